This is an optimization exercise on Yosys and OpenROAD, whose aim is small area and a short achievable clock period, not a production implementation. Where RTL was checked, it was by simulation tests only, not by an equivalence proof against the original. Runs are listed by start time; runs that overlapped did not see each other's results, and the first one shown may already differ from the original design. Not every run is shown, and edits may drop behaviour that the tests do not exercise. The RTL of run 2 was laid out without a check of its function. No activity file was given, so power comes from the tool's default toggle rates.

## design/flow/run.sh

```bash
#!/bin/bash
# synth_recipe.tcl (not shown) runs the flow's synth.tcl, then flattens the netlist and writes it again
# the make line also repeats each setting of config.mk as NAME=value (left out here)
make -C /OpenROAD-flow-scripts/flow DESIGN_CONFIG=/design/flow/config.mk WORK_HOME=/design/flow/orfs CLKGATE_MAP_FILE= SYNTH_SCRIPT=/design/flow/synth_recipe.tcl finish
```

## design/flow/config.mk

```make
export PLATFORM = sky130hd
export DESIGN_NAME = system
export DESIGN_NICKNAME = system
export VERILOG_FILES = /design/flow/design.v
export SDC_FILE = /design/flow/constraint.sdc
export NUM_CORES = 4
export LEC_CHECK = 0
export CAP_MARGIN = 20
export CORE_MARGIN = 2
export CORE_UTILIZATION = 30
export PLACE_DENSITY = 0.4
export SETUP_SLACK_MARGIN = 0.3
export SLEW_MARGIN = 20
```

## design/flow/constraint.sdc

```tcl
create_clock -name core_clock -period 10.0 [get_ports {clk}]
set_input_delay 2.0000 -clock core_clock [delete_from_list [all_inputs] [get_ports {clk}]]
set_output_delay 2.0000 -clock core_clock [all_outputs]
set_load 0.01 [all_outputs]
```

## design/flow/design.v

```verilog
module control(op, 
					reg_dst, reg_write, 
					alu_src, alu_op, 
					mem_to_reg, mem_read, mem_write, 
					branch, jump
					);
	input [5:0]op;
	output  alu_src,reg_dst, reg_write,   
			 mem_to_reg, mem_read, mem_write, 
			 branch, jump;
	output [1:0]alu_op;
	reg reg_dst, reg_write, 
			 alu_src, 
			 mem_to_reg, mem_read, mem_write, 
			 branch, jump;
	reg [1:0]alu_op;
	always@(*)begin
	  case(op)
	      6'd0: begin  reg_dst=1'b1;
			               reg_write=1'b1; 
			               alu_src=1'b0;
							       alu_op=2'd2;
			               mem_to_reg=1'b0; 
							       mem_read=1'b0; 
							       mem_write=1'b0; 
			               branch=1'b0; 
							       jump=1'b0;
 					    end 
			6'd4: begin  reg_dst=1'b0; 
			             reg_write=1'b0; 
			             alu_src=1'b0; 
							     alu_op=2'd1;
			             mem_to_reg=1'b0; 
							     mem_read=1'b0; 
							     mem_write=1'b0; 
			             branch=1'b1; 
							     jump=1'b0;
 					end
			6'd35: begin  reg_dst=1'b0; 
			              reg_write=1'b1; 
			              alu_src=1'b1; 
							      alu_op=2'd0;
			              mem_to_reg=1'b1; 
							      mem_read=1'b1;
							      mem_write=1'b0; 
			              branch=1'b0; 
							      jump=1'b0;
 					end
			6'd43: begin  reg_dst=1'b0; 
			              reg_write=1'b0; 
			              alu_src=1'b1; 
							      alu_op=2'd0;
			              mem_to_reg=1'b0; 
							      mem_read=1'b0; 
							      mem_write=1'b1; 
			              branch=1'b0; 
							      jump=1'b0;
 					end
			6'd2: begin  reg_dst=1'b0; 
			             reg_write=1'b0; 
			             alu_src=1'b0; 
							     alu_op=2'd0;
			             mem_to_reg=1'b0; 
							     mem_read=1'b0; 
							     mem_write=1'b0; 
			             branch=1'b0; 
							     jump=1'b1;
 					end
 			default:begin     
 			             reg_dst=1'b0; 
			             reg_write=1'b0; 
			             alu_src=1'b0; 
							     alu_op=2'd0;
			             mem_to_reg=1'b0; 
							     mem_read=1'b0; 
							     mem_write=1'b0; 
			             branch=1'b0; 
							     jump=1'b0;
							     end  
					endcase
					end
	endmodule		
module alu_control(alu_op, funct, alu_operation);
	input [1:0]alu_op;
	input [5:0]funct;
	output [3:0]alu_operation;
	reg  [3:0]alu_operation;
	always@(*)begin 
     case(alu_op)
	      2'd0 :  alu_operation=4'd2 ;
			  2'd1 :  alu_operation=4'd6 ;
	      2'd2 :  begin
			case(funct)
			   6'd32 : alu_operation=4'd2 ;
				 6'd34 : alu_operation=4'd6 ;
				 6'd36 : alu_operation=4'd0 ;
				 6'd37 : alu_operation=4'd1 ;
				 6'd42 : alu_operation=4'd7 ;
				 default alu_operation=4'd0 ;
				endcase
			end
			default alu_operation=4'd0 ;
	  endcase
		end
endmodule
module program_counter(clk, rst, next_pc, pc);
	input clk, rst;
	input [31:0]next_pc;
	output [31:0]pc;
	reg    [31:0]pc;
	always@(posedge clk or posedge rst)
	 begin
	 if(rst)
	   pc<=32'b0;
	 else
	  pc<=next_pc;
	 end
endmodule
module reg_file(clk, rst, reg_write, 
					 read_addr_1, read_addr_2, write_addr, write_data, 
					 read_data_1, read_data_2
					 );
	input clk, rst, reg_write;
	input [4:0]read_addr_1, read_addr_2,write_addr;
	input [31:0]write_data;
	output [31:0]read_data_1, read_data_2;
	reg    [31:0]read_data_1, read_data_2;
	reg    [31:0]register[31:0];
  integer i;
	always@(posedge clk or posedge rst)begin
	  if(rst)
      for(i=0;i<32;i=i+1)
	       register[i] <= 32'd0; 
	  else if(reg_write)
		     register[write_addr]<=write_data; 
   end
	always@(*)begin
		 if(read_addr_1==0)
		   read_data_1=32'd0;
		 else
		   read_data_1=register[read_addr_1];
		 if(read_addr_2==0)
		   read_data_2=32'd0;
		 else
		   read_data_2=register[read_addr_2];
   end
endmodule
module alu_32bit(in1, in2, alu_operation, alu_result, zero);
	input [31:0]in1, in2;
	input [3:0]alu_operation;
	output [31:0]alu_result;
	output zero;
	reg [31:0]alu_result;
	always@(*)begin
		case(alu_operation)
			4'd0 : alu_result = in1 & in2;
			4'd1  : alu_result = in1 | in2;
			4'd2 : alu_result = in1 + in2;
			4'd6 : alu_result = in1 - in2;
			4'd7 : alu_result = ($signed(in1) < $signed(in2)) ? 32'd1 : 32'd0;
			4'd12 : alu_result = ~(in1 | in2);
			default : alu_result = 32'd0;
		endcase
	end
	assign zero = (alu_result == 32'd0);
endmodule
module adder_32bit(in1, in2, sum);
	input [31:0]in1, in2;
	output [31:0]sum;
	assign sum = in1 + in2;
endmodule
module sign_extend(in, out);
	input [15:0]in;
	output [31:0]out;
	reg  [31:0]out;
	always@(in)
	 begin
	 if(in[15])begin
	    out[31:16]<=16'b1111111111111111;
		 out[15:0]<=in[15:0];
		 end
	else 
	   begin
	    out[31:16]<=16'b000000000000000;
		 out[15:0]<=in[15:0];
		 end
 end
endmodule
module system(clk, rst, 
				  instruction, data_mem_out, 
				  mem_read, mem_write, 
				  alu_out, reg_file_out_2, pc
				  );
	input clk, rst;
	input [31:0]instruction, data_mem_out;
	output mem_read, mem_write;
	output [31:0]alu_out, reg_file_out_2, pc;
	wire [5:0]op         = instruction[31:26];
	wire [4:0]rs         = instruction[25:21];
	wire [4:0]rt         = instruction[20:16];
	wire [4:0]rd         = instruction[15:11];
	wire [4:0]shamt      = instruction[10:6];
	wire [5:0]funct      = instruction[5:0];
	wire [15:0]immediate = instruction[15:0];
	wire [25:0]address   = instruction[25:0];
	wire reg_dst;					 
	wire reg_write;
	wire alu_src;
	wire [1:0]alu_op;
	wire mem_to_reg;
	wire branch;
	wire jump;
	wire [3:0]alu_operation;	 
	wire [31:0]next_pc;			 
	wire [4:0]mux1_out;			 
	wire [31:0]mux2_out;
	wire [31:0]reg_file_out_1;
	wire [31:0]reg_file_out_2;
	wire [31:0]mux3_out;			 
	wire [31:0]alu_out;
	wire zero;
	wire [31:0]sign_extend_out;
	wire [31:0]pc_add_4;			 
	wire [31:0]adder2_out;
	wire pc_src;					 
	wire [31:0]jump_addr;
	control C(.op(op), 
				    .reg_dst(reg_dst), 
				    .reg_write(reg_write), 
				    .alu_src(alu_src), 
				    .alu_op(alu_op), 
				    .mem_to_reg(mem_to_reg), 
				    .mem_read(mem_read), 
				    .mem_write(mem_write), 
			    	 .branch(branch), 
				    .jump(jump)
				 );
	alu_control ALU_C(.alu_op(alu_op), 
							      .funct(funct), 
							      .alu_operation(alu_operation)
							      );
	program_counter PC(.clk(clk), 
							       .rst(rst), 
							       .next_pc(next_pc), 
							       .pc(pc)
							       );
	reg_file RF(.clk(clk), 
					    .rst(rst), 
					    .reg_write(reg_write), 
					    .read_addr_1(rs), 
					    .read_addr_2(rt), 
					    .write_addr(mux1_out), 
					    .write_data(mux2_out), 
					    .read_data_1(reg_file_out_1), 
					    .read_data_2(reg_file_out_2)
					    );
	alu_32bit ALU(.in1(reg_file_out_1), 
					      .in2(mux3_out), 
					      .alu_operation(alu_operation), 
					      .alu_result(alu_out), 
					      .zero(zero)
					     );
	adder_32bit ADD1(.in1(4), 
						  .in2(pc), 
						  .sum(pc_add_4)
						  );
	adder_32bit ADD2(.in1(pc_add_4), 
						       .in2({sign_extend_out[29:0],2'b00}), 
						       .sum(adder2_out)
						  );
	sign_extend SE(.in(immediate), 
						     .out(sign_extend_out)
						     );
	assign next_pc = jump ? jump_addr :
						  pc_src ? adder2_out :
						  pc_add_4;
	assign mux1_out = reg_dst ? rd : rt;
	assign mux2_out = mem_to_reg ? data_mem_out : alu_out;
	assign mux3_out = alu_src ? sign_extend_out : reg_file_out_2;
	assign pc_src = branch & zero;
	assign jump_addr={pc_add_4[31:28],address,2'b00};
endmodule
```

==> key figures, run 1 <==
Status
  – Outcome: complete, no violations

Power and ir drop
  – Pwr per Cell Area: 149 nW/um^2
  – Tot Pwr: 0.0108 W
  – Leakage power: 31.5 nW
  – Max IR drop VDD: 0.000145 V

Worst setup path
  – FF-to-FF setup slack: 3.41 ns
  – R2R Path End: PC.pc[24]
  – Worst Path Max Fanout: 15
  – Crit path capture type: output pin
  – Worst Path Required: 8.00 ns
  – CP Class: input pin to output pin
  – R2R Path Start: RF.register[18][0]
  – R2R cell count: 28
  – Startpoint Class: input pin
  – Worst EP arrival: 7.65 ns

Layout
  – Area Growth Syn to Fin: 30.0%
  – Nets: 7,183
  – Filler cells: 18,518
  – Final cell count without fillers: 9,563
  – Fraction of layout cells with a size suffix above 1: 19.9%

Floorplanning
  – Initial Util: 30.2%
  – Core ar.: 183,000 sq um
  – DIE AREA: 188,000 sq um
  – Io pins: 164
  – Die Ht: 434 um
  – Die X: 434 um
  – Site Rows: 157

STA
  – Hold_ws: 0.509 ns
  – Max Slew Vio Count: 0
  – Relative slew slack: 23.4%
  – Layout Skew: 0.0727 ns
  – Setup TNS: 0 ns
  – RSZ-0062 raised after global routing: true
  – Tcrit/Tclk final: 96.5%
  – Final min period: 9.65 ns
  – Slew @ Worst Pin: 1.15 ns
  – Setup violations, final: 0
  – Max frequency: 0.104 GHz
  – Final-report hold violation count: 0

Global route
  – First-pass GRT wire length: 477,000 um
  – Initial antenna violation count: 13
  – Vias in the first global route: 55,668
  – Largest net degree at the start of global routing: 146
  – GR Overflow Total: 0
  – Total global-route track usage: 36.5%

Synthesis
  – Syn avg cell area: 8.72 sq um
  – Post-synthesis sequential area ratio: 46.2%
  – Synthesized cell area: 55,400 sq um
  – Flop and latch count out of synthesis: 1,022
  – Post-synth EDFFs: 0
  – Cell with the most instances after synthesis: nand2_1
  – Post-synth top area share: 46.2%
  – Async S/R FF share, synth: 100%
  – Yosys cell types: 91
  – Yosys warning count: 7
  – Synth area leaders: dfrtp_1, o21ai_0, nand2_1
  – Area leader, netlist: dfrtp_1
  – Top cells by count, synth: nand2_1, o21ai_0, dfrtp_1, clkbuf_1, a22oi_1
  – Primary FF master, synth: dfrtp_1
  – Post-Synthesis Cells: 6,346

Hold path
  – Hold path depth: 2
  – Min-Delay Endpoint: RF.register[10][15]
  – Start point of the worst hold path: RF.register[10][15]
  – Worst hold path class: flop to flop

CTS
  – Clock Sinks: 1,022
  – Clock buffer depth: 3
  – Cts hold-fix bufs: 0
  – Skew-Pair Late Insertion Delay: 0.82 ns
  – CTS Buf Count: 120
  – Clock root buffer master: clkbuf_16
  – CTS tree: built
  – Clock slew at reported path FFs: 0.07 ns
  – H-tree Lvls: 3

Detailed routing
  – DRT Pass-1 Iters: 9
  – Routed wire length per instance: 36.5 um
  – WL final: 349,000 um
  – Initial DRC count: 8,829
  – Vias/cell: 6.16
  – Post-route ant nets: 0
  – Vias: 58,861
  – DR DRC count: 0

Placement
  – GPL Wtd Cong: 1.00
  – IO Port Bufs: 161
  – Placed cells: 9,293
  – Post-DP HPWL: 238,000 um

Job
  – Max_cap viols: 0
[where the power goes]
| part | total [W] | internal [W] | switching (W) |
|---|---|---|---|
| clock | 0.00483 | 0.00284 | 0.00199 |
| sequential | 0.00432 | 0.00422 | 0.000105 |
| combinational | 0.00160 | 0.000622 | 0.000983 |
| total | 0.0108 | 0.00768 | 0.00308 |
[cell usage in the layout, fill, tap and decap left out, types with 13 or more instances in the layout]
master | Yosys | final
a211oi_1 | 17 | 16
a21o_1 | 28 | 28
a21oi_1 | 237 | 224
a221oi_1 | 206 | 189
a221oi_2 | 1 | 18
a222oi_1 | 64 | 64
a22o_1 | 225 | 222
a22oi_1 | 452 | 451
a31oi_1 | 18 | 16
and3_1 | 21 | 21
buf_12 | 0 | 102
buf_4 | 2 | 800
buf_6 | 4 | 13
bufinv_16 | 0 | 17
clkbuf_1 | 510 | 23
clkbuf_16 | 0 | 123
clkbuf_8 | 0 | 21
clkdlybuf4s50_1 | 0 | 141
clkinv_2 | 0 | 28
dfrtp_1 | 1022 | 1022
ha_1 | 126 | 119
inv_1 | 110 | 108
mux2i_1 | 62 | 32
mux2i_2 | 0 | 23
nand2_1 | 1214 | 1179
nand2_4 | 0 | 31
nand2b_1 | 20 | 19
nand3_1 | 167 | 162
nand4_1 | 111 | 111
nor2_1 | 268 | 205
nor2_4 | 0 | 62
nor3_1 | 59 | 36
nor3_2 | 0 | 18
o211ai_1 | 19 | 19
o21ai_0 | 1047 | 1037
o21bai_1 | 14 | 14
xnor2_1 | 38 | 38
xor2_1 | 19 | 19
[worst max path at each step]
| stage | from | end | slack, ns | depth (start not counted) |
|---|---|---|---|---|
| after floorplan | rst | PC.pc[10] | -6.09 | 1 |
| after detailed placement | instruction[20] | alu_out[26] | -0.70 | 27 |
| after global routing | instruction[23] | alu_out[31] | 0.16 | 24 |
| final | instruction[23] | alu_out[31] | 0.35 | 24 |
| after global placement | instruction[20] | alu_out[20] | -0.67 | 24 |
| after CTS | instruction[18] | alu_out[26] | 0.22 | 27 |
[registers in the layout, summed over array words and instances, names as in the netlist]
register	flops
RF.register	992
PC.pc	30
[critical path, stage by stage]
cell and delay, ns:
clkdlybuf4s50_1 0.56, nand2b_1 0.26, buf_12 0.18, nor2_4 0.74
buf_4 0.29, buf_12 0.24, a22o_1 0.16, a221oi_1 0.05
nand3_1 0.11, nor2_1 0.06, a22o_1 0.41, inv_1 0.16
ha_1 0.27, a21oi_1 0.25, o21ai_0 0.18, a21o_1 0.20
a21oi_1 0.16, nor2_1 0.06, a211o_1 0.30, a31oi_1 0.22
nor2_1 0.06, o21ai_0 0.18, o211ai_1 0.17, dlygate4sd2_1 0.32
[cell type report]
| cell class | count | area [sq um] | share of cell area (%) |
|---|---|---|---|
| multi-input combinational | 4657 | 28800 | 40.1 |
| sequential | 1022 | 25600 | 35.5 |
| timing repair buffer | 1076 | 9790 | 13.6 |
| clock buffer | 167 | 3450 | 4.80 |
| tap | 2464 | 3080 | 4.28 |
| clock inverter | 56 | 785 | 1.09 |
| inverter | 111 | 424 | 0.589 |
| antenna | 10 | 25.0 | 0.0348 |
[per-layer routing]
metal  share of wire [%]  GRT usage, %
met1                  41          48.3
met3                  11          10.6
met2                  43          54.6
met5              0.0037         0.104
met4                 5.6          16.7
[through the flow]
stage | worst slack, ns | area, sq um | utilization (%)
5_1_grt | 0.165 | 71900 | 39.2
2_1_floorplan | -6.09 | 55400 | -
4_1_cts | 0.223 | 71300 | 38.9
6_report | 0.348 | 72000 | 39.3
3_5_place_dp | -0.697 | 66700 | 36.4
3_3_place_gp | -0.668 | 66700 | 36.4
[kinds of logic after synthesis]
kind of cell	count (synthesis)	synth area share, %
adders and majority gates	129	2.96
DFF	1022	46.2
xor gates and xnor gates	57	0.902
AOI/OAI and AO/OA	2454	29.0
muxes	74	1.37
other	1	0.00677
and+or+nand+nor	1941	14.9
buffers and inverters	668	4.63
[timing repair]
| action | 4_1_cts | 5_1_grt |
|---|---|---|
| gates resized for setup | 74 | 107 |
| pin swaps | 29 | 58 |
| buffers inserted | 17 | 20 |
| setup endpoints to repair | 27 | 23 |
==> run 2, diff against run 1 <==
==> design/flow/design.v (replaced) <==
module control(op, reg_write, r_type, mem_read, mem_write, branch, jump);
	input [5:0] op;
	output reg_write, r_type, mem_read, mem_write, branch, jump;
	wire is_r  = (op == 6'd0);
	assign mem_read  = (op == 6'd35);
	assign mem_write = (op == 6'd43);
	assign reg_write = is_r | mem_read;
	assign r_type    = ~op[5] & ~op[2] & ~op[1];
	assign branch    = op[2];
	assign jump      = op[1] & ~op[0];
endmodule
module alu_control(r_type, funct, sub, logic_op, or_op, slt_op);
	input r_type;
	input [5:0] funct;
	output sub, logic_op, or_op, slt_op;
	assign sub      = r_type & funct[1];
	assign logic_op = r_type & funct[2];
	assign or_op    = funct[0];
	assign slt_op   = r_type & funct[3];
endmodule
module program_counter(clk, rst, next_pc, pc);
	input clk, rst;
	input [29:0] next_pc;
	output [29:0] pc;
	reg [29:0] pc;
	always @(posedge clk or posedge rst)
		if (rst) pc <= 30'd0;
		else pc <= next_pc;
endmodule
module reg_file(clk, rst, reg_write,
                read_addr_1, read_addr_2, write_addr, write_data,
                read_data_1, read_data_2);
	input clk, rst, reg_write;
	input [4:0] read_addr_1, read_addr_2, write_addr;
	input [31:0] write_data;
	output [31:0] read_data_1, read_data_2;
	reg [31:1] valid;
	wire [31:0] q [1:31];
	wire [31:1] sel1, sel2;
	genvar i;
	generate
		for (i = 1; i < 32; i = i + 1) begin : r
			reg [31:0] data;
			wire we = reg_write & (write_addr == i);
			always @(posedge clk)
				if (we) data <= write_data;
			always @(posedge clk or posedge rst)
				if (rst) valid[i] <= 1'b0;
				else if (we) valid[i] <= 1'b1;
			assign q[i] = data;
			assign sel1[i] = valid[i] & (read_addr_1 == i);
			assign sel2[i] = valid[i] & (read_addr_2 == i);
		end
	endgenerate
	reg [31:0] rd1, rd2;
	integer k;
	always @(*) begin
		rd1 = 32'd0;
		rd2 = 32'd0;
		for (k = 1; k < 32; k = k + 1) begin
			rd1 = rd1 | ({32{sel1[k]}} & q[k]);
			rd2 = rd2 | ({32{sel2[k]}} & q[k]);
		end
	end
	assign read_data_1 = rd1;
	assign read_data_2 = rd2;
endmodule
module alu_32bit(in1, in2, sub, logic_op, or_op, slt_op, alu_result);
	input [31:0] in1, in2;
	input sub, logic_op, or_op, slt_op;
	output [31:0] alu_result;
	wire [31:0] b = in2 ^ {32{sub}};
	wire [32:0] s = {in1, 1'b1} + {b, sub};
	wire [31:0] sum = s[32:1];
	wire lt = (in1[31] ^ in2[31]) ? in1[31] : sum[31];
	wire [31:0] lg = or_op ? (in1 | in2) : (in1 & in2);
	assign alu_result = logic_op ? lg : slt_op ? {31'd0, lt} : sum;
endmodule
module adder_32bit(in1, in2, sum);
	input [29:0] in1, in2;
	output [29:0] sum;
	assign sum = in1 + in2;
endmodule
module sign_extend(in, out);
	input [15:0] in;
	output [31:0] out;
	assign out = {{16{in[15]}}, in};
endmodule
module system(clk, rst,
              instruction, data_mem_out,
              mem_read, mem_write,
              alu_out, reg_file_out_2, pc);
	input clk, rst;
	input [31:0] instruction, data_mem_out;
	output mem_read, mem_write;
	output [31:0] alu_out, reg_file_out_2, pc;
	wire [5:0] op        = instruction[31:26];
	wire [4:0] rs        = instruction[25:21];
	wire [4:0] rt        = instruction[20:16];
	wire [4:0] rd        = instruction[15:11];
	wire [5:0] funct     = instruction[5:0];
	wire [15:0] immediate = instruction[15:0];
	wire [25:0] address  = instruction[25:0];
	wire reg_write, r_type, branch, jump;
	wire sub, logic_op, or_op, slt_op;
	wire [31:0] reg_file_out_1;
	wire [31:0] sign_extend_out;
	wire [29:0] pc_w, pc_add_4, branch_target, next_pc;
	control C(.op(op), .reg_write(reg_write), .r_type(r_type),
	          .mem_read(mem_read), .mem_write(mem_write),
	          .branch(branch), .jump(jump));
	alu_control ALU_C(.r_type(r_type), .funct(funct), .sub(sub),
	                  .logic_op(logic_op), .or_op(or_op), .slt_op(slt_op));
	program_counter PC(.clk(clk), .rst(rst), .next_pc(next_pc), .pc(pc_w));
	reg_file RF(.clk(clk), .rst(rst), .reg_write(reg_write),
	            .read_addr_1(rs), .read_addr_2(rt),
	            .write_addr(r_type ? rd : rt),
	            .write_data(mem_read ? data_mem_out : alu_out),
	            .read_data_1(reg_file_out_1), .read_data_2(reg_file_out_2));
	sign_extend SE(.in(immediate), .out(sign_extend_out));
	alu_32bit ALU(.in1(reg_file_out_1),
	              .in2(r_type ? reg_file_out_2 : sign_extend_out),
	              .sub(sub), .logic_op(logic_op), .or_op(or_op), .slt_op(slt_op),
	              .alu_result(alu_out));
	adder_32bit ADD1(.in1(pc_w), .in2(30'd1), .sum(pc_add_4));
	adder_32bit ADD2(.in1(pc_add_4), .in2(sign_extend_out[29:0]), .sum(branch_target));
	wire beq_taken = branch & (reg_file_out_1 == reg_file_out_2);
	assign next_pc = jump ? {pc_add_4[29:26], address} :
	                 beq_taken ? branch_target : pc_add_4;
	assign pc = {pc_w, 2'b00};
endmodule
==> key figures, run 2 <==
Worst setup path
  – Most frequent CP cell: buf_4
  – Crit path capture type: output pin
  – Startpoint Class: input pin
  – CP cell instances: clkdlybuf4s50_1, buf_4, buf_4, and3b_4, and3_2, buf_4, a222oi_1, nor4bb_2, nand3_1, buf_4, ha_1, nand4_1, buf_4, o21a_1, o21ai_0, a31oi_2, o21ai_2, xnor2_1, a211o_1, nand2_1, clkdlybuf4s50_1
  – Worst setup path startpoint: instruction[23]
  – R2R Path Start: RF.valid[4]
  – Crit path max-delay cell type: clkdlybuf4s50_1
  – Worst Path Required: 8.00 ns
  – Worst EP arrival: 7.76 ns
  – Crit. path cell count: 21
  – Largest delay contributor family on the critical path: buffers and inverters
  – Worst path buffer plus inverter count: 7
  – CP Class: input pin to output pin
  – R2R cell count: 25
  – CP max stage delay: 0.54 ns
  – Worst Path Max Fanout: 12

Synthesis
  – Post-synthesis sequential area ratio: 59.9%
  – Post-Synthesis Cells: 4,321
  – Top cells by count, synth: edfxtp_1, nand3_1, a22oi_1, clkbuf_1, and3_1
  – Cell with the most instances after synthesis: edfxtp_1
  – Post-synth top area share: 56.9%
  – Area leader, netlist: edfxtp_1
  – Primary FF master, synth: edfxtp_1
  – Syn avg cell area: 12.1 sq um
  – Yosys warning count: 2
  – Async S/R FF share, synth: 5.79%
  – Post-synth EDFFs: 992
  – Synthesized cell area: 52,300 sq um
  – Synth area leaders: edfxtp_1, nand3_1, a22oi_1
  – Yosys cell types: 84
  – Flop and latch count out of synthesis: 1,053

Status
  – Outcome: complete, no violations

STA
  – Setup violations, final: 0
  – Setup TNS: 0 ns
  – Final min period: 9.76 ns
  – Layout Skew: 0.0356 ns
  – Final worst-path setup slack: 0.238 ns
  – Relative slew slack: 17.6%
  – Max frequency: 0.102 GHz
  – Max Slew Vio Count: 0
  – RSZ-0062 raised after global routing: true
  – Final-report hold violation count: 0
  – Slew @ Worst Pin: 1.24 ns
  – Tcrit/Tclk final: 97.6%

Placement
  – Placed cells: 7,099
  – DP Worst Slack: -0.488 ns
  – IO Port Bufs: 161
  – GPL Wtd Cong: 1.00
  – Post-DP HPWL: 246,000 um

Floorplanning
  – Core ar.: 174,000 sq um
  – Die Ht: 422 um
  – Die X: 422 um
  – Initial Util: 30.1%
  – DIE AREA: 178,000 sq um
  – Io pins: 164
  – Site Rows: 153

Job
  – Max_cap viols: 0

Layout
  – Filler cells: 16,776
  – Most flop-heavy register: RF.r.data
  – Number of flip-flops in the largest register: 992
  – Nets: 5,046
  – Most frequent cells in the layout: edfxtp_1, nand3_1, buf_4
  – Top Registers: RF.r.data (992), RF.valid (31), PC.pc (30)
  – Commonest non-fill, non-tap cell in the layout: edfxtp_1
  – Area Growth Syn to Fin: 27.8%
  – Final cell count without fillers: 7,371
  – Fraction of layout cells with a size suffix above 1: 23.8%

Global route
  – GR Overflow Total: 0
  – Total global-route track usage: 39.6%
  – First-pass GRT wire length: 469,000 um
  – Vias in the first global route: 46,882
  – Largest net degree at the start of global routing: 62
  – Initial antenna violation count: 33

Power and ir drop
  – Switch share: 27.5%
  – Sw Pwr: 0.00315 W
  – Pwr per Cell Area: 171 nW/um^2
  – Leakage power: 24.3 nW
  – Tot Pwr: 0.0115 W
  – Power share of the combinational group: 14.1%
  – Int Pwr: 0.00831 W
  – Clock power frac: 41.8%
  – Sequential group share of total power: 44.1%
  – Max IR drop VDD: 0.000178 V

Detailed routing
  – DRT Pass-1 Iters: 12
  – Vias: 50,599
  – WL final: 364,000 um
  – Initial DRC count: 9,657
  – Vias/cell: 6.86
  – DR DRC count: 0
  – Post-route ant nets: 0
  – Routed wire length per instance: 49.4 um

CTS
  – CTS Buf Count: 121
  – Clock buffer depth: 3
  – Skew-Pair Late Insertion Delay: 0.79 ns
  – H-tree Lvls: 3
  – Clock slew at reported path FFs: 0.06 ns
  – Clock root buffer master: clkbuf_16
  – Clock Sinks: 1,053
  – CTS tree: built

Hold path
  – Worst hold path class: flop to flop
  – Start point of the worst hold path: RF.valid[1]
  – Hold path depth: 2
## run 2: changes by cell type after synthesis, moves of 205 or more
cell      before  now
nand2_1     1214  113
edfxtp_1       0  992
dfrtp_1     1022   61
o21ai_0     1047   94
nand3_1      167  659
clkbuf_1     510  285
and3_1        21  245
a22o_1       225    7
a221oi_1     206    1
## run 2: kinds of logic (layout without fill, tap and decap cells)
group / count (synthesis) / after routing / share of synthesized area (%)
and+or+nand+nor: 1667 / 1667 / 18.1
DFF: 1053 / 1053 / 59.9
AOI/OAI and AO/OA: 897 / 897 / 13.0
buffers and inverters: 414 / 1112 / 3.40
xor gates and xnor gates: 139 / 139 / 2.33
adders and majority gates: 95 / 95 / 2.14
muxes: 55 / 55 / 1.17
other: 1 / 28 / 0.00717
## run 2: tightest hold or removal path: cells and delay by family (launching register included)
family / cells / cell delay (ns)
compound gates: 1 / 0.07
buf+inv: 1 / 0.06
flops: 1 / 0.35
## run 2: area by class of cell
| cell class | count | area, sq um | area share [%] |
|---|---|---|---|
| repair buffers | 852 | 7920 | 11.8 |
| flip-flops and latches | 1053 | 31300 | 46.8 |
| inverters | 33 | 124 | 0.185 |
| multi-input cells | 2855 | 20400 | 30.5 |
| clock inverters | 92 | 1040 | 1.56 |
| diodes | 26 | 65.1 | 0.0973 |
| well taps | 2325 | 2910 | 4.35 |
| clock buffers | 135 | 3120 | 4.67 |
## run 2: power by group through the flow
stage	clock network (W)	registers, W	logic [W]
finish	0.00478	0.00505	0.00162
global route	0.00495	0.00506	0.00170
CTS	0.00479	0.00505	0.00158
detailed placement	0	0.00514	0.00156
global placement	0	0.00515	0.00156
floorplan	0	0.00514	0.000789
## run 2: worst paths after layout
path                                    end  slack (ns)
max in group asynchronous       RF.valid[1]        7.60
max reg2reg                RF.r[6].data[29]        3.33
min reg2reg                     RF.valid[1]        0.51
min in group asynchronous         PC.pc[21]        1.81
max                              alu_out[0]        0.24
min                             RF.valid[1]        0.51
## run 2: what timing repair did
item	in CTS	in global routing
hold buffers	0	0
setup buffers	6	12
cloned	1	0
pin swaps	18	34
gates resized for setup	110	73
setup endpoints to repair	25	23
## run 2: routing by layer
metal / global-route usage, % / share of wire, %
met5: 0 / 0.031
met4: 23.0 / 7.2
met3: 12.3 / 13
met2: 58.3 / 42
met1: 51.2 / 37
## run 2: metrics by stage
step                      area [sq um]  utilization, %  hold WS, ns
after detailed placement         61800            35.6        0.497
after floorplan                  52300               -        0.445
final                            66900            38.5        0.514
after global routing             66800            38.5        0.564
after global placement           61600            35.5        0.493
after CTS                        66400            38.2        0.514
==> run 3, diff against run 2 <==
--- a/design/flow/design.v
+++ b/design/flow/design.v
@@ -39,3 +39,3 @@
 	wire [31:1] sel1, sel2;
-	genvar i;
+	genvar i, b;
 	generate
@@ -43,5 +43,10 @@
 			reg [31:0] data;
+			wire [31:0] next;
 			wire we = reg_write & (write_addr == i);
+			wire wen = ~we;
+			for (b = 0; b < 32; b = b + 1) begin : h
+				rf_hold H(.we(we), .wen(wen), .wd(write_data[b]), .q(data[b]), .d(next[b]));
+			end
 			always @(posedge clk)
-				if (we) data <= write_data;
+				data <= next;
 			always @(posedge clk or posedge rst)
@@ -53,15 +58,59 @@
 		end
+		for (b = 0; b < 32; b = b + 1) begin : m
+			wire [31:1] d;
+			for (i = 1; i < 32; i = i + 1) begin : c
+				assign d[i] = q[i][b];
+			end
+			rf_read_bit P1(.sel(sel1), .d(d), .y(read_data_1[b]));
+			rf_read_bit P2(.sel(sel2), .d(d), .y(read_data_2[b]));
+		end
 	endgenerate
-	reg [31:0] rd1, rd2;
-	integer k;
-	always @(*) begin
-		rd1 = 32'd0;
-		rd2 = 32'd0;
-		for (k = 1; k < 32; k = k + 1) begin
-			rd1 = rd1 | ({32{sel1[k]}} & q[k]);
-			rd2 = rd2 | ({32{sel2[k]}} & q[k]);
+endmodule
+module rf_hold(we, wen, wd, q, d);
+	input we, wen, wd, q;
+	output d;
+	assign d = (we & wd) | (wen & q);
+endmodule
+module rf_read_bit(sel, d, y);
+	input [31:1] sel, d;
+	output y;
+	wire [10:0] n;
+	genvar j;
+	generate
+		for (j = 0; j < 10; j = j + 1) begin : g
+			rf_aoi222 A(.a1(sel[3*j+1]), .a2(d[3*j+1]), .b1(sel[3*j+2]), .b2(d[3*j+2]),
+			            .c1(sel[3*j+3]), .c2(d[3*j+3]), .y(n[j]));
 		end
-	end
-	assign read_data_1 = rd1;
-	assign read_data_2 = rd2;
+	endgenerate
+	rf_nand2 N0(.a(sel[31]), .b(d[31]), .y(n[10]));
+	wire [2:0] o;
+	rf_nand4 N1(.a(n[0]), .b(n[1]), .c(n[2]), .d(n[3]), .y(o[0]));
+	rf_nand4 N2(.a(n[4]), .b(n[5]), .c(n[6]), .d(n[7]), .y(o[1]));
+	rf_nand3 N3(.a(n[8]), .b(n[9]), .c(n[10]), .y(o[2]));
+	rf_or3 O(.a(o[0]), .b(o[1]), .c(o[2]), .y(y));
+endmodule
+module rf_aoi222(a1, a2, b1, b2, c1, c2, y);
+	input a1, a2, b1, b2, c1, c2;
+	output y;
+	assign y = ~((a1 & a2) | (b1 & b2) | (c1 & c2));
+endmodule
+module rf_nand2(a, b, y);
+	input a, b;
+	output y;
+	assign y = ~(a & b);
+endmodule
+module rf_nand3(a, b, c, y);
+	input a, b, c;
+	output y;
+	assign y = ~(a & b & c);
+endmodule
+module rf_nand4(a, b, c, d, y);
+	input a, b, c, d;
+	output y;
+	assign y = ~(a & b & c & d);
+endmodule
+module rf_or3(a, b, c, y);
+	input a, b, c;
+	output y;
+	assign y = a | b | c;
 endmodule
@@ -119,3 +168,3 @@
 	            .read_data_1(reg_file_out_1), .read_data_2(reg_file_out_2));
-	sign_extend SE(.in(immediate), .out(sign_extend_out));
+	assign sign_extend_out = {{16{immediate[15]}}, immediate};
 	alu_32bit ALU(.in1(reg_file_out_1),
@@ -124,3 +173,3 @@
 	              .alu_result(alu_out));
-	adder_32bit ADD1(.in1(pc_w), .in2(30'd1), .sum(pc_add_4));
+	assign pc_add_4 = pc_w + 30'd1;
 	adder_32bit ADD2(.in1(pc_add_4), .in2(sign_extend_out[29:0]), .sum(branch_target));
--- a/design/flow/config.mk
+++ b/design/flow/config.mk
@@ -9,5 +9,7 @@
 export CORE_MARGIN = 2
-export CORE_UTILIZATION = 30
-export PLACE_DENSITY = 0.4
-export SETUP_SLACK_MARGIN = 0.3
+export CORE_UTILIZATION = 55
+export CTS_BUF_LIST = sky130_fd_sc_hd__clkbuf_4 sky130_fd_sc_hd__clkbuf_8
+export PLACE_DENSITY = 0.65
+export SETUP_SLACK_MARGIN = 2.5
 export SLEW_MARGIN = 20
+export SYNTH_HIERARCHICAL = 1
==> key figures, run 3 <==
CTS
  – Clock Sinks: 1,053
  – Clock buffer depth: 3
  – CTS tree: built
  – H-tree Lvls: 4
  – CTS Buf Count: 168
  – Clock slew at reported path FFs: 0.06 ns
  – Skew-Pair Late Insertion Delay: 0.95 ns
  – Clock root buffer master: clkbuf_8

Worst setup path
  – Crit path capture type: output pin
  – CP Class: input pin to output pin
  – Crit path max-delay cell type: or3_1
  – Worst Path Required: 8.00 ns
  – Worst Path Max Fanout: 23
  – Startpoint Class: input pin
  – Most frequent CP cell: buf_6
  – FF-to-FF setup slack: 3.84 ns
  – Worst EP arrival: 6.88 ns
  – Largest delay contributor family on the critical path: simple AND/OR/NAND/NOR gates
  – CP max stage delay: 0.56 ns
  – CP cell instances: clkdlybuf4s15_2, buf_4, and3b_1, and3_4, buf_6, a222oi_1, nand4_1, or3_1, ha_1, nand4_1, o211ai_4, o2111ai_4, a211oi_4, buf_6, buf_6, nor3_4, o32ai_4, buf_2
  – Worst path buffer plus inverter count: 6

STA
  – Slew @ Worst Pin: 1.31 ns
  – Hold_ws: 0.499 ns
  – Max Slew Vio Count: 0
  – Setup violations, final: 0
  – Max frequency: 0.113 GHz
  – Final worst-path setup slack: 1.12 ns
  – Relative slew slack: 12.5%
  – Final-report hold violation count: 0
  – Final min period: 8.88 ns
  – Tcrit/Tclk final: 88.8%
  – Layout Skew: 0.0626 ns
  – Setup TNS: 0 ns
  – RSZ-0062 raised after global routing: true

Layout
  – Top Registers: RF.r.data (992), RF.valid (31), PC.pc (30)
  – Most flop-heavy register: RF.r.data
  – Nets: 4,936
  – Area Growth Syn to Fin: 24.6%
  – Most frequent cells in the layout: dfxtp_1, a22o_1, a222oi_1
  – Filler cells: 6,370
  – Final cell count without fillers: 6,092
  – Fraction of layout cells with a size suffix above 1: 21.4%
  – Number of flip-flops in the largest register: 992

Synthesis
  – Simple-Gate Fraction of Synth Area: 9.36%
  – Mux share of post-synthesis cell area: 2.01%
  – Xor and xnor area share after synthesis: 2.61%
  – Post-synthesis adder-cell area fraction: 2.15%
  – Primary FF master, synth: dfxtp_1
  – Post-synth top area share: 42.5%
  – Synthesized cell area: 46,700 sq um
  – Top cells by count, synth: a22o_1, dfxtp_1, a222oi_1, nand2_1, nand4_1
  – Yosys cell types: 110
  – Post-synthesis sequential area ratio: 45.8%
  – Compound-Gate Fraction of Synth Area: 37.0%
  – Largest family of logic cells by synthesized area: compound AO/OA/AOI/OAI gates
  – Synth area leaders: dfxtp_1, a22o_1, a222oi_1
  – Post-synth EDFFs: 0
  – Async S/R FF share, synth: 5.79%
  – Flop and latch count out of synthesis: 1,053
  – Syn avg cell area: 11.1 sq um
  – Area leader, netlist: dfxtp_1
  – Yosys warning count: 8
  – Post-Synthesis Cells: 4,215

Detailed routing
  – Vias/cell: 8.22
  – DR DRC count: 0
  – Initial DRC count: 12,481
  – Post-route ant nets: 0
  – DRT Pass-1 Iters: 17
  – WL final: 231,000 um
  – Routed wire length per instance: 37.9 um
  – Vias: 50,086

Power and ir drop
  – Pwr per Cell Area: 181 nW/um^2
  – Leakage power: 22.5 nW
  – Max IR drop VDD: 0.000151 V

Global route
  – Vias in the first global route: 45,444
  – Largest net degree at the start of global routing: 52
  – Routing usage on met1: 65.8%
  – First-pass GRT wire length: 324,000 um
  – Initial antenna violation count: 26
  – M3 GR Usage: 22.0%
  – Total global-route track usage: 50.7%
  – Busiest layer in global routing: met2
  – Grt met2 use: 66.4%
  – GR Overflow Total: 0

Placement
  – Post-DP HPWL: 134,000 um
  – IO Port Bufs: 161
  – Placed cells: 5,582
  – DP Worst Slack: 0.173 ns
  – GPL Wtd Cong: 0.992

Floorplanning
  – Site Rows: 106
  – Io pins: 164
  – Die X: 295 um
  – Initial Util: 55.7%
  – Core ar.: 83,800 sq um
  – DIE AREA: 87,300 sq um
  – Die Ht: 295 um

Status
  – Outcome: complete, no violations

Job
  – Max_cap viols: 0

Hold path
  – Worst hold path class: flop to flop
run 3: cell types whose count changed in the layout (fill, tap and decap cells not counted), moves of 74 or more:
cell and delta:
dfxtp_1 +992, a222oi_1 +524, nand2_1 +74, a22oi_1 -378, nand3_1 -569, a22o_1 +985, and3_1 -211, clkbuf_8 +204
clkbuf_16 -120, buf_4 -362, edfxtp_1 -992
run 3: logic make-up after synthesis:
family / after synthesis
xor gates and xnor gates: 139
AOI/OAI and AO/OA: 1946
muxes: 86
and+or+nand+nor: 801
buffers and inverters: 106
other: 1
adders and majority gates: 83
DFF: 1053
run 3: power breakdown:
part	switching [W]	leakage [nW]	internal, W
Clock	0.00191	1.99	0.00226
Sequential	0.000197	8.80	0.00439
Combinational	0.00104	11.7	0.000759
run 3: path summary, 6_finish.rpt:
path | from | to | cells after the start
max in group asynchronous | rst | PC.pc[2] | 3
hold / removal | RF.r[12].data[19] | RF.r[12].data[19] | 1
min in group asynchronous | rst | PC.pc[26] | 2
hold reg to reg | RF.r[12].data[19] | RF.r[12].data[19] | 1
setup / recovery | instruction[22] | alu_out[21] | 18
setup reg to reg | RF.valid[16] | RF.r[27].data[21] | 19
run 3: per-stage QoR:
| step | power (W) | area (sq um) | utilization, % |
|---|---|---|---|
| 2_1_floorplan | 0.00574 | 47000 | - |
| 3_3_place_gp | 0.00630 | 51200 | 61.1 |
| 3_5_place_dp | 0.00632 | 51200 | 61.1 |
| 4_1_cts | 0.0104 | 57100 | 68.1 |
| 5_1_grt | 0.0108 | 58200 | 69.4 |
| 6_report | 0.0106 | 58200 | 69.4 |
run 3: area by class of cell:
class | instances | area [sq um] | area share, %
Inverter | 27 | 101 | 0.174
Tap cell | 1134 | 1420 | 2.44
Timing Repair Buffer | 471 | 4670 | 8.03
Sequential cell | 1053 | 21400 | 36.7
Clock inverter | 41 | 507 | 0.871
Antenna cell | 26 | 65.1 | 0.112
Clock buffer | 258 | 3230 | 5.54
Multi-Input combinational cell | 3082 | 26800 | 46.1
run 3: worst register-to-register path, cell delays in order, from the launching register on:
cell	delay, ns
dfrtp_1	0.55
and3_4	0.40
a222oi_1	0.42
nand4_1	0.46
or3_4	0.52
mux2_4	0.31
xor2_4	0.18
ha_4	0.35
nand4_1	0.14
o211ai_4	0.32
o2111ai_4	0.19
a211oi_4	0.39
buf_6	0.17
buf_6	0.10
nor3_4	0.04
o32ai_4	0.34
buf_4	0.17
buf_4	0.09
mux2_2	0.70
a22o_1	0.29
run 3: timing repair:
action | in CTS | in global routing
pin swaps | 215 | 61
hold buffers | 0 | 0
resized for setup | 407 | 78
setup buffers | 100 | 41
gates cloned | 31 | 2
setup endpoints to repair | 45 | 32
run 3: metal layers:
layer  share of wire, %  wire length (um)  up-vias
met4                8.9             20600       16
met3                 18             41300     1202
li1                   -                 -    19860
met5               0.11               257        -
met2                 38             87100     5104
met1                 35             81600    23904
run 3: per-module statistics from Yosys (local to each module, per instance), a selection:
module	times used	cells inside	cell area, sq um
control	1	10	73.8
rf_hold	992	1	8.76
alu_32bit	1	408	2910
rf_nand4	128	1	6.26
system	1	314	2260
alu_control	1	4	26.3
rf_aoi222	640	1	10.0
program_counter	1	31	754
rf_nand2	64	1	3.75
adder_32bit	1	235	1750
reg_file	1	1261	22100
rf_nand3	64	1	5.00
rf_or3	64	1	6.26
==> run 4, diff against run 3 <==
--- a/design/flow/design.v
+++ b/design/flow/design.v
@@ -35,3 +35,3 @@
 	input [31:0] write_data;
-	output [31:0] read_data_1, read_data_2;
+	output [31:0] read_data_1, read_data_2;	 
 	reg [31:1] valid;
@@ -89,3 +89,3 @@
 	rf_nand3 N3(.a(n[8]), .b(n[9]), .c(n[10]), .y(o[2]));
-	rf_or3 O(.a(o[0]), .b(o[1]), .c(o[2]), .y(y));
+	rf_nor3 O(.a(o[0]), .b(o[1]), .c(o[2]), .y(y));
 endmodule
@@ -111,22 +111,382 @@
 endmodule
-module rf_or3(a, b, c, y);
+module rf_nor3(a, b, c, y);
 	input a, b, c;
 	output y;
-	assign y = a | b | c;
+	assign y = ~(a | b | c);
 endmodule
-module alu_32bit(in1, in2, sub, logic_op, or_op, slt_op, alu_result);
-	input [31:0] in1, in2;
-	input sub, logic_op, or_op, slt_op;
+module alu_32bit(in1_n, rt_n, imm, r_type, sub, logic_op, or_op, slt_op, alu_result);
+	input [31:0] in1_n, rt_n;
+	input [15:0] imm;
+	input r_type, sub, logic_op, or_op, slt_op;
 	output [31:0] alu_result;
-	wire [31:0] b = in2 ^ {32{sub}};
-	wire [32:0] s = {in1, 1'b1} + {b, sub};
-	wire [31:0] sum = s[32:1];
-	wire lt = (in1[31] ^ in2[31]) ? in1[31] : sum[31];
-	wire [31:0] lg = or_op ? (in1 | in2) : (in1 & in2);
-	assign alu_result = logic_op ? lg : slt_op ? {31'd0, lt} : sum;
+	wire [31:0] immx = {{16{imm[15]}}, imm};
+	wire arith = ~logic_op & ~slt_op;
+	wire [31:0] g, p, x0n, x1n;
+	wire z0n, z1n;
+	wire G1_1, G1_2, P1_2, G1_3, P1_3, G1_4, P1_4, G1_5, P1_5, G1_6, P1_6, G1_7, P1_7, G1_8, P1_8, G1_9, P1_9, G1_10, P1_10, G1_11, P1_11, G1_12, P1_12, G1_13, P1_13, G1_14, P1_14, G1_15, P1_15, G1_16, P1_16, G1_17, P1_17, G1_18, P1_18, G1_19, P1_19, G1_20, P1_20, G1_21, P1_21, G1_22, P1_22, G1_23, P1_23, G1_24, P1_24, G1_25, P1_25, G1_26, P1_26, G1_27, P1_27, G1_28, P1_28, G1_29, P1_29, G1_30, P1_30, v0, G2_2, G2_3, G2_4, P2_4, G2_5, P2_5, G2_6, P2_6, G2_7, P2_7, G2_8, P2_8, G2_9, P2_9, G2_10, P2_10, G2_11, P2_11, G2_12, P2_12, G2_13, P2_13, G2_14, P2_14, G2_15, P2_15, G2_16, P2_16, G2_17, P2_17, G2_18, P2_18, G2_19, P2_19, G2_20, P2_20, G2_21, P2_21, G2_22, P2_22, G2_23, P2_23, G2_24, P2_24, G2_25, P2_25, G2_26, P2_26, G2_27, P2_27, G2_28, P2_28, G2_29, P2_29, G2_30, P2_30, G3_4, v1, G3_5, G3_6, G3_7, G3_8, P3_8, G3_9, P3_9, G3_10, P3_10, G3_11, P3_11, G3_12, P3_12, G3_13, P3_13, G3_14, P3_14, G3_15, P3_15, G3_16, P3_16, G3_17, P3_17, G3_18, P3_18, G3_19, P3_19, G3_20, P3_20, G3_21, P3_21, G3_22, P3_22, G3_23, P3_23, G3_24, P3_24, G3_25, P3_25, G3_26, P3_26, G3_27, P3_27, G3_28, P3_28, G3_29, P3_29, G3_30, P3_30, G4_8, G4_9, v2, G4_10, v3, G4_11, G4_12, G4_13, G4_14, G4_15, G4_16, P4_16, G4_17, P4_17, G4_18, P4_18, G4_19, P4_19, G4_20, P4_20, G4_21, P4_21, G4_22, P4_22, G4_23, P4_23, G4_24, P4_24, G4_25, P4_25, G4_26, P4_26, G4_27, P4_27, G4_28, P4_28, G4_29, P4_29, G4_30, P4_30, G5_16, G5_17, G5_18, G5_19, v4, G5_20, v5, G5_21, v6, G5_22, v7, G5_23, G5_24, G5_25, G5_26, G5_27, G5_28, G5_29, G5_30;
+	alu_bit B0(.a_n(in1_n[0]), .rt_n(rt_n[0]), .imm(immx[0]), .r_type(r_type), .sub(sub), .logic_op(logic_op), .or_op(or_op), .arith(arith), .g(g[0]), .p(p[0]), .x0n(x0n[0]), .x1n(x1n[0]));
+	alu_bit B1(.a_n(in1_n[1]), .rt_n(rt_n[1]), .imm(immx[1]), .r_type(r_type), .sub(sub), .logic_op(logic_op), .or_op(or_op), .arith(arith), .g(g[1]), .p(p[1]), .x0n(x0n[1]), .x1n(x1n[1]));
+	alu_bit B2(.a_n(in1_n[2]), .rt_n(rt_n[2]), .imm(immx[2]), .r_type(r_type), .sub(sub), .logic_op(logic_op), .or_op(or_op), .arith(arith), .g(g[2]), .p(p[2]), .x0n(x0n[2]), .x1n(x1n[2]));
+	alu_bit B3(.a_n(in1_n[3]), .rt_n(rt_n[3]), .imm(immx[3]), .r_type(r_type), .sub(sub), .logic_op(logic_op), .or_op(or_op), .arith(arith), .g(g[3]), .p(p[3]), .x0n(x0n[3]), .x1n(x1n[3]));
+	alu_bit B4(.a_n(in1_n[4]), .rt_n(rt_n[4]), .imm(immx[4]), .r_type(r_type), .sub(sub), .logic_op(logic_op), .or_op(or_op), .arith(arith), .g(g[4]), .p(p[4]), .x0n(x0n[4]), .x1n(x1n[4]));
+	alu_bit B5(.a_n(in1_n[5]), .rt_n(rt_n[5]), .imm(immx[5]), .r_type(r_type), .sub(sub), .logic_op(logic_op), .or_op(or_op), .arith(arith), .g(g[5]), .p(p[5]), .x0n(x0n[5]), .x1n(x1n[5]));
+	alu_bit B6(.a_n(in1_n[6]), .rt_n(rt_n[6]), .imm(immx[6]), .r_type(r_type), .sub(sub), .logic_op(logic_op), .or_op(or_op), .arith(arith), .g(g[6]), .p(p[6]), .x0n(x0n[6]), .x1n(x1n[6]));
+	alu_bit B7(.a_n(in1_n[7]), .rt_n(rt_n[7]), .imm(immx[7]), .r_type(r_type), .sub(sub), .logic_op(logic_op), .or_op(or_op), .arith(arith), .g(g[7]), .p(p[7]), .x0n(x0n[7]), .x1n(x1n[7]));
+	alu_bit B8(.a_n(in1_n[8]), .rt_n(rt_n[8]), .imm(immx[8]), .r_type(r_type), .sub(sub), .logic_op(logic_op), .or_op(or_op), .arith(arith), .g(g[8]), .p(p[8]), .x0n(x0n[8]), .x1n(x1n[8]));
+	alu_bit B9(.a_n(in1_n[9]), .rt_n(rt_n[9]), .imm(immx[9]), .r_type(r_type), .sub(sub), .logic_op(logic_op), .or_op(or_op), .arith(arith), .g(g[9]), .p(p[9]), .x0n(x0n[9]), .x1n(x1n[9]));
+	alu_bit B10(.a_n(in1_n[10]), .rt_n(rt_n[10]), .imm(immx[10]), .r_type(r_type), .sub(sub), .logic_op(logic_op), .or_op(or_op), .arith(arith), .g(g[10]), .p(p[10]), .x0n(x0n[10]), .x1n(x1n[10]));
+	alu_bit B11(.a_n(in1_n[11]), .rt_n(rt_n[11]), .imm(immx[11]), .r_type(r_type), .sub(sub), .logic_op(logic_op), .or_op(or_op), .arith(arith), .g(g[11]), .p(p[11]), .x0n(x0n[11]), .x1n(x1n[11]));
+	alu_bit B12(.a_n(in1_n[12]), .rt_n(rt_n[12]), .imm(immx[12]), .r_type(r_type), .sub(sub), .logic_op(logic_op), .or_op(or_op), .arith(arith), .g(g[12]), .p(p[12]), .x0n(x0n[12]), .x1n(x1n[12]));
+	alu_bit B13(.a_n(in1_n[13]), .rt_n(rt_n[13]), .imm(immx[13]), .r_type(r_type), .sub(sub), .logic_op(logic_op), .or_op(or_op), .arith(arith), .g(g[13]), .p(p[13]), .x0n(x0n[13]), .x1n(x1n[13]));
+	alu_bit B14(.a_n(in1_n[14]), .rt_n(rt_n[14]), .imm(immx[14]), .r_type(r_type), .sub(sub), .logic_op(logic_op), .or_op(or_op), .arith(arith), .g(g[14]), .p(p[14]), .x0n(x0n[14]), .x1n(x1n[14]));
+	alu_bit B15(.a_n(in1_n[15]), .rt_n(rt_n[15]), .imm(immx[15]), .r_type(r_type), .sub(sub), .logic_op(logic_op), .or_op(or_op), .arith(arith), .g(g[15]), .p(p[15]), .x0n(x0n[15]), .x1n(x1n[15]));
+	alu_bit B16(.a_n(in1_n[16]), .rt_n(rt_n[16]), .imm(immx[16]), .r_type(r_type), .sub(sub), .logic_op(logic_op), .or_op(or_op), .arith(arith), .g(g[16]), .p(p[16]), .x0n(x0n[16]), .x1n(x1n[16]));
+	alu_bit B17(.a_n(in1_n[17]), .rt_n(rt_n[17]), .imm(immx[17]), .r_type(r_type), .sub(sub), .logic_op(logic_op), .or_op(or_op), .arith(arith), .g(g[17]), .p(p[17]), .x0n(x0n[17]), .x1n(x1n[17]));
+	alu_bit B18(.a_n(in1_n[18]), .rt_n(rt_n[18]), .imm(immx[18]), .r_type(r_type), .sub(sub), .logic_op(logic_op), .or_op(or_op), .arith(arith), .g(g[18]), .p(p[18]), .x0n(x0n[18]), .x1n(x1n[18]));
+	alu_bit B19(.a_n(in1_n[19]), .rt_n(rt_n[19]), .imm(immx[19]), .r_type(r_type), .sub(sub), .logic_op(logic_op), .or_op(or_op), .arith(arith), .g(g[19]), .p(p[19]), .x0n(x0n[19]), .x1n(x1n[19]));
+	alu_bit B20(.a_n(in1_n[20]), .rt_n(rt_n[20]), .imm(immx[20]), .r_type(r_type), .sub(sub), .logic_op(logic_op), .or_op(or_op), .arith(arith), .g(g[20]), .p(p[20]), .x0n(x0n[20]), .x1n(x1n[20]));
+	alu_bit B21(.a_n(in1_n[21]), .rt_n(rt_n[21]), .imm(immx[21]), .r_type(r_type), .sub(sub), .logic_op(logic_op), .or_op(or_op), .arith(arith), .g(g[21]), .p(p[21]), .x0n(x0n[21]), .x1n(x1n[21]));
+	alu_bit B22(.a_n(in1_n[22]), .rt_n(rt_n[22]), .imm(immx[22]), .r_type(r_type), .sub(sub), .logic_op(logic_op), .or_op(or_op), .arith(arith), .g(g[22]), .p(p[22]), .x0n(x0n[22]), .x1n(x1n[22]));
+	alu_bit B23(.a_n(in1_n[23]), .rt_n(rt_n[23]), .imm(immx[23]), .r_type(r_type), .sub(sub), .logic_op(logic_op), .or_op(or_op), .arith(arith), .g(g[23]), .p(p[23]), .x0n(x0n[23]), .x1n(x1n[23]));
+	alu_bit B24(.a_n(in1_n[24]), .rt_n(rt_n[24]), .imm(immx[24]), .r_type(r_type), .sub(sub), .logic_op(logic_op), .or_op(or_op), .arith(arith), .g(g[24]), .p(p[24]), .x0n(x0n[24]), .x1n(x1n[24]));
+	alu_bit B25(.a_n(in1_n[25]), .rt_n(rt_n[25]), .imm(immx[25]), .r_type(r_type), .sub(sub), .logic_op(logic_op), .or_op(or_op), .arith(arith), .g(g[25]), .p(p[25]), .x0n(x0n[25]), .x1n(x1n[25]));
+	alu_bit B26(.a_n(in1_n[26]), .rt_n(rt_n[26]), .imm(immx[26]), .r_type(r_type), .sub(sub), .logic_op(logic_op), .or_op(or_op), .arith(arith), .g(g[26]), .p(p[26]), .x0n(x0n[26]), .x1n(x1n[26]));
+	alu_bit B27(.a_n(in1_n[27]), .rt_n(rt_n[27]), .imm(immx[27]), .r_type(r_type), .sub(sub), .logic_op(logic_op), .or_op(or_op), .arith(arith), .g(g[27]), .p(p[27]), .x0n(x0n[27]), .x1n(x1n[27]));
+	alu_bit B28(.a_n(in1_n[28]), .rt_n(rt_n[28]), .imm(immx[28]), .r_type(r_type), .sub(sub), .logic_op(logic_op), .or_op(or_op), .arith(arith), .g(g[28]), .p(p[28]), .x0n(x0n[28]), .x1n(x1n[28]));
+	alu_bit B29(.a_n(in1_n[29]), .rt_n(rt_n[29]), .imm(immx[29]), .r_type(r_type), .sub(sub), .logic_op(logic_op), .or_op(or_op), .arith(arith), .g(g[29]), .p(p[29]), .x0n(x0n[29]), .x1n(x1n[29]));
+	alu_bit B30(.a_n(in1_n[30]), .rt_n(rt_n[30]), .imm(immx[30]), .r_type(r_type), .sub(sub), .logic_op(logic_op), .or_op(or_op), .arith(arith), .g(g[30]), .p(p[30]), .x0n(x0n[30]), .x1n(x1n[30]));
+	alu_bit B31(.a_n(in1_n[31]), .rt_n(rt_n[31]), .imm(immx[31]), .r_type(r_type), .sub(sub), .logic_op(logic_op), .or_op(or_op), .arith(arith), .g(g[31]), .p(p[31]), .x0n(x0n[31]), .x1n(x1n[31]));
+	alu_slt LT(.slt(slt_op), .p31(p[31]), .a31_n(in1_n[31]), .x0n(x0n[0]), .z0n(z0n), .z1n(z1n));
+	alu_aoi21 A1_1(.gh(g[1]), .ph(p[1]), .gl(g[0]), .y(G1_1));
+	alu_aoi21 A1_2(.gh(g[2]), .ph(p[2]), .gl(g[1]), .y(G1_2));
+	alu_nand2 N1_2(.a(p[2]), .b(p[1]), .y(P1_2));
+	alu_aoi21 A1_3(.gh(g[3]), .ph(p[3]), .gl(g[2]), .y(G1_3));
+	alu_nand2 N1_3(.a(p[3]), .b(p[2]), .y(P1_3));
+	alu_aoi21 A1_4(.gh(g[4]), .ph(p[4]), .gl(g[3]), .y(G1_4));
+	alu_nand2 N1_4(.a(p[4]), .b(p[3]), .y(P1_4));
+	alu_aoi21 A1_5(.gh(g[5]), .ph(p[5]), .gl(g[4]), .y(G1_5));
+	alu_nand2 N1_5(.a(p[5]), .b(p[4]), .y(P1_5));
+	alu_aoi21 A1_6(.gh(g[6]), .ph(p[6]), .gl(g[5]), .y(G1_6));
+	alu_nand2 N1_6(.a(p[6]), .b(p[5]), .y(P1_6));
+	alu_aoi21 A1_7(.gh(g[7]), .ph(p[7]), .gl(g[6]), .y(G1_7));
+	alu_nand2 N1_7(.a(p[7]), .b(p[6]), .y(P1_7));
+	alu_aoi21 A1_8(.gh(g[8]), .ph(p[8]), .gl(g[7]), .y(G1_8));
+	alu_nand2 N1_8(.a(p[8]), .b(p[7]), .y(P1_8));
+	alu_aoi21 A1_9(.gh(g[9]), .ph(p[9]), .gl(g[8]), .y(G1_9));
+	alu_nand2 N1_9(.a(p[9]), .b(p[8]), .y(P1_9));
+	alu_aoi21 A1_10(.gh(g[10]), .ph(p[10]), .gl(g[9]), .y(G1_10));
+	alu_nand2 N1_10(.a(p[10]), .b(p[9]), .y(P1_10));
+	alu_aoi21 A1_11(.gh(g[11]), .ph(p[11]), .gl(g[10]), .y(G1_11));
+	alu_nand2 N1_11(.a(p[11]), .b(p[10]), .y(P1_11));
+	alu_aoi21 A1_12(.gh(g[12]), .ph(p[12]), .gl(g[11]), .y(G1_12));
+	alu_nand2 N1_12(.a(p[12]), .b(p[11]), .y(P1_12));
+	alu_aoi21 A1_13(.gh(g[13]), .ph(p[13]), .gl(g[12]), .y(G1_13));
+	alu_nand2 N1_13(.a(p[13]), .b(p[12]), .y(P1_13));
+	alu_aoi21 A1_14(.gh(g[14]), .ph(p[14]), .gl(g[13]), .y(G1_14));
+	alu_nand2 N1_14(.a(p[14]), .b(p[13]), .y(P1_14));
+	alu_aoi21 A1_15(.gh(g[15]), .ph(p[15]), .gl(g[14]), .y(G1_15));
+	alu_nand2 N1_15(.a(p[15]), .b(p[14]), .y(P1_15));
+	alu_aoi21 A1_16(.gh(g[16]), .ph(p[16]), .gl(g[15]), .y(G1_16));
+	alu_nand2 N1_16(.a(p[16]), .b(p[15]), .y(P1_16));
+	alu_aoi21 A1_17(.gh(g[17]), .ph(p[17]), .gl(g[16]), .y(G1_17));
+	alu_nand2 N1_17(.a(p[17]), .b(p[16]), .y(P1_17));
+	alu_aoi21 A1_18(.gh(g[18]), .ph(p[18]), .gl(g[17]), .y(G1_18));
+	alu_nand2 N1_18(.a(p[18]), .b(p[17]), .y(P1_18));
+	alu_aoi21 A1_19(.gh(g[19]), .ph(p[19]), .gl(g[18]), .y(G1_19));
+	alu_nand2 N1_19(.a(p[19]), .b(p[18]), .y(P1_19));
+	alu_aoi21 A1_20(.gh(g[20]), .ph(p[20]), .gl(g[19]), .y(G1_20));
+	alu_nand2 N1_20(.a(p[20]), .b(p[19]), .y(P1_20));
+	alu_aoi21 A1_21(.gh(g[21]), .ph(p[21]), .gl(g[20]), .y(G1_21));
+	alu_nand2 N1_21(.a(p[21]), .b(p[20]), .y(P1_21));
+	alu_aoi21 A1_22(.gh(g[22]), .ph(p[22]), .gl(g[21]), .y(G1_22));
+	alu_nand2 N1_22(.a(p[22]), .b(p[21]), .y(P1_22));
+	alu_aoi21 A1_23(.gh(g[23]), .ph(p[23]), .gl(g[22]), .y(G1_23));
+	alu_nand2 N1_23(.a(p[23]), .b(p[22]), .y(P1_23));
+	alu_aoi21 A1_24(.gh(g[24]), .ph(p[24]), .gl(g[23]), .y(G1_24));
+	alu_nand2 N1_24(.a(p[24]), .b(p[23]), .y(P1_24));
+	alu_aoi21 A1_25(.gh(g[25]), .ph(p[25]), .gl(g[24]), .y(G1_25));
+	alu_nand2 N1_25(.a(p[25]), .b(p[24]), .y(P1_25));
+	alu_aoi21 A1_26(.gh(g[26]), .ph(p[26]), .gl(g[25]), .y(G1_26));
+	alu_nand2 N1_26(.a(p[26]), .b(p[25]), .y(P1_26));
+	alu_aoi21 A1_27(.gh(g[27]), .ph(p[27]), .gl(g[26]), .y(G1_27));
+	alu_nand2 N1_27(.a(p[27]), .b(p[26]), .y(P1_27));
+	alu_aoi21 A1_28(.gh(g[28]), .ph(p[28]), .gl(g[27]), .y(G1_28));
+	alu_nand2 N1_28(.a(p[28]), .b(p[27]), .y(P1_28));
+	alu_aoi21 A1_29(.gh(g[29]), .ph(p[29]), .gl(g[28]), .y(G1_29));
+	alu_nand2 N1_29(.a(p[29]), .b(p[28]), .y(P1_29));
+	alu_aoi21 A1_30(.gh(g[30]), .ph(p[30]), .gl(g[29]), .y(G1_30));
+	alu_nand2 N1_30(.a(p[30]), .b(p[29]), .y(P1_30));
+	alu_inv Iv0(.a(g[0]), .y(v0));
+	alu_oai21 O2_2(.gh(G1_2), .ph(P1_2), .gl(v0), .y(G2_2));
+	alu_oai21 O2_3(.gh(G1_3), .ph(P1_3), .gl(G1_1), .y(G2_3));
+	alu_oai21 O2_4(.gh(G1_4), .ph(P1_4), .gl(G1_2), .y(G2_4));
+	alu_nor2 R2_4(.a(P1_4), .b(P1_2), .y(P2_4));
+	alu_oai21 O2_5(.gh(G1_5), .ph(P1_5), .gl(G1_3), .y(G2_5));
+	alu_nor2 R2_5(.a(P1_5), .b(P1_3), .y(P2_5));
+	alu_oai21 O2_6(.gh(G1_6), .ph(P1_6), .gl(G1_4), .y(G2_6));
+	alu_nor2 R2_6(.a(P1_6), .b(P1_4), .y(P2_6));
+	alu_oai21 O2_7(.gh(G1_7), .ph(P1_7), .gl(G1_5), .y(G2_7));
+	alu_nor2 R2_7(.a(P1_7), .b(P1_5), .y(P2_7));
+	alu_oai21 O2_8(.gh(G1_8), .ph(P1_8), .gl(G1_6), .y(G2_8));
+	alu_nor2 R2_8(.a(P1_8), .b(P1_6), .y(P2_8));
+	alu_oai21 O2_9(.gh(G1_9), .ph(P1_9), .gl(G1_7), .y(G2_9));
+	alu_nor2 R2_9(.a(P1_9), .b(P1_7), .y(P2_9));
+	alu_oai21 O2_10(.gh(G1_10), .ph(P1_10), .gl(G1_8), .y(G2_10));
+	alu_nor2 R2_10(.a(P1_10), .b(P1_8), .y(P2_10));
+	alu_oai21 O2_11(.gh(G1_11), .ph(P1_11), .gl(G1_9), .y(G2_11));
+	alu_nor2 R2_11(.a(P1_11), .b(P1_9), .y(P2_11));
+	alu_oai21 O2_12(.gh(G1_12), .ph(P1_12), .gl(G1_10), .y(G2_12));
+	alu_nor2 R2_12(.a(P1_12), .b(P1_10), .y(P2_12));
+	alu_oai21 O2_13(.gh(G1_13), .ph(P1_13), .gl(G1_11), .y(G2_13));
+	alu_nor2 R2_13(.a(P1_13), .b(P1_11), .y(P2_13));
+	alu_oai21 O2_14(.gh(G1_14), .ph(P1_14), .gl(G1_12), .y(G2_14));
+	alu_nor2 R2_14(.a(P1_14), .b(P1_12), .y(P2_14));
+	alu_oai21 O2_15(.gh(G1_15), .ph(P1_15), .gl(G1_13), .y(G2_15));
+	alu_nor2 R2_15(.a(P1_15), .b(P1_13), .y(P2_15));
+	alu_oai21 O2_16(.gh(G1_16), .ph(P1_16), .gl(G1_14), .y(G2_16));
+	alu_nor2 R2_16(.a(P1_16), .b(P1_14), .y(P2_16));
+	alu_oai21 O2_17(.gh(G1_17), .ph(P1_17), .gl(G1_15), .y(G2_17));
+	alu_nor2 R2_17(.a(P1_17), .b(P1_15), .y(P2_17));
+	alu_oai21 O2_18(.gh(G1_18), .ph(P1_18), .gl(G1_16), .y(G2_18));
+	alu_nor2 R2_18(.a(P1_18), .b(P1_16), .y(P2_18));
+	alu_oai21 O2_19(.gh(G1_19), .ph(P1_19), .gl(G1_17), .y(G2_19));
+	alu_nor2 R2_19(.a(P1_19), .b(P1_17), .y(P2_19));
+	alu_oai21 O2_20(.gh(G1_20), .ph(P1_20), .gl(G1_18), .y(G2_20));
+	alu_nor2 R2_20(.a(P1_20), .b(P1_18), .y(P2_20));
+	alu_oai21 O2_21(.gh(G1_21), .ph(P1_21), .gl(G1_19), .y(G2_21));
+	alu_nor2 R2_21(.a(P1_21), .b(P1_19), .y(P2_21));
+	alu_oai21 O2_22(.gh(G1_22), .ph(P1_22), .gl(G1_20), .y(G2_22));
+	alu_nor2 R2_22(.a(P1_22), .b(P1_20), .y(P2_22));
+	alu_oai21 O2_23(.gh(G1_23), .ph(P1_23), .gl(G1_21), .y(G2_23));
+	alu_nor2 R2_23(.a(P1_23), .b(P1_21), .y(P2_23));
+	alu_oai21 O2_24(.gh(G1_24), .ph(P1_24), .gl(G1_22), .y(G2_24));
+	alu_nor2 R2_24(.a(P1_24), .b(P1_22), .y(P2_24));
+	alu_oai21 O2_25(.gh(G1_25), .ph(P1_25), .gl(G1_23), .y(G2_25));
+	alu_nor2 R2_25(.a(P1_25), .b(P1_23), .y(P2_25));
+	alu_oai21 O2_26(.gh(G1_26), .ph(P1_26), .gl(G1_24), .y(G2_26));
+	alu_nor2 R2_26(.a(P1_26), .b(P1_24), .y(P2_26));
+	alu_oai21 O2_27(.gh(G1_27), .ph(P1_27), .gl(G1_25), .y(G2_27));
+	alu_nor2 R2_27(.a(P1_27), .b(P1_25), .y(P2_27));
+	alu_oai21 O2_28(.gh(G1_28), .ph(P1_28), .gl(G1_26), .y(G2_28));
+	alu_nor2 R2_28(.a(P1_28), .b(P1_26), .y(P2_28));
+	alu_oai21 O2_29(.gh(G1_29), .ph(P1_29), .gl(G1_27), .y(G2_29));
+	alu_nor2 R2_29(.a(P1_29), .b(P1_27), .y(P2_29));
+	alu_oai21 O2_30(.gh(G1_30), .ph(P1_30), .gl(G1_28), .y(G2_30));
+	alu_nor2 R2_30(.a(P1_30), .b(P1_28), .y(P2_30));
+	alu_aoi21 A3_4(.gh(G2_4), .ph(P2_4), .gl(g[0]), .y(G3_4));
+	alu_inv Iv1(.a(G1_1), .y(v1));
+	alu_aoi21 A3_5(.gh(G2_5), .ph(P2_5), .gl(v1), .y(G3_5));
+	alu_aoi21 A3_6(.gh(G2_6), .ph(P2_6), .gl(G2_2), .y(G3_6));
+	alu_aoi21 A3_7(.gh(G2_7), .ph(P2_7), .gl(G2_3), .y(G3_7));
+	alu_aoi21 A3_8(.gh(G2_8), .ph(P2_8), .gl(G2_4), .y(G3_8));
+	alu_nand2 N3_8(.a(P2_8), .b(P2_4), .y(P3_8));
+	alu_aoi21 A3_9(.gh(G2_9), .ph(P2_9), .gl(G2_5), .y(G3_9));
+	alu_nand2 N3_9(.a(P2_9), .b(P2_5), .y(P3_9));
+	alu_aoi21 A3_10(.gh(G2_10), .ph(P2_10), .gl(G2_6), .y(G3_10));
+	alu_nand2 N3_10(.a(P2_10), .b(P2_6), .y(P3_10));
+	alu_aoi21 A3_11(.gh(G2_11), .ph(P2_11), .gl(G2_7), .y(G3_11));
+	alu_nand2 N3_11(.a(P2_11), .b(P2_7), .y(P3_11));
+	alu_aoi21 A3_12(.gh(G2_12), .ph(P2_12), .gl(G2_8), .y(G3_12));
+	alu_nand2 N3_12(.a(P2_12), .b(P2_8), .y(P3_12));
+	alu_aoi21 A3_13(.gh(G2_13), .ph(P2_13), .gl(G2_9), .y(G3_13));
+	alu_nand2 N3_13(.a(P2_13), .b(P2_9), .y(P3_13));
+	alu_aoi21 A3_14(.gh(G2_14), .ph(P2_14), .gl(G2_10), .y(G3_14));
+	alu_nand2 N3_14(.a(P2_14), .b(P2_10), .y(P3_14));
+	alu_aoi21 A3_15(.gh(G2_15), .ph(P2_15), .gl(G2_11), .y(G3_15));
+	alu_nand2 N3_15(.a(P2_15), .b(P2_11), .y(P3_15));
+	alu_aoi21 A3_16(.gh(G2_16), .ph(P2_16), .gl(G2_12), .y(G3_16));
+	alu_nand2 N3_16(.a(P2_16), .b(P2_12), .y(P3_16));
+	alu_aoi21 A3_17(.gh(G2_17), .ph(P2_17), .gl(G2_13), .y(G3_17));
+	alu_nand2 N3_17(.a(P2_17), .b(P2_13), .y(P3_17));
+	alu_aoi21 A3_18(.gh(G2_18), .ph(P2_18), .gl(G2_14), .y(G3_18));
+	alu_nand2 N3_18(.a(P2_18), .b(P2_14), .y(P3_18));
+	alu_aoi21 A3_19(.gh(G2_19), .ph(P2_19), .gl(G2_15), .y(G3_19));
+	alu_nand2 N3_19(.a(P2_19), .b(P2_15), .y(P3_19));
+	alu_aoi21 A3_20(.gh(G2_20), .ph(P2_20), .gl(G2_16), .y(G3_20));
+	alu_nand2 N3_20(.a(P2_20), .b(P2_16), .y(P3_20));
+	alu_aoi21 A3_21(.gh(G2_21), .ph(P2_21), .gl(G2_17), .y(G3_21));
+	alu_nand2 N3_21(.a(P2_21), .b(P2_17), .y(P3_21));
+	alu_aoi21 A3_22(.gh(G2_22), .ph(P2_22), .gl(G2_18), .y(G3_22));
+	alu_nand2 N3_22(.a(P2_22), .b(P2_18), .y(P3_22));
+	alu_aoi21 A3_23(.gh(G2_23), .ph(P2_23), .gl(G2_19), .y(G3_23));
+	alu_nand2 N3_23(.a(P2_23), .b(P2_19), .y(P3_23));
+	alu_aoi21 A3_24(.gh(G2_24), .ph(P2_24), .gl(G2_20), .y(G3_24));
+	alu_nand2 N3_24(.a(P2_24), .b(P2_20), .y(P3_24));
+	alu_aoi21 A3_25(.gh(G2_25), .ph(P2_25), .gl(G2_21), .y(G3_25));
+	alu_nand2 N3_25(.a(P2_25), .b(P2_21), .y(P3_25));
+	alu_aoi21 A3_26(.gh(G2_26), .ph(P2_26), .gl(G2_22), .y(G3_26));
+	alu_nand2 N3_26(.a(P2_26), .b(P2_22), .y(P3_26));
+	alu_aoi21 A3_27(.gh(G2_27), .ph(P2_27), .gl(G2_23), .y(G3_27));
+	alu_nand2 N3_27(.a(P2_27), .b(P2_23), .y(P3_27));
+	alu_aoi21 A3_28(.gh(G2_28), .ph(P2_28), .gl(G2_24), .y(G3_28));
+	alu_nand2 N3_28(.a(P2_28), .b(P2_24), .y(P3_28));
+	alu_aoi21 A3_29(.gh(G2_29), .ph(P2_29), .gl(G2_25), .y(G3_29));
+	alu_nand2 N3_29(.a(P2_29), .b(P2_25), .y(P3_29));
+	alu_aoi21 A3_30(.gh(G2_30), .ph(P2_30), .gl(G2_26), .y(G3_30));
+	alu_nand2 N3_30(.a(P2_30), .b(P2_26), .y(P3_30));
+	alu_oai21 O4_8(.gh(G3_8), .ph(P3_8), .gl(v0), .y(G4_8));
+	alu_oai21 O4_9(.gh(G3_9), .ph(P3_9), .gl(G1_1), .y(G4_9));
+	alu_inv Iv2(.a(G2_2), .y(v2));
+	alu_oai21 O4_10(.gh(G3_10), .ph(P3_10), .gl(v2), .y(G4_10));
+	alu_inv Iv3(.a(G2_3), .y(v3));
+	alu_oai21 O4_11(.gh(G3_11), .ph(P3_11), .gl(v3), .y(G4_11));
+	alu_oai21 O4_12(.gh(G3_12), .ph(P3_12), .gl(G3_4), .y(G4_12));
+	alu_oai21 O4_13(.gh(G3_13), .ph(P3_13), .gl(G3_5), .y(G4_13));
+	alu_oai21 O4_14(.gh(G3_14), .ph(P3_14), .gl(G3_6), .y(G4_14));
+	alu_oai21 O4_15(.gh(G3_15), .ph(P3_15), .gl(G3_7), .y(G4_15));
+	alu_oai21 O4_16(.gh(G3_16), .ph(P3_16), .gl(G3_8), .y(G4_16));
+	alu_nor2 R4_16(.a(P3_16), .b(P3_8), .y(P4_16));
+	alu_oai21 O4_17(.gh(G3_17), .ph(P3_17), .gl(G3_9), .y(G4_17));
+	alu_nor2 R4_17(.a(P3_17), .b(P3_9), .y(P4_17));
+	alu_oai21 O4_18(.gh(G3_18), .ph(P3_18), .gl(G3_10), .y(G4_18));
+	alu_nor2 R4_18(.a(P3_18), .b(P3_10), .y(P4_18));
+	alu_oai21 O4_19(.gh(G3_19), .ph(P3_19), .gl(G3_11), .y(G4_19));
+	alu_nor2 R4_19(.a(P3_19), .b(P3_11), .y(P4_19));
+	alu_oai21 O4_20(.gh(G3_20), .ph(P3_20), .gl(G3_12), .y(G4_20));
+	alu_nor2 R4_20(.a(P3_20), .b(P3_12), .y(P4_20));
+	alu_oai21 O4_21(.gh(G3_21), .ph(P3_21), .gl(G3_13), .y(G4_21));
+	alu_nor2 R4_21(.a(P3_21), .b(P3_13), .y(P4_21));
+	alu_oai21 O4_22(.gh(G3_22), .ph(P3_22), .gl(G3_14), .y(G4_22));
+	alu_nor2 R4_22(.a(P3_22), .b(P3_14), .y(P4_22));
+	alu_oai21 O4_23(.gh(G3_23), .ph(P3_23), .gl(G3_15), .y(G4_23));
+	alu_nor2 R4_23(.a(P3_23), .b(P3_15), .y(P4_23));
+	alu_oai21 O4_24(.gh(G3_24), .ph(P3_24), .gl(G3_16), .y(G4_24));
+	alu_nor2 R4_24(.a(P3_24), .b(P3_16), .y(P4_24));
+	alu_oai21 O4_25(.gh(G3_25), .ph(P3_25), .gl(G3_17), .y(G4_25));
+	alu_nor2 R4_25(.a(P3_25), .b(P3_17), .y(P4_25));
+	alu_oai21 O4_26(.gh(G3_26), .ph(P3_26), .gl(G3_18), .y(G4_26));
+	alu_nor2 R4_26(.a(P3_26), .b(P3_18), .y(P4_26));
+	alu_oai21 O4_27(.gh(G3_27), .ph(P3_27), .gl(G3_19), .y(G4_27));
+	alu_nor2 R4_27(.a(P3_27), .b(P3_19), .y(P4_27));
+	alu_oai21 O4_28(.gh(G3_28), .ph(P3_28), .gl(G3_20), .y(G4_28));
+	alu_nor2 R4_28(.a(P3_28), .b(P3_20), .y(P4_28));
+	alu_oai21 O4_29(.gh(G3_29), .ph(P3_29), .gl(G3_21), .y(G4_29));
+	alu_nor2 R4_29(.a(P3_29), .b(P3_21), .y(P4_29));
+	alu_oai21 O4_30(.gh(G3_30), .ph(P3_30), .gl(G3_22), .y(G4_30));
+	alu_nor2 R4_30(.a(P3_30), .b(P3_22), .y(P4_30));
+	alu_aoi21 A5_16(.gh(G4_16), .ph(P4_16), .gl(g[0]), .y(G5_16));
+	alu_aoi21 A5_17(.gh(G4_17), .ph(P4_17), .gl(v1), .y(G5_17));
+	alu_aoi21 A5_18(.gh(G4_18), .ph(P4_18), .gl(G2_2), .y(G5_18));
+	alu_aoi21 A5_19(.gh(G4_19), .ph(P4_19), .gl(G2_3), .y(G5_19));
+	alu_inv Iv4(.a(G3_4), .y(v4));
+	alu_aoi21 A5_20(.gh(G4_20), .ph(P4_20), .gl(v4), .y(G5_20));
+	alu_inv Iv5(.a(G3_5), .y(v5));
+	alu_aoi21 A5_21(.gh(G4_21), .ph(P4_21), .gl(v5), .y(G5_21));
+	alu_inv Iv6(.a(G3_6), .y(v6));
+	alu_aoi21 A5_22(.gh(G4_22), .ph(P4_22), .gl(v6), .y(G5_22));
+	alu_inv Iv7(.a(G3_7), .y(v7));
+	alu_aoi21 A5_23(.gh(G4_23), .ph(P4_23), .gl(v7), .y(G5_23));
+	alu_aoi21 A5_24(.gh(G4_24), .ph(P4_24), .gl(G4_8), .y(G5_24));
+	alu_aoi21 A5_25(.gh(G4_25), .ph(P4_25), .gl(G4_9), .y(G5_25));
+	alu_aoi21 A5_26(.gh(G4_26), .ph(P4_26), .gl(G4_10), .y(G5_26));
+	alu_aoi21 A5_27(.gh(G4_27), .ph(P4_27), .gl(G4_11), .y(G5_27));
+	alu_aoi21 A5_28(.gh(G4_28), .ph(P4_28), .gl(G4_12), .y(G5_28));
+	alu_aoi21 A5_29(.gh(G4_29), .ph(P4_29), .gl(G4_13), .y(G5_29));
+	alu_aoi21 A5_30(.gh(G4_30), .ph(P4_30), .gl(G4_14), .y(G5_30));
+	alu_muxi M1(.s(g[0]), .a0(x0n[1]), .a1(x1n[1]), .y(alu_result[1]));
+	alu_muxi M2(.s(G1_1), .a0(x1n[2]), .a1(x0n[2]), .y(alu_result[2]));
+	alu_muxi M3(.s(G2_2), .a0(x0n[3]), .a1(x1n[3]), .y(alu_result[3]));
+	alu_muxi M4(.s(G2_3), .a0(x0n[4]), .a1(x1n[4]), .y(alu_result[4]));
+	alu_muxi M5(.s(G3_4), .a0(x1n[5]), .a1(x0n[5]), .y(alu_result[5]));
+	alu_muxi M6(.s(G3_5), .a0(x1n[6]), .a1(x0n[6]), .y(alu_result[6]));
+	alu_muxi M7(.s(G3_6), .a0(x1n[7]), .a1(x0n[7]), .y(alu_result[7]));
+	alu_muxi M8(.s(G3_7), .a0(x1n[8]), .a1(x0n[8]), .y(alu_result[8]));
+	alu_muxi M9(.s(G4_8), .a0(x0n[9]), .a1(x1n[9]), .y(alu_result[9]));
+	alu_muxi M10(.s(G4_9), .a0(x0n[10]), .a1(x1n[10]), .y(alu_result[10]));
+	alu_muxi M11(.s(G4_10), .a0(x0n[11]), .a1(x1n[11]), .y(alu_result[11]));
+	alu_muxi M12(.s(G4_11), .a0(x0n[12]), .a1(x1n[12]), .y(alu_result[12]));
+	alu_muxi M13(.s(G4_12), .a0(x0n[13]), .a1(x1n[13]), .y(alu_result[13]));
+	alu_muxi M14(.s(G4_13), .a0(x0n[14]), .a1(x1n[14]), .y(alu_result[14]));
+	alu_muxi M15(.s(G4_14), .a0(x0n[15]), .a1(x1n[15]), .y(alu_result[15]));
+	alu_muxi M16(.s(G4_15), .a0(x0n[16]), .a1(x1n[16]), .y(alu_result[16]));
+	alu_muxi M17(.s(G5_16), .a0(x1n[17]), .a1(x0n[17]), .y(alu_result[17]));
+	alu_muxi M18(.s(G5_17), .a0(x1n[18]), .a1(x0n[18]), .y(alu_result[18]));
+	alu_muxi M19(.s(G5_18), .a0(x1n[19]), .a1(x0n[19]), .y(alu_result[19]));
+	alu_muxi M20(.s(G5_19), .a0(x1n[20]), .a1(x0n[20]), .y(alu_result[20]));
+	alu_muxi M21(.s(G5_20), .a0(x1n[21]), .a1(x0n[21]), .y(alu_result[21]));
+	alu_muxi M22(.s(G5_21), .a0(x1n[22]), .a1(x0n[22]), .y(alu_result[22]));
+	alu_muxi M23(.s(G5_22), .a0(x1n[23]), .a1(x0n[23]), .y(alu_result[23]));
+	alu_muxi M24(.s(G5_23), .a0(x1n[24]), .a1(x0n[24]), .y(alu_result[24]));
+	alu_muxi M25(.s(G5_24), .a0(x1n[25]), .a1(x0n[25]), .y(alu_result[25]));
+	alu_muxi M26(.s(G5_25), .a0(x1n[26]), .a1(x0n[26]), .y(alu_result[26]));
+	alu_muxi M27(.s(G5_26), .a0(x1n[27]), .a1(x0n[27]), .y(alu_result[27]));
+	alu_muxi M28(.s(G5_27), .a0(x1n[28]), .a1(x0n[28]), .y(alu_result[28]));
+	alu_muxi M29(.s(G5_28), .a0(x1n[29]), .a1(x0n[29]), .y(alu_result[29]));
+	alu_muxi M30(.s(G5_29), .a0(x1n[30]), .a1(x0n[30]), .y(alu_result[30]));
+	alu_muxi M31(.s(G5_30), .a0(x1n[31]), .a1(x0n[31]), .y(alu_result[31]));
+	alu_muxi M0(.s(G5_30), .a0(z1n), .a1(z0n), .y(alu_result[0]));
+endmodule
+module alu_bit(a_n, rt_n, imm, r_type, sub, logic_op, or_op, arith, g, p, x0n, x1n);
+	input a_n, rt_n, imm, r_type, sub, logic_op, or_op, arith;
+	output g, p, x0n, x1n;
+	wire a, b;
+	alu_asel A(.a_n(a_n), .sub(sub), .a(a));
+	alu_bsel S(.rt_n(rt_n), .imm(imm), .r_type(r_type), .b(b));
+	alu_gp GP(.a(a), .b(b), .g(g), .p(p));
+	alu_res R(.g(g), .p(p), .sub(sub), .logic_op(logic_op), .or_op(or_op), .arith(arith),
+	          .x0n(x0n), .x1n(x1n));
+endmodule
+module alu_asel(a_n, sub, a);
+	input a_n, sub;
+	output a;
+	assign a = ~a_n ^ sub;
+endmodule
+module alu_bsel(rt_n, imm, r_type, b);
+	input rt_n, imm, r_type;
+	output b;
+	assign b = r_type ? ~rt_n : imm;
+endmodule
+module alu_gp(a, b, g, p);
+	input a, b;
+	output g, p;
+	assign g = a & b;
+	assign p = a ^ b;
+endmodule
+module alu_res(g, p, sub, logic_op, or_op, arith, x0n, x1n);
+	input g, p, sub, logic_op, or_op, arith;
+	output x0n, x1n;
+	wire other = logic_op & (g | (or_op & p));
+	assign x0n = ~(arith ? (p ^ sub) : other);
+	assign x1n = ~(arith ? ~(p ^ sub) : other);
+endmodule
+module alu_slt(slt, p31, a31_n, x0n, z0n, z1n);
+	input slt, p31, a31_n, x0n;
+	output z0n, z1n;
+	assign z0n = slt ? ~(~p31 & ~a31_n) : x0n;
+	assign z1n = slt ? ~(p31 | ~a31_n) : x0n;
+endmodule
+module alu_aoi21(gh, ph, gl, y);
+	input gh, ph, gl;
+	output y;
+	assign y = ~(gh | (ph & gl));
+endmodule
+module alu_oai21(gh, ph, gl, y);
+	input gh, ph, gl;
+	output y;
+	assign y = ~(gh & (ph | gl));
+endmodule
+module alu_nand2(a, b, y);
+	input a, b;
+	output y;
+	assign y = ~(a & b);
+endmodule
+module alu_nor2(a, b, y);
+	input a, b;
+	output y;
+	assign y = ~(a | b);
+endmodule
+module alu_inv(a, y);
+	input a;
+	output y;
+	assign y = ~a;
+endmodule
+module alu_muxi(s, a0, a1, y);
+	input s, a0, a1;
+	output y;
+	assign y = ~(s ? a1 : a0);
 endmodule
 module adder_32bit(in1, in2, sum);
-	input [29:0] in1, in2;
-	output [29:0] sum;
-	assign sum = in1 + in2;
+	input [15:0] in1, in2;
+	output [16:0] sum;
+	assign sum = {1'b0, in1} + {1'b0, in2} + 17'd1;
 endmodule
@@ -154,3 +514,3 @@
 	wire sub, logic_op, or_op, slt_op;
-	wire [31:0] reg_file_out_1;
+	wire [31:0] rd1_n, rd2_n;	 
 	wire [31:0] sign_extend_out;
@@ -167,11 +527,18 @@
 	            .write_data(mem_read ? data_mem_out : alu_out),
-	            .read_data_1(reg_file_out_1), .read_data_2(reg_file_out_2));
+	            .read_data_1(rd1_n), .read_data_2(rd2_n));
+	assign reg_file_out_2 = ~rd2_n;
 	assign sign_extend_out = {{16{immediate[15]}}, immediate};
-	alu_32bit ALU(.in1(reg_file_out_1),
-	              .in2(r_type ? reg_file_out_2 : sign_extend_out),
+	alu_32bit ALU(.in1_n(rd1_n), .rt_n(rd2_n), .imm(immediate), .r_type(r_type),
 	              .sub(sub), .logic_op(logic_op), .or_op(or_op), .slt_op(slt_op),
 	              .alu_result(alu_out));
-	assign pc_add_4 = pc_w + 30'd1;
-	adder_32bit ADD2(.in1(pc_add_4), .in2(sign_extend_out[29:0]), .sum(branch_target));
-	wire beq_taken = branch & (reg_file_out_1 == reg_file_out_2);
+	wire [16:0] lo_inc = {1'b0, pc_w[15:0]} + 17'd1;
+	wire [13:0] hi_inc = pc_w[29:16] + 14'd1;
+	wire [13:0] hi_dec = pc_w[29:16] - 14'd1;
+	assign pc_add_4 = {lo_inc[16] ? hi_inc : pc_w[29:16], lo_inc[15:0]};
+	wire [16:0] lo_br;
+	adder_32bit ADD2(.in1(pc_w[15:0]), .in2(immediate), .sum(lo_br));
+	wire imm_sign = immediate[15];
+	assign branch_target = {(lo_br[16] == imm_sign) ? pc_w[29:16] :
+	                        lo_br[16] ? hi_inc : hi_dec, lo_br[15:0]};
+	wire beq_taken = branch & (rd1_n == rd2_n);
 	assign next_pc = jump ? {pc_add_4[29:26], address} :
==> design/flow/flow/run.sh (new file) <==
#!/bin/bash
# The standard layout (standard.sh: ORFS synth to finish) with three
# changes to how it is made:
#  - ABC's assumed output load is 5 fF instead of 5 pF, so hierarchical
#    synthesis does not upsize every small module's output;
#  - the resizer may swap cells across footprints;
#  - the port buffers are buf_4 instead of the default delay buffer.
# Each ORFS step keeps its own log under orfs/logs; make's output goes to
# flow_make.log here.
set -euo pipefail
bash standard.sh ABC_LOAD_IN_FF=0.005 MATCH_CELL_FOOTPRINT=0 \
  "BUFFER_PORTS_ARGS=-buffer_cell sky130_fd_sc_hd__buf_4" finish > flow_make.log 2>&1
==> design/flow/standard.sh (new file) <==
#!/bin/bash
# synth_recipe.tcl (not shown) runs the flow's synth.tcl, then flattens the netlist and writes it again
# the make line also repeats each setting of config.mk as NAME=value (left out here)
make -C /OpenROAD-flow-scripts/flow DESIGN_CONFIG=/design/flow/config.mk WORK_HOME=/design/flow/orfs CLKGATE_MAP_FILE= SYNTH_SCRIPT=/design/flow/synth_recipe.tcl "${@:-finish}"
--- a/design/flow/config.mk
+++ b/design/flow/config.mk
@@ -12,3 +12,3 @@
 export PLACE_DENSITY = 0.65
-export SETUP_SLACK_MARGIN = 2.5
+export SETUP_SLACK_MARGIN = 2.1
 export SLEW_MARGIN = 20
removed: design/flow/run.sh
==> key figures, run 4 <==
Status
  – Failed at: global routing (5_1_grt)
  – Outcome: did not finish
  – Tool error: [ERROR GRT-0232] Routing congestion too high. Check the congestion heatmap in the GUI.

Placement
  – IO Port Bufs: 161
  – Placed Instance Area: 52,200 sq um
  – Post-DP HPWL: 143,000 um
  – DP Worst Slack: 0.685 ns
  – GPL Wtd Cong: 1.02

Synthesis
  – Syn avg cell area: 10.8 sq um
  – Synthesized cell area: 47,600 sq um
  – Post-Synthesis Cells: 4,410
  – Yosys warning count: 8

CTS
  – Clock buffer depth: 3
  – H-tree Lvls: 4
  – Clock root buffer master: clkbuf_8
  – Clock Sinks: 1,053
  – Cts hold-fix bufs: 0
  – CTS Buf Count: 170

Global route
  – GR Overflow Total: 1
  – Total global-route track usage: 54.1%
  – Largest net degree at the start of global routing: 103

Floorplanning
  – Die Ht: 298 um
  – Io pins: 164
  – Site Rows: 107
  – Initial Util: 55.7%
  – Die X: 298 um
## run 4: stage by stage
step           util, %  std cells
4_1_cts           67.9       6281
3_5_place_dp      61.0       5862
2_1_floorplan        -       4411
3_3_place_gp      60.9       5860
## run 4: layer usage
metal  GRT overflow  global-route usage, %
met2              0                   71.3
met5              0                   9.21
met1              0                   65.5
met3              1                   29.7
met4              0                   37.6
## run 4: worst max path at each step
stage                        to             from
CTS                 alu_out[30]  instruction[25]
detailed placement  alu_out[20]  instruction[23]
global placement    alu_out[20]  instruction[23]
floorplan           alu_out[24]  instruction[28]
## run 4: timing repair
action,4_1_cts
pin swaps,164
cloned,24
setup endpoints to repair,32
resized for setup,272
buffers inserted,87
endpoints found under the hold margin,0
## run 4: power by group through the flow
| stage | clock network, W | logic [W] | registers, W |
|---|---|---|---|
| 3_3_place_gp | 0 | 0.00124 | 0.00466 |
| 2_1_floorplan | 0 | 0.000815 | 0.00462 |
| 3_5_place_dp | 0 | 0.00126 | 0.00466 |
| 4_1_cts | 0.00412 | 0.00132 | 0.00458 |
==> run 5, diff against run 4 <==
--- a/design/flow/config.mk
+++ b/design/flow/config.mk
@@ -9,5 +9,5 @@
 export CORE_MARGIN = 2
-export CORE_UTILIZATION = 55
+export CORE_UTILIZATION = 50
 export CTS_BUF_LIST = sky130_fd_sc_hd__clkbuf_4 sky130_fd_sc_hd__clkbuf_8
-export PLACE_DENSITY = 0.65
+export PLACE_DENSITY = 0.6
 export SETUP_SLACK_MARGIN = 2.1
==> key figures, run 5 <==
Worst setup path
  – Largest delay contributor family on the critical path: simple AND/OR/NAND/NOR gates
  – Worst EP arrival: 6.28 ns
  – Crit path capture type: output pin
  – Worst path buffer plus inverter count: 4
  – CP cell instances: buf_12, and3b_2, buf_4, and3_2, a222oi_1, nand4_1, nor3_4, buf_6, mux2i_4, ha_4, a21oi_4, o21ai_2, a21oi_2, o21ai_4, a21oi_4, mux2i_2, buf_4
  – CP Class: input pin to output pin
  – CP max stage delay: 0.54 ns
  – Crit. path cell count: 17
  – Worst Path Required: 8.00 ns
  – Crit path max-delay cell type: nand4_1
  – Worst Path Max Fanout: 10
  – Startpoint Class: input pin
  – R2R cell count: 18

Global route
  – Total global-route track usage: 50.4%
  – Largest net degree at the start of global routing: 99
  – GR Overflow Total: 0
  – First-pass GRT wire length: 357,000 um
  – Vias in the first global route: 47,346
  – Initial antenna violation count: 24

Detailed routing
  – Initial DRC count: 13,521
  – Post-route ant nets: 0
  – Vias: 53,436
  – WL final: 261,000 um
  – Routed wire length per instance: 39.7 um
  – Vias/cell: 8.11
  – DR DRC count: 0
  – DRT Pass-1 Iters: 31

Synthesis
  – Post-Synthesis Cells: 4,410
  – Synthesized cell area: 47,600 sq um
  – Syn avg cell area: 10.8 sq um
  – Yosys warning count: 8

Floorplanning
  – Io pins: 164
  – DIE AREA: 97,800 sq um
  – Site Rows: 113
  – Die Ht: 313 um
  – Die X: 313 um
  – Initial Util: 50.3%
  – Core ar.: 94,700 sq um

STA
  – Final min period: 8.28 ns
  – Setup violations, final: 0
  – RSZ-0062 raised after global routing: true
  – Max frequency: 0.121 GHz
  – Setup TNS: 0 ns
  – Final-report hold violation count: 0
  – Max Slew Vio Count: 0
  – Relative slew slack: 14.3%
  – Layout Skew: 0.0532 ns
  – Slew @ Worst Pin: 1.29 ns
  – Tcrit/Tclk final: 82.8%

Layout
  – Register Area: 21,400 sq um
  – Fraction of layout cells with a size suffix above 1: 28.3%
  – Top Registers: RF.r.data (992), RF.valid (31), PC.pc (30)
  – Most flop-heavy register: RF.r.data
  – Filler cells: 7,789
  – Area of the multi-input gates: 28,600 sq um
  – Number of flip-flops in the largest register: 992
  – Fin util: 64.3%
  – Area Growth Syn to Fin: 27.9%
  – Nets: 5,273
  – Most frequent cells in the layout: dfxtp_1, a22o_1, a222oi_1

CTS
  – Clock slew at reported path FFs: 0.05 ns
  – Clock Sinks: 1,053
  – CTS Buf Count: 175
  – Clock buffer depth: 3
  – H-tree Lvls: 4
  – CTS tree: built
  – Skew-Pair Late Insertion Delay: 0.91 ns
  – Clock root buffer master: clkbuf_8

Power and ir drop
  – Max IR drop VDD: 0.000146 V
  – Pwr per Cell Area: 169 nW/um^2
  – Leakage power: 24.0 nW

Hold path
  – Worst hold path class: flop to flop
  – Hold path depth: 1

Status
  – Outcome: complete, no violations

Job
  – Max_cap viols: 0

Placement
  – GPL Wtd Cong: 0.990
  – IO Port Bufs: 161
  – Post-DP HPWL: 143,000 um
[run 5: area by class of cell]
type / count / area share, %
diodes: 24 / 0.0986
clock buffers: 271 / 5.61
clock inverters: 48 / 0.680
inverters: 88 / 0.542
multi-input cells: 3272 / 46.9
flip-flops and latches: 1053 / 35.1
well taps: 1265 / 2.60
repair buffers: 565 / 8.51
[run 5: path summary, 6_finish.rpt]
path	startpoint	to	slack, ns
setup / recovery	instruction[17]	alu_out[31]	1.72
hold / removal	PC.pc[29]	PC.pc[29]	0.47
setup reg to reg	RF.valid[21]	RF.r[22].data[17]	4.13
hold reg to reg	PC.pc[29]	PC.pc[29]	0.47
max in group asynchronous	rst	PC.pc[14]	8.43
min in group asynchronous	rst	RF.valid[23]	1.23
[run 5: power by group]
| part | total, W | internal, W | switching, W |
|---|---|---|---|
| Clock | 0.00424 | 0.00231 | 0.00193 |
| Combinational | 0.00147 | 0.000584 | 0.000885 |
| Sequential | 0.00460 | 0.00437 | 0.000225 |
| Total | 0.0103 | 0.00727 | 0.00304 |
[run 5: repair_timing]
action | in CTS | in global routing
buffers inserted | 139 | 97
hold buffers | 0 | 0
pin swaps | 188 | 123
gates cloned | 48 | 11
resized for setup | 288 | 188
endpoints found under the setup margin | 32 | 29
[run 5: layer usage]
metal / vias to the layer above / GRT usage, % / routed length [um]
met5: - / 10.2 / 1140
met3: 1415 / 27.2 / 46900
met2: 5248 / 65.8 / 97900
met1: 25716 / 62.5 / 92500
li1: 21031 / - / -
met4: 26 / 32.7 / 23000
[run 5: metrics by stage]
step | total power [W] | area (sq um) | hold slack, ns | worst slack [ns] | instances
after detailed placement | 0.00593 | 52200 | 0.458 | 0.660 | 5943
after floorplan | 0.00543 | 47900 | 0.433 | 1.46 | 4411
after CTS | 0.0101 | 58800 | 0.479 | 2.08 | 6449
after global routing | 0.0106 | 60900 | 0.502 | 1.81 | 6573
final | 0.0103 | 60900 | 0.473 | 1.72 | 6586
after global placement | 0.00592 | 52000 | 0.457 | 0.299 | 5936

==> static timing again, ports no longer ideal <==
In the flow no input, the clock included, has a driving cell. The finished layouts below were timed again as built, in two steps. Step 1 sets driving cells, clkbuf_16 on the clock port and buf_2 on the other inputs (assumed; they add their load-dependent delay and slew). Step 2 adds t to the input delays and takes it off the output delays; t is the mean of the earliest and latest rising clock arrival at the registers after step 1. Input paths then give back, and output paths get back, about the clock's delay inside the block. a / b / c = ideal / step 1 / step 2; a / b = the first two.
run	shift t [ns]	setup slack, ns	worst data-port slew with drivers (ns)
run 1	0.873	0.348 / 0.259 / 0.259	0.14
run 2	0.876	0.238 / 0.191 / 0.191	0.10
run 3	0.995	1.119 / 1.005 / 1.005	0.17
run 5	0.955	1.723 / 1.539 / 1.539	0.26
After both steps setup and hold are still met in every run listed. The setup slack of run 5, which loses most, moves by -0.184 ns with the drivers and by -0.184 ns with both steps.
